Source: an optimization exercise on an open RTL-to-GDS flow (aim: small area). Production flows keep margins and buffers that such runs may drop.
At most, simulation tests tie the RTL to the original design; equivalence was not proved.
Order is by start time. A run may have started before the one above it ended, and the first run may already hold edits.
Not every run is shown, and edits may drop behaviour that the tests do not exercise.
For run 1, only the layout was checked, not whether the RTL still works.
No activity file was given, so power comes from the tool's default toggle rates.

==> flow/run.sh <==
#!/bin/bash
# synth_recipe.tcl (not shown) runs the flow's synth.tcl, then flattens the netlist and writes it again
# the make line also repeats each setting of config.mk as NAME=value (left out here)
make -C /OpenROAD-flow-scripts/flow DESIGN_CONFIG=/design/flow/config.mk WORK_HOME=/design/flow/orfs CLKGATE_MAP_FILE= SYNTH_SCRIPT=/design/flow/synth_recipe.tcl finish
==> flow/config.mk <==
export PLATFORM = sky130hd
export DESIGN_NAME = parking_meter_core
export DESIGN_NICKNAME = parking_meter_core
export VERILOG_FILES = /design/flow/design.v
export SDC_FILE = /design/flow/constraint.sdc
export NUM_CORES = 4
export LEC_CHECK = 0
export CAP_MARGIN = 20
export CORE_MARGIN = 2
export CORE_UTILIZATION = 40
export SLEW_MARGIN = 20
==> flow/design.v <==
`timescale 1ns / 1ps
module second_counter(
    input clk,
    input tick,
    input rst,
    input parked,
    output reg [11:0] sec_count
    );
	always @(posedge clk) begin
		if (rst)
			sec_count <= 0;
		else if (tick && !parked)
			if (sec_count > 3599)
				sec_count <= 0;
			else
				sec_count <= sec_count + 1;
	end
endmodule
`timescale 1ns / 1ps
module cost_convert(
 input [7:0] sw, 
 input [11:0] sec_count,
 output [13:0] cst
);
 reg [13:0] cost;
 assign cst = cost;
 wire [2:0] location;
 assign location = sw[7:5];
 wire [4:0] hour;
 assign hour = sw[4:0];
 reg [11:0] min_count;
 always @* begin
  cost = 0;
  if(sec_count % 60 != 0)
     min_count = sec_count / 60 + 1;
  else
     min_count = sec_count / 60;
   if (location == 'b000) begin
   if (hour >= 'b00000 && hour < 'b01000) begin
      cost = min_count * 1;
   end else if (hour >= 'b01000 && hour < 'b01101) begin
      cost = min_count * 2;
   end else if (hour >= 'b01101 && hour < 'b10010) begin
      cost = min_count * 2;
   end else if (hour >= 'b10010 && hour < 'b11000) begin
      cost = min_count * 1;
   end
   end else if (location == 'b001) begin
   if (hour >= 'b00000 && hour < 'b01000) begin
      cost = min_count * 2;
   end else if (hour >= 'b01000 && hour < 'b01101) begin
      cost = min_count * 3;
   end else if (hour >= 'b01101 && hour < 'b10010) begin
      cost = min_count * 3;
   end else if (hour >= 'b10010 && hour < 'b11000) begin
      cost = min_count * 2;
   end
   end else if (location == 'b010) begin
   if (hour >= 'b00000 && hour < 'b01000) begin
      cost = min_count * 3;
   end else if (hour >= 'b01000 && hour < 'b01101) begin
      cost = min_count * 4;
   end else if (hour >= 'b01101 && hour < 'b10010) begin
      cost = min_count * 4;
   end else if (hour >= 'b10010 && hour < 'b11000) begin
      cost = min_count * 3;
   end
   end else if (location == 'b011) begin
   if (hour >= 'b00000 && hour < 'b01000) begin
      cost = min_count * 4;
   end else if (hour >= 'b01000 && hour < 'b01101) begin
      cost = min_count * 5;
   end else if (hour >= 'b01101 && hour < 'b10010) begin
      cost = min_count * 5;
   end else if (hour >= 'b10010 && hour < 'b11000) begin
      cost = min_count * 4;
   end
   end else if (location == 'b100) begin
   if (hour >= 'b00000 && hour < 'b01000) begin
      cost = min_count * 5;
   end else if (hour >= 'b01000 && hour < 'b01101) begin
      cost = min_count * 6;
   end else if (hour >= 'b01101 && hour < 'b10010) begin
      cost = min_count * 6;
   end else if (hour >= 'b10010 && hour < 'b11000) begin
      cost = min_count * 5;
   end
   end else if (location == 'b101) begin
   if (hour >= 'b00000 && hour < 'b01000) begin
      cost = min_count * 6;
   end else if (hour >= 'b01000 && hour < 'b01101) begin
      cost = min_count * 7;
   end else if (hour >= 'b01101 && hour < 'b10010) begin
      cost = min_count * 7;
   end else if (hour >= 'b10010 && hour < 'b11000) begin
      cost = min_count * 6;
   end
   end else if (location == 'b110) begin
   if (hour >= 'b00000 && hour < 'b01000) begin
      cost = min_count * 7;
   end else if (hour >= 'b01000 && hour < 'b01101) begin
      cost = min_count * 8;
   end else if (hour >= 'b01101 && hour < 'b10010) begin
      cost = min_count * 8;
   end else if (hour >= 'b10010 && hour < 'b11000) begin
      cost = min_count * 7;
   end
   end else if (location == 'b111) begin
   if (hour >= 'b00000 && hour < 'b01000) begin
      cost = min_count * 8;
   end else if (hour >= 'b01000 && hour < 'b01101) begin
      cost = min_count * 9;
   end else if (hour >= 'b01101 && hour < 'b10010) begin
      cost = min_count * 9;
   end else if (hour >= 'b10010 && hour < 'b11000) begin
      cost = min_count * 8;
   end
   end
 end
endmodule
`timescale 1ns / 1ps
module time_display(
    input [11:0] sec_count,
    output [3:0] min_tens,
    output [3:0] min_ones,
    output [3:0] sec_tens,
    output [3:0] sec_ones
    );
	assign min_tens = (sec_count / 600) % 10;
	assign min_ones = (sec_count / 60) % 10;
	assign sec_tens = ((sec_count % 60) / 10) % 10;
	assign sec_ones = sec_count % 10;
endmodule
`timescale 1ns / 1ps
module cost_display(
    input [13:0] cost,
    output [3:0] dol_tens,
    output [3:0] dol_ones,
    output [3:0] cent_tens,
    output [3:0] cent_ones
    );
	assign dol_tens = (cost / 1000) % 10;
	assign dol_ones = (cost / 100) % 10;
	assign cent_tens = (cost / 10) % 10;
	assign cent_ones = cost % 10;
endmodule
`timescale 1ns / 1ps
module display_control(
    input clk,
    input rst,
    input scan,
    input blink,
    input parked,
    input [3:0] digit3,
    input [3:0] digit2,
    input [3:0] digit1,
    input [3:0] digit0,
    output reg [7:0] seg,
    output reg [3:0] an
    );
	reg [1:0] digit;
	reg [3:0] value;
	always @(posedge clk) begin
	if (rst) begin
		digit <= 0;
		value <= 0;
		seg <= 'b11111111;
		an <= 'b1111;
	end
	else if (scan) begin
		case (digit)
			0: value <= digit0;
			1: value <= digit1;
			2: value <= digit2;
			3: value <= digit3;
		endcase
		case (value)
			0: seg <= 'b11000000;
			1: seg <= 'b11111001;
			2: seg <= 'b10100100;
			3: seg <= 'b10110000;
			4: seg <= 'b10011001;
			5: seg <= 'b10010010;
			6: seg <= 'b10000010;
			7: seg <= 'b11111000;
			8: seg <= 'b10000000;
			9: seg <= 'b10010000;
		endcase
		if (parked) begin
			if (blink)
				seg <= 'b11111111;
			else if (digit == 3)
				seg[7] <= 0;
		end
		case (digit)
			0: an <= 'b0111;
			1: an <= 'b1110;
			2: an <= 'b1101;
			3: an <= 'b1011;
		endcase
		digit <= digit + 1;
	end
	end
endmodule
`timescale 1ns / 1ps
module parking_meter_core(
    input clk,
    input rst,
    input tick,
    input scan,
    input blink,
    input parked,
    input [7:0] sw,
    output [7:0] seg,
    output [3:0] an
    );
	wire [11:0] sec_count;
	second_counter second_counter1(
		.clk(clk),
		.tick(tick),
		.rst(rst),
		.parked(parked),
		.sec_count(sec_count)
	);
	wire [13:0] cost;
	cost_convert cost_convert1(.sw(sw), .sec_count(sec_count), .cst(cost));
	wire [3:0] min_tens;
	wire [3:0] min_ones;
	wire [3:0] sec_tens;
	wire [3:0] sec_ones;
	time_display time_display1(
		.sec_count(sec_count),
		.min_tens(min_tens),
		.min_ones(min_ones),
		.sec_tens(sec_tens),
		.sec_ones(sec_ones)
	);
	wire [3:0] dol_tens;
	wire [3:0] dol_ones;
	wire [3:0] cent_tens;
	wire [3:0] cent_ones;
	cost_display cost_display1(
		.cost(cost),
		.dol_tens(dol_tens),
		.dol_ones(dol_ones),
		.cent_tens(cent_tens),
		.cent_ones(cent_ones)
	);
	reg [3:0] digit3;
	reg [3:0] digit2;
	reg [3:0] digit1;
	reg [3:0] digit0;
	always @* begin
		if (parked) begin
			digit3 = dol_tens;
			digit2 = dol_ones;
			digit1 = cent_tens;
			digit0 = cent_ones;
		end
		else begin
			digit3 = min_tens;
			digit2 = min_ones;
			digit1 = sec_tens;
			digit0 = sec_ones;
		end	
	end
	display_control display_control1(
		.clk(clk),
		.rst(rst),
		.scan(scan),
		.blink(blink),
		.parked(parked),
		.digit3(digit3),
		.digit2(digit2),
		.digit1(digit1),
		.digit0(digit0),
		.seg(seg),
		.an(an)
	);
endmodule
==> flow/constraint.sdc <==
create_clock -name core_clock -period 25.0 [get_ports {clk}]
set_input_delay 5.0000 -clock core_clock [delete_from_list [all_inputs] [get_ports {clk}]]
set_output_delay 5.0000 -clock core_clock [all_outputs]
set_load 0.01 [all_outputs]
==> run notes, run 1 <==
Clock Sinks 30; Hold Violations, Final 0; Critical Path AT 16680 ps; CTS Root Cell clkbuf_16; reg2reg setup slack 8500 ps; drt initial violations 1374; initial antenna violation count 0; top cells by count, synth nor2_1, nand2_1, o21ai_0, a21oi_1, clkbuf_1; Worst-Margin Slew 1010 ps; LEAKAGE 4.08 nW; Max Cap Viol 0; power density cells 28.9 mW/mm^2; Worst R2R Start second_counter1.sec_count[9]; Setup TNS 0 ps; delay of the slowest critical-path stage 850 ps; Final period util 0.660; Clk pwr share 0.192; async set-reset flop share out of synthesis 0; sequential area share after synthesis 0.0589; Final min period 16500 ps; via count 12100; Initial Utilization 0.406; top-count cell post-synth nor2_1; area leader, netlist ha_1; CP endpoint kind flop; unrepaired setup endpoints after global routing no; area fraction of the dominant cell type after synthesis 0.0675; P_sw 0.147 mW; R2R cell count 54; first-pass GRT wire length 58300 um; Min Hold Slack 465 ps; Final setup viols 0; min-delay worst type reg -> reg; H-Tree Depth 2; max-slew violation count 0; Max clock buf depth 2; Peak VDD IR 0.0766 mV; largest net degree at the start of global routing 60; combinational share of power 0.621; core box area 0.0251 sq mm; drt first pass iters 5; Antenna Cells 0; WL per Instance 19.9 um; Syn Inst Count 1537; Nets 1571; Area contributors post-synth ha_1, dfxtp_1, o21ai_0; gpl congestion 1.00; Slowest-stage cell, CP dfxtp_1; critical path launch point type flop; dominant synthesized flop cell dfxtp_1; post-route antenna net violation count 0; relative slew slack 0.310; setup bufs post-CTS 0; # hold bufs at CTS 0; PortBufs 24; routed wire length 36300 um; Crit. Startpoint second_counter1.sec_count[9]; Worst Path Max Fanout 22; Cell Count, Final, Fillers Out 1822; GRT Total Usage 0.266; FP Rows 58; Layout area overhead 5.30%; RR Endpoint display_control1.value[2]; die area 0.0268 sq mm; CP Class reg -> reg; CTS clk-pin slew, worst paths 50 ps; Ports 26; cts bufs inserted 5; internal power 0.164 mW; Vias/cell 6.66; CP endpoint display_control1.value[2]; Post-CTS Resized 0; Net Sw Frac 0.472; syn_nets 1617; Die Y 164 um; CTS tree done; hpwl dp 27600 um; Synth Register Bits 30; synth warn 4; vias in the first global route 11000; Worst-Skew Late Latency 280 ps; syn_area_per_cell 6.64 sq um; Worst Clk Skew 6.39 ps; Sequential Power Share 0.187; share of layout cells above drive strength 1 0.0690; GRT Residual Overflow 0; CP Data Required Time 25180 ps; Die Span X 164 um; # fillers 2752; synthesized area 0.0102 sq mm; status timing/DRC/antenna clean; # DRC 0; number of flops mapped to enable cells by yosys 0; Peak Freq 60.6 MHz; Distinct cells, synth 112; placed cells 1814
-- how the worst min path moves through the flow --
stage                       startpoint                 endpoint  slack [ps]  depth (start not counted)
2_1_floorplan  display_control1.seg[1]  display_control1.seg[1]         490                          2
3_3_place_gp   display_control1.seg[0]  display_control1.seg[0]         450                          1
3_5_place_dp   display_control1.seg[0]  display_control1.seg[0]         450                          1
4_1_cts        display_control1.seg[3]  display_control1.seg[3]         470                          1
5_1_grt        display_control1.seg[0]  display_control1.seg[0]         490                          1
6_report       display_control1.seg[3]  display_control1.seg[3]         470                          1
-- sequential cells by signal, summed over array words and instances, names as in the netlist --
register	flops
display_control1.digit	2
second_counter1.sec_count	12
display_control1.seg	8
display_control1.value	4
display_control1.an	4
-- cell type report --
cell class / count / area (sq um) / share of cell area
clock inverter: 1 / 5.00 / 0.000466
timing repair buffer: 40 / 355 / 0.0331
multi-input combinational: 1354 / 9000 / 0.838
sequential: 30 / 601 / 0.0559
tap: 330 / 413 / 0.0384
clock buffer: 7 / 143 / 0.0133
inverter: 60 / 225 / 0.0210
-- layer usage --
metal	track usage	share of wire	routed length (um)
met4	0.0857	0.030	1100
met5	0	0	0
met1	0.377	0.46	16600
met3	0.0230	0.078	2840
met2	0.425	0.44	15800
-- stage by stage --
stage	util	area [sq um]	power (mW)	worst slack, ps
2_1_floorplan	-	10200	0.203	12260
3_3_place_gp	0.422	10600	0.245	8980
3_5_place_dp	0.422	10600	0.246	8910
4_1_cts	0.428	10700	0.308	8850
5_1_grt	0.428	10700	0.334	7400
6_report	0.428	10700	0.310	8500
-- kinds of logic (layout without fill, tap and decap cells) --
kind of cell | count (synthesis) | in the layout | share of synthesized area
simple gates | 612 | 612 | 0.297
xor+xnor | 50 | 50 | 0.0429
compound gates | 596 | 596 | 0.422
flops | 30 | 30 | 0.0589
buf+inv | 153 | 108 | 0.0598
mux | 27 | 27 | 0.0275
fa+ha+maj | 69 | 69 | 0.0920
-- critical path, delay by kind of cell, from the launching register on --
kind / cells / cell delay, ps
and+or+nand+nor: 15 / 5250
DFF: 1 / 850
buffers and inverters: 5 / 1130
AOI/OAI and AO/OA: 26 / 6800
muxes: 1 / 320
adders and majority gates: 6 / 1880
xor gates and xnor gates: 1 / 120
-- cell usage in the layout, fill, tap and decap left out, types with 13 or more instances in the layout --
master and instances:
inv_1 55, and2_1 27, ha_1 55, nor2_1 154, a21oi_1 114, and3_1 23, mux2i_1 19, nand2b_1 24
a31oi_1 25, dfxtp_1 30, a211o_1 13, o31ai_1 18, o21ai_1 13, clkdlybuf4s50_1 23, a211oi_1 27, nor3_1 59
xor2_1 13, o211ai_1 22, or3_1 15, o21bai_1 16, buf_4 16, nand4_1 19, a21o_1 23, nand3_1 58
o21ai_0 116, o22ai_1 15, nand2_1 153, xnor2_1 37, a221oi_1 15
-- power by group through the flow --
stage               Combinational (mW)  Sequential, mW  Clock, mW
finish                           0.193          0.0581     0.0596
global route                     0.211          0.0589     0.0636
CTS                              0.189          0.0579     0.0616
detailed placement               0.187          0.0587          0
global placement                 0.186          0.0587          0
floorplan                        0.145          0.0571          0
==> run 2: changes to the inputs <==
==> flow/design.v (replaced) <==
`timescale 1ns / 1ps
module parking_meter_core(
    input clk,
    input rst,
    input tick,
    input scan,
    input blink,
    input parked,
    input [7:0] sw,
    output [7:0] seg,
    output [3:0] an
    );
	reg [2:0] mt;
	reg [3:0] mo;
	reg [2:0] st;
	reg [3:0] so;
	wire so9 = so[3] & so[0];
	wire st5 = st[2] & st[0];
	wire mo9 = mo[3] & mo[0];
	wire top = mt[2] & mt[1];
	wire [3:0] so_n = {(so[3] ^ (so[2] & so[1] & so[0])) & ~so9, so[2] ^ (so[1] & so[0]), (so[1] ^ so[0]) & ~so9, ~so[0]};
	wire [2:0] st_n = {(st[2] ^ (st[1] & st[0])) & ~st5, (st[1] ^ st[0]) & ~st5, ~st[0] & ~st5};
	wire [3:0] mo_n = {(mo[3] ^ (mo[2] & mo[1] & mo[0])) & ~mo9, mo[2] ^ (mo[1] & mo[0]), (mo[1] ^ mo[0]) & ~mo9, ~mo[0]};
	wire [2:0] mt_n = {mt[2] ^ (mt[1] & mt[0]), mt[1] ^ mt[0], ~mt[0]};
	always @(posedge clk) begin
		if (rst || (tick && !parked && top)) begin
			mt <= 0; mo <= 0; st <= 0; so <= 0;
		end
		else if (tick && !parked) begin
			so <= so_n;
			if (so9) begin
				st <= st_n;
				if (st5) begin
					mo <= mo_n;
					if (mo9)
						mt <= mt_n;
				end
			end
		end
	end
	wire part = |{st, so};
	wire [3:0] cmo = part ? (mo9 ? 4'd0 : mo_n) : mo;
	wire [2:0] cmt = (part & mo9) ? mt_n : mt;
	wire [3:0] rate;
	assign rate[0] = (~sw[5] & ~sw[4] & ~sw[3]) | (sw[5] & ~sw[4] & sw[3]) | (~sw[5] & ~sw[3] & sw[1]) | (sw[5] & sw[4] & ~sw[3] & ~sw[2] & ~sw[1]) | (~sw[5] & ~sw[3] & sw[2]);
	assign rate[1] = (~sw[6] & ~sw[4] & sw[3]) | (~sw[6] & sw[4] & ~sw[3] & ~sw[2] & ~sw[1]) | (~sw[6] & sw[5] & ~sw[3]) | (sw[6] & ~sw[5] & ~sw[4] & ~sw[3]) | (sw[6] & ~sw[5] & ~sw[3] & sw[1]) | (sw[6] & ~sw[5] & ~sw[3] & sw[2]);
	assign rate[2] = (~sw[7] & sw[6] & ~sw[4] & sw[3]) | (~sw[7] & sw[6] & sw[4] & ~sw[3] & ~sw[2] & ~sw[1]) | (sw[7] & ~sw[6] & ~sw[4]) | (sw[7] & ~sw[6] & ~sw[3]) | (sw[7] & ~sw[5] & ~sw[4] & ~sw[3]) | (sw[7] & ~sw[5] & ~sw[3] & sw[1]) | (~sw[7] & sw[6] & sw[5] & ~sw[3]) | (sw[7] & ~sw[5] & ~sw[3] & sw[2]);
	assign rate[3] = (sw[7] & sw[6] & ~sw[4] & sw[3]) | (sw[7] & sw[6] & sw[4] & ~sw[3] & ~sw[2] & ~sw[1]) | (sw[7] & sw[6] & sw[5] & ~sw[3]);
	wire [7:0] x;
	assign x[0] = (rate[0] & cmo[0]);
	assign x[1] = (rate[3] & ~rate[0] & ~cmo[2] & cmo[1] & ~cmo[0]) | (rate[3] & cmo[2] & ~cmo[1] & ~cmo[0]) | (rate[3] & cmo[2] & cmo[1] & cmo[0]) | (rate[3] & ~rate[0] & cmo[3] & cmo[0]) | (~rate[3] & ~rate[2] & ~rate[1] & rate[0] & cmo[1]) | (rate[3] & rate[0] & cmo[3] & ~cmo[0]) | (rate[1] & ~rate[0] & cmo[2] & cmo[1] & ~cmo[0]) | (~rate[2] & rate[1] & ~rate[0] & cmo[3] & ~cmo[0]) | (rate[1] & ~cmo[3] & ~cmo[2] & ~cmo[1] & cmo[0]) | (rate[2] & rate[1] & ~rate[0] & cmo[1] & ~cmo[0]) | (rate[2] & ~rate[1] & ~rate[0] & ~cmo[2] & cmo[1] & cmo[0]) | (rate[2] & ~rate[1] & ~rate[0] & cmo[2] & ~cmo[1] & ~cmo[0]) | (rate[2] & rate[1] & ~rate[0] & cmo[2] & cmo[1]) | (rate[2] & ~rate[1] & ~rate[0] & cmo[3]) | (~rate[2] & rate[1] & rate[0] & cmo[2] & ~cmo[1] & ~cmo[0]) | (rate[2] & rate[1] & cmo[2] & cmo[1] & ~cmo[0]) | (rate[2] & rate[1] & rate[0] & cmo[3]) | (rate[3] & rate[0] & cmo[1] & cmo[0]) | (rate[1] & rate[0] & cmo[3] & cmo[0]) | (~rate[2] & rate[1] & rate[0] & ~cmo[2] & cmo[1] & ~cmo[0]) | (~rate[2] & rate[1] & ~rate[0] & ~cmo[3] & ~cmo[2] & cmo[0]);
	assign x[2] = (rate[3] & ~rate[0] & ~cmo[2] & cmo[1]) | (rate[3] & ~rate[0] & cmo[1] & cmo[0]) | (rate[3] & ~rate[0] & cmo[3] & ~cmo[0]) | (rate[3] & ~cmo[2] & cmo[1] & cmo[0]) | (~rate[2] & rate[1] & ~rate[0] & cmo[1] & cmo[0]) | (~rate[2] & rate[1] & cmo[3] & ~cmo[0]) | (rate[0] & cmo[2] & ~cmo[1] & cmo[0]) | (~rate[2] & rate[1] & rate[0] & cmo[3]) | (rate[2] & ~rate[0] & cmo[2] & ~cmo[0]) | (rate[2] & ~rate[1] & rate[0] & cmo[0]) | (rate[1] & rate[0] & ~cmo[2] & cmo[1] & ~cmo[0]) | (rate[1] & rate[0] & cmo[3] & ~cmo[0]) | (rate[2] & ~rate[0] & ~cmo[2] & ~cmo[1] & cmo[0]) | (~rate[2] & ~rate[1] & rate[0] & cmo[2] & ~cmo[0]) | (~rate[3] & ~rate[2] & ~rate[1] & rate[0] & cmo[2]) | (~rate[2] & rate[1] & ~cmo[2] & cmo[1] & ~cmo[0]) | (rate[2] & rate[0] & ~cmo[3] & ~cmo[1] & cmo[0]);
	assign x[3] = (rate[3] & ~cmo[3] & ~cmo[2] & ~cmo[1] & cmo[0]) | (rate[2] & ~rate[1] & ~rate[0] & ~cmo[2] & cmo[1] & ~cmo[0]) | (rate[2] & rate[1] & ~rate[0] & ~cmo[2] & cmo[1] & cmo[0]) | (~rate[2] & rate[1] & ~rate[0] & cmo[2] & ~cmo[1] & ~cmo[0]) | (rate[3] & ~rate[0] & cmo[2] & cmo[1] & ~cmo[0]) | (rate[2] & ~rate[1] & ~rate[0] & cmo[2] & cmo[1] & cmo[0]) | (rate[2] & rate[1] & ~rate[0] & cmo[3] & ~cmo[0]) | (~rate[2] & rate[1] & ~rate[0] & cmo[3] & cmo[0]) | (rate[3] & rate[0] & ~cmo[2] & cmo[1] & ~cmo[0]) | (~rate[2] & rate[1] & rate[0] & ~cmo[2] & cmo[1] & cmo[0]) | (rate[2] & rate[1] & rate[0] & cmo[2] & ~cmo[1] & ~cmo[0]) | (~rate[3] & ~rate[2] & ~rate[1] & rate[0] & cmo[3]) | (~rate[2] & rate[1] & rate[0] & cmo[2] & cmo[1] & ~cmo[0]) | (rate[2] & rate[1] & rate[0] & cmo[2] & cmo[1] & cmo[0]);
	assign x[4] = (rate[3] & ~cmo[2] & cmo[1] & ~cmo[0]) | (rate[3] & cmo[2] & ~cmo[1] & ~cmo[0]) | (rate[3] & ~rate[0] & cmo[2] & cmo[1] & cmo[0]) | (rate[3] & ~rate[0] & cmo[3] & cmo[0]) | (rate[3] & rate[0] & cmo[3] & ~cmo[0]) | (~rate[2] & rate[1] & ~rate[0] & cmo[3]) | (rate[2] & ~rate[1] & ~rate[0] & cmo[2] & ~cmo[1] & ~cmo[0]) | (rate[2] & ~rate[1] & ~rate[0] & cmo[3]) | (rate[2] & ~rate[1] & rate[0] & cmo[1]) | (rate[1] & cmo[2] & ~cmo[1] & cmo[0]) | (rate[2] & rate[1] & rate[0] & cmo[3] & ~cmo[0]) | (rate[1] & ~rate[0] & cmo[2] & cmo[1] & ~cmo[0]) | (rate[2] & rate[1] & ~rate[0] & ~cmo[2] & cmo[1]) | (~rate[2] & rate[1] & rate[0] & cmo[2] & ~cmo[0]) | (rate[3] & rate[0] & cmo[1] & ~cmo[0]) | (rate[2] & ~rate[0] & cmo[3] & cmo[0]) | (rate[2] & ~rate[1] & ~cmo[2] & cmo[1] & cmo[0]) | (~rate[2] & rate[1] & ~rate[0] & cmo[2] & cmo[1]) | (rate[2] & rate[1] & ~cmo[2] & cmo[1] & ~cmo[0]);
	assign x[5] = (rate[3] & ~cmo[2] & cmo[1] & cmo[0]) | (rate[3] & cmo[2] & ~cmo[1] & ~cmo[0]) | (rate[3] & ~rate[0] & cmo[3]) | (rate[3] & rate[0] & cmo[1] & cmo[0]) | (rate[3] & cmo[3] & ~cmo[0]) | (~rate[2] & rate[1] & rate[0] & cmo[2] & cmo[1] & cmo[0]) | (rate[1] & rate[0] & cmo[3] & cmo[0]) | (rate[2] & ~rate[1] & ~rate[0] & cmo[3]) | (rate[2] & rate[1] & rate[0] & ~cmo[2] & cmo[1] & cmo[0]) | (~rate[2] & rate[1] & rate[0] & cmo[3]) | (rate[2] & ~rate[1] & rate[0] & cmo[2]) | (rate[2] & rate[1] & cmo[2] & ~cmo[1]) | (rate[2] & ~rate[1] & cmo[2] & cmo[1]) | (rate[2] & cmo[2] & ~cmo[1] & cmo[0]) | (rate[2] & rate[1] & ~rate[0] & cmo[2] & ~cmo[0]);
	assign x[6] = (rate[3] & cmo[2] & cmo[0]) | (rate[3] & cmo[2] & cmo[1]) | (rate[2] & rate[0] & cmo[3]) | (rate[2] & rate[1] & cmo[2] & cmo[1] & cmo[0]) | (rate[3] & ~rate[0] & cmo[3]) | (rate[2] & rate[1] & cmo[3]) | (rate[3] & cmo[3] & ~cmo[0]) | (rate[2] & rate[1] & rate[0] & cmo[2] & cmo[1]);
	assign x[7] = (rate[3] & rate[0] & cmo[3] & cmo[0]);
	wire [6:0] z;
	assign z[0] = (rate[0] & cmt[0]);
	assign z[1] = (rate[3] & ~rate[0] & ~cmt[2] & cmt[1] & ~cmt[0]) | (~rate[3] & ~rate[2] & ~rate[1] & rate[0] & cmt[1]) | (rate[2] & ~rate[1] & ~rate[0] & cmt[1] & cmt[0]) | (rate[2] & ~rate[1] & ~rate[0] & cmt[2] & ~cmt[1] & ~cmt[0]) | (rate[3] & cmt[2] & ~cmt[1] & ~cmt[0]) | (rate[2] & rate[1] & ~rate[0] & cmt[1] & ~cmt[0]) | (rate[1] & ~cmt[2] & ~cmt[1] & cmt[0]) | (rate[1] & ~rate[0] & cmt[2] & cmt[1]) | (~rate[2] & rate[1] & rate[0] & cmt[2] & ~cmt[1] & ~cmt[0]) | (rate[2] & rate[1] & cmt[2] & cmt[1]) | (rate[3] & rate[0] & cmt[1] & cmt[0]) | (~rate[2] & rate[1] & ~rate[0] & cmt[1] & cmt[0]) | (~rate[3] & ~rate[2] & rate[0] & ~cmt[2] & cmt[1] & ~cmt[0]);
	assign z[2] = (rate[3] & ~rate[0] & ~cmt[2] & cmt[1]) | (~rate[2] & ~rate[1] & rate[0] & cmt[2]) | (rate[2] & ~cmt[2] & ~cmt[1] & cmt[0]) | (rate[2] & ~rate[0] & cmt[2] & ~cmt[0]) | (rate[1] & rate[0] & ~cmt[2] & cmt[1] & ~cmt[0]) | (rate[3] & cmt[1] & cmt[0]) | (rate[2] & ~rate[1] & rate[0] & cmt[0]) | (rate[0] & cmt[2] & cmt[0]) | (~rate[2] & rate[1] & ~rate[0] & ~cmt[2] & cmt[1]);
	assign z[3] = (rate[3] & ~cmt[2] & ~cmt[1] & cmt[0]) | (rate[2] & ~rate[1] & ~rate[0] & ~cmt[2] & cmt[1] & ~cmt[0]) | (rate[3] & ~rate[0] & cmt[2] & cmt[1]) | (rate[3] & rate[0] & ~cmt[2] & cmt[1] & ~cmt[0]) | (rate[2] & rate[1] & ~rate[0] & cmt[1] & cmt[0]) | (~rate[2] & rate[1] & rate[0] & cmt[1] & cmt[0]) | (~rate[2] & rate[1] & ~rate[0] & cmt[2] & ~cmt[1] & ~cmt[0]) | (rate[2] & rate[1] & rate[0] & cmt[2] & ~cmt[1] & ~cmt[0]) | (~rate[2] & rate[1] & rate[0] & cmt[2] & cmt[1]);
	assign z[4] = (rate[3] & ~cmt[2] & cmt[1] & ~cmt[0]) | (rate[1] & cmt[2] & cmt[0]) | (rate[2] & ~rate[1] & ~rate[0] & cmt[2] & ~cmt[1] & ~cmt[0]) | (rate[3] & cmt[2] & ~cmt[1] & ~cmt[0]) | (rate[2] & ~rate[1] & rate[0] & cmt[1]) | (~rate[2] & rate[1] & rate[0] & cmt[2]) | (rate[2] & rate[1] & ~rate[0] & cmt[1]) | (rate[3] & rate[0] & cmt[1] & ~cmt[0]) | (~rate[2] & rate[1] & cmt[2] & cmt[1]) | (rate[2] & ~rate[0] & cmt[1] & cmt[0]) | (rate[2] & rate[1] & ~cmt[2] & cmt[1] & ~cmt[0]);
	assign z[5] = (rate[3] & cmt[1] & cmt[0]) | (rate[3] & cmt[2] & ~cmt[1] & ~cmt[0]) | (rate[2] & cmt[2] & cmt[0]) | (rate[2] & rate[1] & rate[0] & cmt[1] & cmt[0]) | (rate[2] & ~rate[0] & cmt[2] & cmt[1]) | (rate[2] & rate[0] & cmt[2] & ~cmt[1]) | (rate[2] & ~rate[1] & rate[0] & cmt[2]) | (rate[2] & rate[1] & ~rate[0] & cmt[2]);
	assign z[6] = (rate[3] & cmt[2] & cmt[0]) | (rate[2] & rate[1] & rate[0] & cmt[2] & cmt[1]) | (rate[3] & cmt[2] & cmt[1]);
	wire [4:0] w;
	assign w[0] = (~z[0] & x[4]) | (z[0] & ~x[4]);
	assign w[1] = (z[3] & ~z[0] & x[6] & ~x[5]) | (~z[3] & ~z[2] & ~z[1] & ~z[0] & x[5]) | (z[3] & x[7]) | (z[3] & z[0] & x[5] & x[4]) | (z[3] & x[6] & ~x[5] & ~x[4]) | (~z[3] & ~z[2] & ~z[1] & z[0] & ~x[5] & x[4]) | (~z[3] & ~z[2] & ~z[1] & x[5] & ~x[4]) | (~z[2] & z[1] & z[0] & ~x[6] & x[5] & x[4]) | (z[2] & ~z[1] & x[7]) | (z[2] & z[1] & ~z[0] & x[6] & x[5]) | (z[1] & ~x[7] & ~x[6] & ~x[5] & ~x[4]) | (z[2] & z[1] & z[0] & x[6] & ~x[5] & x[4]) | (z[2] & z[1] & x[6] & x[5] & ~x[4]) | (z[2] & ~z[1] & z[0] & x[6] & x[5] & x[4]) | (~z[2] & z[1] & ~z[0] & ~x[7] & ~x[5]) | (z[2] & ~z[1] & ~x[6] & x[5] & ~x[4]) | (~z[2] & z[1] & x[6] & ~x[5] & ~x[4]) | (z[1] & ~z[0] & ~x[6] & ~x[5] & x[4]) | (z[2] & ~z[1] & ~z[0] & ~x[6] & x[5]) | (z[2] & ~z[1] & z[0] & ~x[6] & ~x[5] & x[4]);
	assign w[2] = (z[3] & x[7]) | (~z[3] & ~z[2] & z[0] & ~x[6] & x[5] & x[4]) | (~z[2] & z[1] & ~x[6] & x[5]) | (~z[2] & z[1] & z[0] & ~x[6] & x[4]) | (z[2] & z[1] & z[0] & x[6] & x[5] & x[4]) | (z[3] & x[6] & x[5]) | (~z[3] & ~z[2] & ~z[1] & x[6] & ~x[4]) | (z[2] & ~z[1] & ~x[7] & ~x[6] & ~x[5]) | (z[2] & z[1] & ~x[6] & ~x[5] & ~x[4]) | (~z[3] & ~z[2] & ~z[0] & x[6] & ~x[5]) | (z[2] & ~z[1] & ~x[6] & x[5] & ~x[4]) | (~z[2] & ~z[1] & z[0] & x[6] & ~x[5] & x[4]) | (~z[2] & ~z[1] & ~z[0] & x[6] & x[5]) | (~z[2] & z[1] & x[6] & ~x[5] & ~x[4]) | (z[2] & ~z[0] & ~x[6] & ~x[5] & x[4]) | (z[2] & ~z[1] & ~z[0] & ~x[7] & ~x[6]);
	assign w[3] = (z[2] & ~z[1] & ~z[0] & x[6] & ~x[5]) | (z[2] & z[1] & ~z[0] & ~x[6] & x[5]) | (~z[2] & z[1] & ~z[0] & x[6] & x[5]) | (~z[3] & ~z[2] & ~z[1] & x[7]) | (z[3] & ~x[7] & ~x[6] & ~x[5] & ~x[4]) | (z[2] & z[1] & z[0] & ~x[6] & ~x[5] & x[4]) | (z[2] & z[1] & ~x[6] & x[5] & ~x[4]) | (z[2] & ~z[1] & z[0] & ~x[6] & x[5] & x[4]) | (z[2] & ~z[1] & x[6] & ~x[5] & ~x[4]) | (~z[2] & z[1] & z[0] & x[6] & ~x[5] & x[4]) | (~z[2] & z[1] & x[6] & x[5] & ~x[4]) | (~z[3] & ~z[2] & ~z[1] & z[0] & x[6] & x[5] & x[4]) | (z[3] & ~z[0] & ~x[6] & ~x[5] & x[4]);
	assign w[4] = (z[3] & x[5]) | (z[3] & x[6]) | (z[3] & x[7]) | (z[3] & z[0] & x[4]) | (z[1] & x[7]) | (z[2] & z[1] & x[6]) | (z[2] & x[6] & x[5]) | (z[2] & x[7]) | (z[2] & z[1] & z[0] & x[5] & x[4]) | (z[2] & z[0] & x[6] & x[4]) | (z[1] & z[0] & x[6] & x[5] & x[4]);
	wire [6:0] pat;
	assign pat[0] = (~code[3] & ~code[2] & ~code[1] & code[0]) | (code[3] & code[1]) | (code[2] & ~code[1] & ~code[0]);
	assign pat[1] = (code[3] & code[1]) | (code[2] & ~code[1] & code[0]) | (code[2] & code[1] & ~code[0]);
	assign pat[2] = (~code[2] & code[1] & ~code[0]) | (code[3] & code[1]);
	assign pat[3] = (~code[3] & ~code[2] & ~code[1] & code[0]) | (code[3] & code[1]) | (code[2] & ~code[1] & ~code[0]) | (code[2] & code[1] & code[0]);
	assign pat[4] = (code[0]) | (code[3] & code[1]) | (code[2] & ~code[1]);
	assign pat[5] = (~code[3] & ~code[2] & code[0]) | (~code[2] & code[1]) | (code[1] & code[0]);
	assign pat[6] = (~code[3] & ~code[2] & ~code[1]) | (code[3] & code[1]) | (code[2] & code[1] & code[0]);
	wire [3:0] f0 = x[3:0];
	wire [3:0] f1 = w[3:0];
	wire [2:0] f2 = w[4] ? {z[6] ^ (z[5] & z[4]), z[5] ^ z[4], ~z[4]} : z[6:4];
	reg [1:0] p;
	reg [3:0] v;
	reg [3:0] code;
	reg dp;
	reg [3:0] d;
	always @* begin
		case (p)
			2'd0: d = parked ? f0 : so;
			2'd1: d = parked ? f1 : {1'b0, st};
			2'd2: d = parked ? {1'b0, f2} : mo;
			default: d = parked ? 4'd0 : {1'b0, mt};
		endcase
	end
	wire rs = code[3] & code[2];
	wire blank = parked & blink;
	always @(posedge clk) begin
		if (rst) begin
			p <= 0;
			code <= 4'd15;
			dp <= 1'b1;
		end
		else if (scan) begin
			p <= {p[1] ^ p[0], ~p[0]};
			code <= blank ? 4'd10 : (rs ? 4'd0 : v);
			dp <= ~(parked & ~blink & p[1] & p[0]);
		end
	end
	always @(posedge clk)
		if (scan)
			v <= d;
	assign seg = {dp, pat};
	assign an = {~(~rs & ~p[1] & p[0]), ~(~rs & ~p[1] & ~p[0]),
	             ~(~rs & p[1] & p[0]), ~(~rs & p[1] & ~p[0])};
endmodule
--- a/flow/config.mk
+++ b/flow/config.mk
@@ -5,7 +5,8 @@
 export SDC_FILE = /design/flow/constraint.sdc
 export NUM_CORES = 4
 export LEC_CHECK = 0
+export ABC_AREA = 1
 export CAP_MARGIN = 20
 export CORE_MARGIN = 2
-export CORE_UTILIZATION = 40
+export CORE_UTILIZATION = 60
 export SLEW_MARGIN = 20
==> run 2 against run 1 <==
Sequential power shrank 24%. Combinational power is about 80% lower. Clock-buffer cell count down 4. Sequential cell count decreased by 5. Synthesized cell count is 57% lower. Highest routed layer unchanged. Area after synthesis fell by 64%. Largest cell class unchanged. Clock power shrank 58%. First-iteration DRC count decreased by 68%. Maximum frequency grew 100%.
==> run notes, run 2 <==
status timing/DRC/antenna clean; Worst R2R Start st[0]; commonest non-fill, non-tap cell in the layout nand2_1; Peak VDD IR 0.0282 mV; LEAKAGE 2.06 nW; largest net degree at the start of global routing 21; setup slack after layout 16740 ps; Layout area overhead 7.70%; Crit. Startpoint sw[1]; CP Data Required Time 25030 ps; Util after Layout 0.666; Area contributors post-synth nand2_1, nand3_1, dfxtp_1; H-Tree Depth 1; Final min period 8260 ps; Worst Path Max Fanout 14; Place WS 16570 ps; relative slew slack 0.567; area leader, netlist nand2_1; Die Span X 81.9 um; FP Rows 28; Post-CTS Resized 0; Final period util 0.330; CP Buf/Inv Count 2; top cells by count, synth nand2_1, nand3_1, inv_1, nor2_1, o21ai_0; WL per Instance 14.6 um; top-count cell post-synth nand2_1; Slowest-stage cell, CP clkdlybuf4s50_1; hpwl dp 8370 um; GRT Total Usage 0.334; CP top delay family simple AND/OR/NAND/NOR gates; number of flops mapped to enable cells by yosys 4; CP cell instances clkdlybuf4s50_1, nor2_1, nand2_1, nand3_4, nand2_1, nand2_1, nand2_1, inv_1, nand3_1, nand3_1, nor2_1, nand2_1, nor2_2, nor2_1, nand3_1, nand3_1, nor2_1, nand3_1, nand2_1, nand3_1, nand2_1, nand2_1; area fraction of the dominant cell type after synthesis 0.193; most used cell, CP nand2_1; Distinct cells, synth 39; CP endpoint kind flop; # DRC 0; delay of the slowest critical-path stage 460 ps; Min Hold Slack 469 ps; power density cells 27.7 mW/mm^2; min-delay worst type reg -> reg; # hold bufs at CTS 0; Initial Utilization 0.619; syn_area_per_cell 5.55 sq um; CTS tree done; die area 0.00671 sq mm; synth warn 1; CTS clk-pin slew, worst paths 80 ps; critical path launch point type input port; Max Cap Viol 0; post-route antenna net violation count 0; cts bufs inserted 3; routed wire length 10800 um; first-pass GRT wire length 17700 um; Die Y 81.9 um; Vias/cell 6.01; Worst-Skew Late Latency 280 ps; drt first pass iters 7; Synth Register Bits 25; drt initial violations 440; Worst-Margin Slew 647 ps; Critical Path AT 8280 ps; unrepaired setup endpoints after global routing no; Worst Clk Skew 12.0 ps; min-delay src v[1]; gpl congestion 0.980; GRT Residual Overflow 0; Ports 26; sequential area share after synthesis 0.148; Setup TNS 0 ps; synthesized area 0.00364 sq mm; Syn Inst Count 656; dominant synthesized flop cell dfxtp_1; Max clock buf depth 2; PortBufs 24; initial antenna violation count 0; Clock Sinks 25; Design Power 0.109 mW; most frequent cells in the layout nand2_1, nand3_1, inv_1, nor2_1, o21ai_0; Nets 694; Peak Freq 121 MHz; Hold Violations, Final 0; CP Class in -> reg; Final setup viols 0; share of layout cells above drive strength 1 0.0867; vias in the first global route 3772; async set-reset flop share out of synthesis 0; max-slew violation count 0; setup bufs post-CTS 0; core box area 0.00589 sq mm; syn_nets 680; CTS Root Cell clkbuf_8; Antenna Cells 0; via count 4473
==> run 2: changes by cell type in the layout (fill, tap and decap cells not counted), sizes merged, moves of 28 or more <==
cell and change:
and2 -28, o21ai -91, nor2 -74, nand2 +55
a21oi -84, nor3 -53, a211oi -28, xnor2 -37
ha -45, nand3 +40
==> run 2: final cells by class <==
cell class	instances	area, sq um
Multi-Input combinational cell	531	2670
Fill cell	587	1960
Sequential cell	25	541
Inverter	83	312
Timing Repair Buffer	26	255
Tap cell	75	93.8
Clock buffer	3	41.3
Clock inverter	1	6.26
==> run 2: logic make-up (layout without fill, tap and decap cells) <==
group	after synthesis	in the layout	synth area share
AO/OA/AOI/OAI	103	103	0.163
XOR/XNOR	4	4	0.00962
buffers and inverters	100	113	0.118
AND/OR/NAND/NOR	414	414	0.527
adder cells (fa/ha/maj)	10	10	0.0344
flip-flops	25	25	0.148
==> run 2: layer usage <==
metal  wire length [um]  vias up  GRT usage  share of wire
li1                   -     2206          -              -
met1               4720     1988      0.461           0.44
met2               4810      251      0.534           0.44
met3               1100       28     0.0714           0.10
met4                212        0     0.0683          0.020
met5                  0        -          0              0
==> run 2: worst reg2reg max path, delay by kind of cell, from the launching register on <==
family / cells / cell delay (ps)
adder cells (fa/ha/maj): 1 / 180
buffers and inverters: 3 / 450
flip-flops: 1 / 340
AND/OR/NAND/NOR: 21 / 2380
==> run 2: worst paths after layout <==
check | slack [ps] | cells after the start | to
max | 16740 | 22 | v[2]
min | 470 | 2 | code[1]
max reg2reg | 21420 | 25 | v[2]
min reg2reg | 470 | 2 | code[1]
==> run 2: through the flow <==
stage | cells | cell area (sq um)
detailed placement | 740 | 3870
finish | 744 | 3920
global placement | 740 | 3870
CTS | 744 | 3920
floorplan | 656 | 3640
global route | 744 | 3920
==> run 2: report_power, final <==
part	internal (mW)	total [mW]	switching (mW)
clock network	0.0114	0.0248	0.0134
logic	0.0137	0.0395	0.0257
registers	0.0426	0.0444	0.00172
total	0.0678	0.109	0.0408
==> run 3: changes to the inputs <==
==> flow/design.v (replaced) <==
module parking_meter_core(clk, rst, tick, scan, blink, parked, sw, seg, an);
  input clk;
  wire clk;
  input rst;
  wire rst;
  input tick;
  wire tick;
  input scan;
  wire scan;
  input blink;
  wire blink;
  input parked;
  wire parked;
  input [7:0] sw;
  wire [7:0] sw;
  output [7:0] seg;
  wire [7:0] seg;
  output [3:0] an;
  wire [3:0] an;
  reg [3:0] code;
  wire [3:0] d;
  reg dp;
  reg [3:0] mo;
  wire [3:0] mo_n;
  reg [2:0] mt;
  wire [2:0] mt_n;
  wire n0;
  wire n1;
  wire n10;
  wire n100;
  wire n101;
  wire n102;
  wire n103;
  wire n104;
  wire n105;
  wire n106;
  wire n107;
  wire n108;
  wire n109;
  wire n11;
  wire n110;
  wire n111;
  wire n112;
  wire n113;
  wire n114;
  wire n115;
  wire n116;
  wire n117;
  wire n118;
  wire n119;
  wire n12;
  wire n120;
  wire n121;
  wire n122;
  wire n123;
  wire n124;
  wire n125;
  wire n126;
  wire n127;
  wire n128;
  wire n129;
  wire n13;
  wire n130;
  wire n131;
  wire n132;
  wire n133;
  wire n134;
  wire n135;
  wire n136;
  wire n137;
  wire n138;
  wire n139;
  wire n14;
  wire n140;
  wire n141;
  wire n142;
  wire n143;
  wire n144;
  wire n145;
  wire n146;
  wire n147;
  wire n148;
  wire n149;
  wire n15;
  wire n150;
  wire n151;
  wire n152;
  wire n153;
  wire n154;
  wire n155;
  wire n156;
  wire n157;
  wire n158;
  wire n159;
  wire n16;
  wire n160;
  wire n161;
  wire n162;
  wire n163;
  wire n164;
  wire n165;
  wire n166;
  wire n167;
  wire n168;
  wire n169;
  wire n17;
  wire n170;
  wire n171;
  wire n172;
  wire n173;
  wire n174;
  wire n175;
  wire n176;
  wire n177;
  wire n178;
  wire n179;
  wire n18;
  wire n180;
  wire n181;
  wire n182;
  wire n183;
  wire n184;
  wire n185;
  wire n186;
  wire n187;
  wire n188;
  wire n189;
  wire n19;
  wire n190;
  wire n191;
  wire n192;
  wire n193;
  wire n194;
  wire n195;
  wire n196;
  wire n197;
  wire n198;
  wire n199;
  wire n2;
  wire n20;
  wire n200;
  wire n201;
  wire n202;
  wire n203;
  wire n204;
  wire n205;
  wire n206;
  wire n207;
  wire n208;
  wire n209;
  wire n21;
  wire n210;
  wire n211;
  wire n212;
  wire n213;
  wire n214;
  wire n215;
  wire n216;
  wire n217;
  wire n218;
  wire n219;
  wire n22;
  wire n220;
  wire n221;
  wire n222;
  wire n223;
  wire n224;
  wire n225;
  wire n226;
  wire n227;
  wire n228;
  wire n229;
  wire n23;
  wire n230;
  wire n231;
  wire n232;
  wire n233;
  wire n234;
  wire n235;
  wire n236;
  wire n237;
  wire n238;
  wire n239;
  wire n24;
  wire n240;
  wire n241;
  wire n242;
  wire n243;
  wire n244;
  wire n245;
  wire n246;
  wire n247;
  wire n248;
  wire n249;
  wire n25;
  wire n250;
  wire n251;
  wire n252;
  wire n253;
  wire n254;
  wire n255;
  wire n256;
  wire n257;
  wire n258;
  wire n259;
  wire n26;
  wire n260;
  wire n261;
  wire n262;
  wire n263;
  wire n264;
  wire n265;
  wire n266;
  wire n267;
  wire n268;
  wire n269;
  wire n27;
  wire n270;
  wire n271;
  wire n272;
  wire n273;
  wire n274;
  wire n275;
  wire n276;
  wire n277;
  wire n278;
  wire n279;
  wire n28;
  wire n280;
  wire n281;
  wire n282;
  wire n283;
  wire n284;
  wire n285;
  wire n286;
  wire n287;
  wire n288;
  wire n289;
  wire n29;
  wire n290;
  wire n291;
  wire n292;
  wire n293;
  wire n294;
  wire n295;
  wire n296;
  wire n297;
  wire n298;
  wire n299;
  wire n3;
  wire n30;
  wire n300;
  wire n301;
  wire n302;
  wire n303;
  wire n304;
  wire n305;
  wire n306;
  wire n307;
  wire n308;
  wire n309;
  wire n31;
  wire n310;
  wire n311;
  wire n312;
  wire n313;
  wire n314;
  wire n315;
  wire n316;
  wire n317;
  wire n318;
  wire n319;
  wire n32;
  wire n320;
  wire n321;
  wire n322;
  wire n323;
  wire n324;
  wire n325;
  wire n326;
  wire n327;
  wire n328;
  wire n329;
  wire n33;
  wire n330;
  wire n331;
  wire n332;
  wire n333;
  wire n334;
  wire n335;
  wire n336;
  wire n337;
  wire n338;
  wire n339;
  wire n34;
  wire n340;
  wire n341;
  wire n342;
  wire n343;
  wire n344;
  wire n345;
  wire n346;
  wire n347;
  wire n348;
  wire n349;
  wire n35;
  wire n350;
  wire n351;
  wire n352;
  wire n353;
  wire n354;
  wire n355;
  wire n356;
  wire n357;
  wire n358;
  wire n359;
  wire n36;
  wire n360;
  wire n37;
  wire n38;
  wire n39;
  wire n4;
  wire n40;
  wire n41;
  wire n42;
  wire n43;
  wire n44;
  wire n45;
  wire n46;
  wire n47;
  wire n48;
  wire n49;
  wire n5;
  wire n50;
  wire n51;
  wire n52;
  wire n53;
  wire n54;
  wire n55;
  wire n56;
  wire n57;
  wire n58;
  wire n59;
  wire n6;
  wire n60;
  wire n61;
  wire n62;
  wire n63;
  wire n64;
  wire n65;
  wire n66;
  wire n67;
  wire n68;
  wire n69;
  wire n7;
  wire n70;
  wire n71;
  wire n72;
  wire n73;
  wire n74;
  wire n75;
  wire n76;
  wire n77;
  wire n78;
  wire n79;
  wire n8;
  wire n80;
  wire n81;
  wire n82;
  wire n83;
  wire n84;
  wire n85;
  wire n86;
  wire n87;
  wire n88;
  wire n89;
  wire n9;
  wire n90;
  wire n91;
  wire n92;
  wire n93;
  wire n94;
  wire n95;
  wire n96;
  wire n97;
  wire n98;
  wire n99;
  reg [1:0] p;
  reg [3:0] so;
  wire [3:0] so_n;
  reg [2:0] st;
  wire [2:0] st_n;
  reg [3:0] v;
  assign n272 = mt[1] & mt[0];
  assign n271 = ~mt[1] & ~mt[0];
  assign mt_n[1] = ~n271 & ~n272;
  assign n270 = sw[3] & sw[4];
  assign n269 = ~sw[1] & sw[4];
  assign n268 = n269 & ~sw[2];
  assign n267 = ~n268 & ~sw[3];
  assign n266 = n267 & ~sw[5];
  assign n265 = ~n266 & sw[6];
  assign n264 = n266 & ~sw[6];
  assign n263 = ~n264 & ~n265;
  assign n262 = n263 & ~n270;
  assign n261 = ~st[2] & ~so[0];
  assign n260 = n261 & ~so[2];
  assign n259 = ~so[3] & ~so[1];
  assign n258 = ~st[1] & ~st[0];
  assign n257 = n258 & n259;
  assign n256 = n257 & n260;
  assign n255 = mo[0] & mo[3];
  assign n254 = n255 & ~n256;
  assign n253 = n254 & mt[0];
  assign n252 = ~n253 & ~mt[1];
  assign n251 = n253 & mt[1];
  assign n250 = ~n251 & ~n252;
  assign n249 = n250 & n262;
  assign n248 = ~n265 & sw[7];
  assign n247 = ~n267 & sw[5];
  assign n246 = ~n247 & ~sw[6];
  assign n245 = ~n246 & ~n248;
  assign n244 = n245 & n249;
  assign n243 = n265 & ~sw[7];
  assign n242 = ~n243 & ~n248;
  assign n241 = ~n242 & ~n270;
  assign n240 = n247 & ~n270;
  assign n239 = ~n240 & ~n266;
  assign n238 = ~n254 & ~mt[0];
  assign n237 = ~n238 & ~n253;
  assign n236 = n237 & ~n239;
  assign n235 = ~n236 & ~n250;
  assign n234 = ~n235 & n263;
  assign n233 = ~n234 & n241;
  assign n232 = ~n233 & ~n244;
  assign n231 = ~n251 & ~mt[2];
  assign n230 = mt[1] & mt[2];
  assign n229 = n230 & n253;
  assign n228 = ~n229 & ~n231;
  assign n227 = n228 & ~n232;
  assign n226 = ~n270 & sw[7];
  assign n225 = n226 & n265;
  assign n224 = n262 & sw[7];
  assign n223 = n224 & n237;
  assign n222 = ~n223 & ~n225;
  assign n221 = ~n222 & n250;
  assign n220 = ~n221 & ~n227;
  assign n219 = ~n256 & mo[0];
  assign n218 = n256 & ~mo[0];
  assign n217 = ~n218 & ~n219;
  assign n216 = mo[1] & mo[0];
  assign n215 = n216 & mo[2];
  assign n214 = ~n215 & ~mo[3];
  assign mo_n[3] = ~n214 & ~n255;
  assign n213 = mo_n[3] & ~n217;
  assign n212 = n217 & mo[3];
  assign n211 = ~n212 & ~n213;
  assign n210 = ~n211 & n241;
  assign n209 = mo[1] & ~mo[0];
  assign n208 = mo[0] & ~mo[3];
  assign n207 = n208 & ~mo[1];
  assign mo_n[1] = n207 | n209;
  assign n206 = mo_n[1] & ~n217;
  assign n205 = n206 & mo[2];
  assign n204 = n205 & n224;
  assign n203 = ~n204 & ~n210;
  assign n202 = ~n203 & ~n239;
  assign n201 = ~mo_n[1] & ~n217;
  assign n200 = ~n219 & mo[2];
  assign n199 = n217 & mo[1];
  assign n198 = ~n216 & ~mo[2];
  assign mo_n[2] = ~n198 & ~n215;
  assign n197 = mo_n[2] & ~n209;
  assign n196 = n197 & ~n199;
  assign n195 = n196 & ~mo[3];
  assign n194 = ~n195 & ~n200;
  assign n193 = ~n194 & n225;
  assign n192 = n193 & ~n201;
  assign n191 = n199 & mo[2];
  assign n190 = ~n191 & n211;
  assign n189 = ~n190 & n224;
  assign n188 = n217 & ~n239;
  assign n187 = ~n188 & n225;
  assign n186 = n187 & ~n211;
  assign n185 = ~n186 & ~n189;
  assign n184 = n185 & ~n192;
  assign n183 = n184 & ~n202;
  assign n182 = n237 & n241;
  assign n181 = n228 & ~n239;
  assign n180 = n181 & ~n249;
  assign n179 = ~n236 & n249;
  assign n178 = n179 & ~n181;
  assign n177 = ~n178 & ~n180;
  assign n176 = n177 & ~n182;
  assign n175 = n182 & ~n230;
  assign n174 = n175 & ~n177;
  assign n173 = ~n174 & ~n176;
  assign n172 = n173 & ~n183;
  assign n171 = n183 & n210;
  assign n170 = ~n171 & ~n193;
  assign n169 = ~n170 & ~n192;
  assign n168 = ~n217 & n239;
  assign n167 = ~n168 & ~n188;
  assign n166 = n167 & ~n190;
  assign n165 = n168 & ~n194;
  assign n164 = ~n165 & n206;
  assign n163 = ~n164 & ~n166;
  assign n162 = n194 & ~n217;
  assign n161 = ~n162 & ~n213;
  assign n160 = ~n161 & n224;
  assign n159 = ~n160 & ~n225;
  assign n158 = ~n159 & ~n163;
  assign n157 = n167 & ~n194;
  assign n156 = ~n211 & n239;
  assign n155 = ~n156 & ~n157;
  assign n154 = ~n155 & ~sw[7];
  assign n153 = n196 & n217;
  assign n152 = n165 & mo_n[1];
  assign n151 = ~n152 & ~n153;
  assign n150 = n151 & ~n154;
  assign n149 = ~n150 & n262;
  assign n148 = ~n199 & ~n206;
  assign n147 = n148 & ~n262;
  assign n146 = n147 & n165;
  assign n145 = ~n239 & ~n262;
  assign n144 = n145 & ~n148;
  assign n143 = n199 & ~mo[2];
  assign n142 = ~n143 & ~n212;
  assign n141 = ~n142 & n239;
  assign n140 = ~n141 & ~n144;
  assign n139 = n140 & ~n146;
  assign n138 = ~n139 & n241;
  assign n137 = ~n138 & ~n149;
  assign n136 = n137 & ~n158;
  assign n135 = n136 & ~n169;
  assign n134 = ~n135 & n236;
  assign n133 = ~n148 & n262;
  assign n132 = n133 & ~n165;
  assign n131 = ~n194 & n241;
  assign n130 = n131 & ~n146;
  assign n129 = n130 & ~n132;
  assign n128 = ~n212 & sw[7];
  assign n127 = ~n128 & n262;
  assign n126 = n127 & ~n190;
  assign n125 = n247 & sw[6];
  assign n124 = ~n125 & ~n194;
  assign n123 = n199 & n226;
  assign n122 = n123 & ~n124;
  assign n121 = ~n122 & ~n126;
  assign n120 = ~n121 & ~n246;
  assign n119 = ~n120 & ~n186;
  assign n118 = n119 & ~n129;
  assign n117 = n118 & ~n169;
  assign n116 = n117 & ~n134;
  assign n115 = ~n117 & n134;
  assign n114 = ~n115 & ~n116;
  assign n113 = n237 & n262;
  assign n112 = ~n239 & n250;
  assign n111 = ~n112 & n113;
  assign n110 = n112 & ~n113;
  assign n109 = ~n110 & ~n111;
  assign n108 = n109 & n114;
  assign n107 = ~n108 & ~n116;
  assign n106 = ~n173 & n183;
  assign n105 = ~n106 & ~n172;
  assign n104 = n105 & n107;
  assign n103 = ~n104 & ~n172;
  assign n102 = n228 & n236;
  assign n101 = ~n102 & ~n250;
  assign n100 = ~n101 & n241;
  assign n99 = n228 & n262;
  assign n98 = n99 & ~n112;
  assign n97 = ~n98 & ~n113;
  assign n96 = n97 & n100;
  assign n95 = n98 & ~n100;
  assign n94 = ~n225 & ~n244;
  assign n93 = ~n94 & n237;
  assign n92 = ~n93 & ~n95;
  assign n91 = n92 & ~n96;
  assign n90 = n91 & n103;
  assign n89 = ~n91 & ~n103;
  assign n88 = ~n89 & ~n90;
  assign n87 = n125 & n226;
  assign n86 = n87 & n212;
  assign n85 = ~n86 & n88;
  assign n84 = ~n85 & ~n90;
  assign n83 = n84 & ~n220;
  assign n82 = ~n84 & n220;
  assign n81 = ~n82 & ~n83;
  assign n80 = ~n105 & ~n107;
  assign n79 = ~n80 & ~n104;
  assign n78 = ~n79 & n81;
  assign n77 = n226 & n228;
  assign n76 = n77 & ~n233;
  assign n75 = n76 & ~n83;
  assign n74 = ~n76 & n83;
  assign n73 = ~n74 & ~n75;
  assign n72 = n86 & ~n88;
  assign n71 = ~n72 & ~n85;
  assign n70 = ~n71 & n73;
  assign n69 = n70 & ~n78;
  assign n68 = n71 & ~n73;
  assign n67 = n79 & ~n81;
  assign n66 = ~n67 & n68;
  assign n65 = ~n66 & ~n69;
  assign n64 = ~n109 & ~n114;
  assign n63 = ~n64 & ~n108;
  assign n62 = ~n70 & n78;
  assign n61 = ~n62 & ~n68;
  assign n60 = n61 & ~n69;
  assign n59 = ~n60 & ~n63;
  assign n58 = n59 & n65;
  assign n57 = ~n67 & ~n68;
  assign n56 = ~n57 & ~n78;
  assign n55 = ~n68 & n78;
  assign n54 = ~n55 & ~n56;
  assign n53 = n63 & ~n65;
  assign n52 = ~n53 & ~n54;
  assign n51 = n52 & ~n58;
  assign n50 = ~n51 & parked;
  assign n49 = ~st[2] & ~parked;
  assign n48 = p[0] & ~p[1];
  assign n47 = n48 & ~n49;
  assign n46 = n47 & ~n50;
  assign n45 = n68 & ~n81;
  assign n44 = ~p[0] & p[1];
  assign n43 = n44 & parked;
  assign n42 = n43 & ~n73;
  assign n41 = n42 & ~n45;
  assign n40 = ~p[0] & ~p[1];
  assign n39 = n40 & parked;
  assign n38 = n39 & n188;
  assign n37 = ~mo_n[1] & ~mo_n[3];
  assign n36 = n37 & ~n161;
  assign n35 = ~n239 & n241;
  assign n34 = ~n145 & ~n241;
  assign n33 = ~n34 & ~n35;
  assign n32 = ~n225 & ~n262;
  assign n31 = n32 & ~n33;
  assign n30 = ~n31 & ~n153;
  assign n29 = n30 & ~n36;
  assign n28 = n161 & ~n199;
  assign n27 = n28 & n33;
  assign n26 = ~n28 & ~n33;
  assign n25 = ~n26 & ~n27;
  assign n24 = ~n201 & ~mo[3];
  assign n23 = n24 & ~n143;
  assign n22 = ~n23 & n245;
  assign n21 = n23 & ~n245;
  assign n20 = ~n21 & ~n22;
  assign n19 = ~n20 & n25;
  assign n18 = ~n19 & n29;
  assign n17 = ~n18 & n38;
  assign n16 = ~n25 & ~n188;
  assign n15 = n29 & n39;
  assign n14 = n15 & n16;
  assign n13 = p[0] & p[1];
  assign n12 = n13 & mt[2];
  assign n11 = n44 & mo[2];
  assign n10 = n40 & so[2];
  assign n9 = ~n10 & ~n11;
  assign n8 = n9 & ~n12;
  assign n7 = ~n8 & ~parked;
  assign n6 = ~n7 & ~n14;
  assign n5 = n6 & ~n17;
  assign n4 = n5 & ~n41;
  assign d[2] = ~n4 | n46;
  assign n3 = n53 & ~n56;
  assign n2 = ~n3 & ~n60;
  assign n1 = ~n2 & n63;
  assign n0 = n48 & parked;
  assign n360 = n0 & ~n59;
  assign n359 = n360 & ~n1;
  assign n358 = n61 & n81;
  assign n357 = ~n358 & ~n45;
  assign n356 = ~n357 & n43;
  assign n355 = n13 & mt[1];
  assign n354 = n48 & st[1];
  assign n353 = ~n354 & ~n355;
  assign n352 = n44 & mo[1];
  assign n351 = n40 & so[1];
  assign n350 = ~n351 & ~n352;
  assign n349 = n350 & n353;
  assign n348 = ~n349 & ~parked;
  assign n347 = n25 & n188;
  assign n346 = ~n20 & n26;
  assign n345 = n20 & ~n26;
  assign n344 = ~n345 & ~n346;
  assign n343 = ~n344 & ~n347;
  assign n342 = ~n25 & n188;
  assign n341 = ~n342 & n15;
  assign n340 = n341 & ~n343;
  assign n339 = ~n340 & ~n348;
  assign n338 = n339 & ~n356;
  assign d[1] = ~n338 | n359;
  assign n337 = n2 & n43;
  assign n336 = n135 & ~n236;
  assign n335 = n0 & ~n134;
  assign n334 = n335 & ~n336;
  assign n333 = n48 & st[0];
  assign n332 = n40 & so[0];
  assign n331 = ~n332 & ~n333;
  assign n330 = n13 & mt[0];
  assign n329 = n44 & mo[0];
  assign n328 = ~n329 & ~n330;
  assign n327 = n328 & n331;
  assign n326 = ~n327 & ~parked;
  assign n325 = ~n326 & ~n38;
  assign n324 = n325 & ~n334;
  assign d[0] = ~n324 | n337;
  assign n323 = ~n3 & ~n58;
  assign n322 = ~n323 & n0;
  assign n321 = n44 & mo[3];
  assign n320 = n40 & so[3];
  assign n319 = ~n320 & ~n321;
  assign n318 = ~n319 & ~parked;
  assign n317 = n15 & ~n16;
  assign n315 = n317 & n343;
  assign n311 = ~n315 & ~n318;
  assign d[3] = ~n311 | n322;
  assign n310 = blink & parked;
  assign n314 = ~n310 & v[2];
  assign n313 = n310 | v[1];
  assign n312 = ~n310 & v[0];
  assign n306 = tick & ~parked;
  assign n309 = so[3] & so[0];
  assign n303 = n309 & n306;
  assign n308 = st[2] & st[0];
  assign n304 = n308 & n303;
  assign n305 = n304 & n255;
  assign n307 = code[2] & code[3];
  assign an[3] = n307 | ~n48;
  assign an[2] = n307 | ~n40;
  assign n302 = ~code[2] & ~code[3];
  assign n301 = n302 & code[0];
  assign n300 = ~code[0] & code[2];
  assign n299 = ~n300 & ~n301;
  assign n298 = ~n299 & ~code[1];
  assign n294 = code[1] & code[3];
  assign seg[0] = n294 | n298;
  assign an[1] = n307 | ~n13;
  assign an[0] = n307 | ~n44;
  assign n293 = ~blink & parked;
  assign n297 = ~n293 | ~n13;
  assign n296 = n310 | v[3];
  assign n295 = n44 | n48;
  assign n292 = n302 & ~code[1];
  assign n291 = ~n300 & code[1];
  assign n290 = n291 & code[2];
  assign n289 = ~n290 & ~n294;
  assign seg[6] = ~n289 | n292;
  assign n288 = n291 & ~code[0];
  assign seg[2] = n288 | n294;
  assign seg[5] = n291 | n301;
  assign seg[3] = ~n289 | n298;
  assign n287 = ~seg[3] & code[2];
  assign seg[1] = n287 | n294;
  assign seg[4] = seg[0] | code[0];
  assign n285 = ~n272 & ~mt[2];
  assign n284 = n272 & mt[2];
  assign mt_n[2] = ~n284 & ~n285;
  assign n283 = n306 & n230;
  assign n286 = n283 | rst;
  assign n282 = st[1] & st[0];
  assign n281 = n282 & ~st[2];
  assign n280 = st[2] & ~st[0];
  assign st_n[2] = n280 | n281;
  assign n279 = ~n308 & ~n258;
  assign st_n[1] = n279 & ~n281;
  assign n278 = so[1] & so[0];
  assign n277 = n278 & so[2];
  assign n276 = ~n277 & ~so[3];
  assign so_n[3] = ~n276 & ~n309;
  assign n275 = ~n278 & ~so[2];
  assign so_n[2] = ~n275 & ~n277;
  assign n274 = so[1] & ~so[0];
  assign n273 = n259 & so[0];
  assign so_n[1] = n273 | n274;
  assign mt_n[0] = ~mt[0];
  assign mo_n[0] = ~mo[0];
  assign so_n[0] = ~so[0];
  assign n316 = ~p[0];
  assign st_n[0] = ~st[0];
  always @(posedge clk)
    if (n286) so[0] <= 1'h0;
    else if (n306) so[0] <= so_n[0];
  always @(posedge clk)
    if (n286) so[1] <= 1'h0;
    else if (n306) so[1] <= so_n[1];
  always @(posedge clk)
    if (n286) so[2] <= 1'h0;
    else if (n306) so[2] <= so_n[2];
  always @(posedge clk)
    if (n286) so[3] <= 1'h0;
    else if (n306) so[3] <= so_n[3];
  always @(posedge clk)
    if (n286) st[0] <= 1'h0;
    else if (n303) st[0] <= st_n[0];
  always @(posedge clk)
    if (n286) st[1] <= 1'h0;
    else if (n303) st[1] <= st_n[1];
  always @(posedge clk)
    if (n286) st[2] <= 1'h0;
    else if (n303) st[2] <= st_n[2];
  always @(posedge clk)
    if (n286) mo[0] <= 1'h0;
    else if (n304) mo[0] <= mo_n[0];
  always @(posedge clk)
    if (n286) mo[1] <= 1'h0;
    else if (n304) mo[1] <= mo_n[1];
  always @(posedge clk)
    if (n286) mo[2] <= 1'h0;
    else if (n304) mo[2] <= mo_n[2];
  always @(posedge clk)
    if (n286) mo[3] <= 1'h0;
    else if (n304) mo[3] <= mo_n[3];
  always @(posedge clk)
    if (n286) mt[0] <= 1'h0;
    else if (n305) mt[0] <= mt_n[0];
  always @(posedge clk)
    if (n286) mt[1] <= 1'h0;
    else if (n305) mt[1] <= mt_n[1];
  always @(posedge clk)
    if (n286) mt[2] <= 1'h0;
    else if (n305) mt[2] <= mt_n[2];
  always @(posedge clk)
    if (rst) dp <= 1'h1;
    else if (scan) dp <= n297;
  always @(posedge clk)
    if (rst) code[0] <= 1'h1;
    else if (scan) code[0] <= n312;
  always @(posedge clk)
    if (rst) code[1] <= 1'h1;
    else if (scan) code[1] <= n313;
  always @(posedge clk)
    if (rst) code[2] <= 1'h1;
    else if (scan) code[2] <= n314;
  always @(posedge clk)
    if (rst) code[3] <= 1'h1;
    else if (scan) code[3] <= n296;
  always @(posedge clk)
    if (rst) p[0] <= 1'h0;
    else if (scan) p[0] <= n316;
  always @(posedge clk)
    if (rst) p[1] <= 1'h0;
    else if (scan) p[1] <= n295;
  always @(posedge clk)
    if (rst) v[0] <= 1'h0;
    else if (scan) v[0] <= d[0];
  always @(posedge clk)
    if (rst) v[1] <= 1'h0;
    else if (scan) v[1] <= d[1];
  always @(posedge clk)
    if (rst) v[2] <= 1'h0;
    else if (scan) v[2] <= d[2];
  always @(posedge clk)
    if (rst) v[3] <= 1'h0;
    else if (scan) v[3] <= d[3];
  assign seg[7] = dp;
endmodule
==> run 3 against run 2 <==
Still clean. Clock power fell by 2%. First-iteration DRC count fell by 76%. Core utilization rose by 3.9 points. Register-to-register slack got worse by 1200 ps. Maximum frequency fell by 12%. Sequential share of layout area rose by 4.0 points. Via count fell by 42%. Setup slack got worse by 1200 ps. Final area fell by 28%. Area after synthesis fell by 31%. Sequential cell count did not move. Routed wire length fell by 46%. Highest routed layer unchanged.
==> run notes, run 3 <==
Peak VDD IR 0.0413 mV; share of layout cells above drive strength 1 0.0926; Clock Sinks 25; synthesized area 0.00249 sq mm; power density cells 32.8 mW/mm^2; relative slew slack 0.584; CP Data Required Time 25210 ps; CTS Root Cell clkbuf_8; GRT Residual Overflow 0; Worst Clk Skew 6.26 ps; hpwl dp 4730 um; most used cell, CP nand2_1; status timing/DRC/antenna clean; Initial Utilization 0.624; FP Rows 23; CP endpoint kind flop; dominant synthesized flop cell dfxtp_1; critical path launch point type input port; Final period util 0.377; via count 2588; Layout area overhead 13.1%; drt initial violations 105; first-pass GRT wire length 9920 um; H-Tree Depth 1; unrepaired setup endpoints after global routing no; # hold bufs at CTS 0; initial antenna violation count 0; delay of the slowest critical-path stage 450 ps; WHS Path Cells 2; Worst-Skew Late Latency 270 ps; Design Power 0.0926 mW; commonest non-fill, non-tap cell in the layout nand2_1; top cells by count, synth nand2_1, inv_1, nor2_1, nand3_1, o21ai_0; Die Y 68.5 um; CP Class in -> reg; cts bufs inserted 3; CTS tree done; Vias/cell 5.37; Area contributors post-synth dfxtp_1, nand2_1, inv_1; gpl congestion 0.984; PortBufs 24; Worst-Margin Slew 620 ps; CTS clk-pin slew, worst paths 80 ps; Post-CTS Resized 0; Synth Register Bits 25; GRT Total Usage 0.274; Antenna Cells 0; setup bufs post-CTS 0; reg2reg setup slack 20240 ps; sequential area share after synthesis 0.201; Critical Path AT 9630 ps; routed wire length 5810 um; number of flops mapped to enable cells by yosys 0; die area 0.00469 sq mm; most frequent cells in the layout nand2_1, inv_1, nor2_1, nand3_1, o21ai_0; Ports 26; Peak Freq 106 MHz; largest net degree at the start of global routing 15; vias in the first global route 2277; Nets 464; CP Buf/Inv Count 8; Setup TNS 0 ps; area leader, netlist dfxtp_1; async set-reset flop share out of synthesis 0; R2R cell count 30; synth warn 1; area fraction of the dominant cell type after synthesis 0.201; Die Span X 68.5 um; top-count cell post-synth nand2_1; Slowest-stage cell, CP clkdlybuf4s50_1; Max Cap Viol 0; post-route antenna net violation count 0; LEAKAGE 1.36 nW; # DRC 0; Crit. path cell count 32; Distinct cells, synth 40; drt first pass iters 4; Max clock buf depth 2; max-slew violation count 0; syn_area_per_cell 6.11 sq um; Hold Violations, Final 0; Worst Path Max Fanout 8; core box area 0.00400 sq mm; Final min period 9420 ps; CP top delay family simple AND/OR/NAND/NOR gates; WL per Instance 12.1 um; Final setup viols 0; syn_nets 439; Syn Inst Count 408; biggest regs code: 4 flops, mo: 4 flops, v: 4 flops; min-delay worst type reg -> reg
## run 3: power by group
| group | total, mW | switching (mW) | internal [mW] |
|---|---|---|---|
| Sequential | 0.0423 | 0.00118 | 0.0411 |
| Combinational | 0.0261 | 0.0154 | 0.0108 |
| Clock | 0.0242 | 0.0130 | 0.0112 |
## run 3: cells by family after synthesis
group,Yosys count,synth area share
and+or+nand+nor,214,0.408
buffers and inverters,75,0.116
AOI/OAI and AO/OA,73,0.168
DFF,25,0.201
adders and majority gates,17,0.0943
xor gates and xnor gates,4,0.0140
## run 3: through the flow
| stage | hold slack (ps) | instance area, sq um | utilization | std cells | worst slack (ps) |
|---|---|---|---|---|---|
| after floorplan | 439 | 2490 | - | 408 | 16280 |
| after global placement | 449 | 2780 | 0.694 | 478 | 15430 |
| after detailed placement | 461 | 2780 | 0.694 | 478 | 15350 |
| after CTS | 481 | 2820 | 0.705 | 482 | 15620 |
| after global routing | 489 | 2820 | 0.705 | 482 | 15160 |
| final | 489 | 2820 | 0.705 | 482 | 15580 |
## run 3: area by class of cell
type	count	area, sq um
tap	50	62.6
fill	361	1180
clock inverter	1	5.00
timing repair buffer	24	240
multi-input combinational	308	1710
sequential	25	500
clock buffer	3	41.3
inverter	71	267
## run 3: path summary, 6_finish.rpt
path,startpoint,end
hold reg to reg,v[1],code[1]
hold / removal,v[1],code[1]
setup / recovery,sw[2],v[2]
setup reg to reg,so[2],v[2]
## run 3: routing by layer
metal / part of all wire / vias to the layer above / track usage / wire [um]
met1: 0.48 / 1144 / 0.381 / 2790
met2: 0.47 / 64 / 0.445 / 2710
met4: 0.0084 / 0 / 0.0600 / 49
li1: - / 1374 / - / -
met5: 0 / - / 0 / 0
met3: 0.046 / 6 / 0.0395 / 267
## run 3: worst register-to-register path, delay by kind of cell, from the launching register on
family | cells | cell delay, ps
AOI/OAI and AO/OA | 3 | 380
adders and majority gates | 5 | 1610
DFF | 1 | 350
buffers and inverters | 4 | 240
and+or+nand+nor | 18 | 2140
==> run 4: changes to the inputs <==
==> flow/flow/run.sh (new file) <==
#!/bin/bash
# Standard layout, but the port buffers are the smallest buffer (buf_1).
cp standard.sh standard_sh_copy.log
export BUFFER_PORTS_ARGS="-buffer_cell sky130_fd_sc_hd__buf_1"
bash standard.sh > standard.log 2>&1
==> flow/standard.sh (new file) <==
#!/bin/bash
# synth_recipe.tcl (not shown) runs the flow's synth.tcl, then flattens the netlist and writes it again
# the make line also repeats each setting of config.mk as NAME=value (left out here)
make -C /OpenROAD-flow-scripts/flow DESIGN_CONFIG=/design/flow/config.mk WORK_HOME=/design/flow/orfs CLKGATE_MAP_FILE= SYNTH_SCRIPT=/design/flow/synth_recipe.tcl "${@:-finish}"
removed: flow/run.sh
==> run 4 against run 3 <==
Critical path depth down 2. Critical path type unchanged. Highest routed layer unchanged. Register-to-register slack better by 70 ps. Clock skew up 0.80 ps. Maximum frequency up 4.9%. Combinational power down 13%. Clock power about the same. Routed wire length down 2.5%.
==> run notes, run 4 <==
cts bufs inserted 3; CP endpoint kind flop; post-route antenna net violation count 0; biggest regs code: 4 flops, mo: 4 flops, v: 4 flops; CTS clk-pin slew, worst paths 80 ps; Initial Utilization 0.624; critical path launch point type input port; async set-reset flop share out of synthesis 0; Worst Clk Skew 7.06 ps; Worst-Margin Slew 585 ps; Peak Freq 111 MHz; Worst-Skew Late Latency 270 ps; gpl congestion 0.975; PortBufs 24; routed wire length 5660 um; Area contributors post-synth dfxtp_1, nand2_1, inv_1; Sequential Power Share 0.475; dominant synthesized flop cell dfxtp_1; core box area 0.00400 sq mm; Net Sw Frac 0.326; Max Cap Viol 0; Cell Count, Final, Fillers Out 482; GRT Total Usage 0.255; Post-CTS Resized 0; power density cells 33.3 mW/mm^2; Nets 464; Antenna Cells 0; Setup TNS 0 ps; CTS tree done; Distinct cells, synth 40; delay of the slowest critical-path stage 400 ps; top-count cell post-synth nand2_1; H-Tree Depth 1; max-slew violation count 0; synth warn 1; vias in the first global route 2145; Slowest-stage cell, CP fa_1; top cells by count, synth nand2_1, inv_1, nor2_1, nand3_1, o21ai_0; placed cells 478; Max clock buf depth 2; largest net degree at the start of global routing 15; Design Power 0.0890 mW; Critical Path AT 9180 ps; combinational share of power 0.256; Util after Layout 0.668; number of flops mapped to enable cells by yosys 0; # fillers 428; min-delay worst type reg -> reg; area fraction of the dominant cell type after synthesis 0.201; Synth Register Bits 25; sequential area share after synthesis 0.201; initial antenna violation count 0; drt first pass iters 5; area leader, netlist dfxtp_1; Final period util 0.359; FP Rows 23; drt initial violations 139; Vias/cell 5.40; status timing/DRC/antenna clean; # DRC 0; Die Y 68.5 um; CTS Root Cell clkbuf_8; LEAKAGE 1.29 nW; Die Span X 68.5 um; Syn Inst Count 408; WL per Instance 11.8 um; Clock Sinks 25; CP Class in -> reg; CP Data Required Time 25210 ps; first-pass GRT wire length 9190 um; synthesized area 0.00249 sq mm; internal power 0.0600 mW; Clk pwr share 0.268; Layout area overhead 7.02%; hpwl dp 4590 um; unrepaired setup endpoints after global routing no; Min Hold Slack 482 ps; most frequent cells in the layout nand2_1, inv_1, nor2_1, nand3_1, o21ai_0; Hold Violations, Final 0; die area 0.00469 sq mm; Ports 26; syn_nets 439; Final setup viols 0; Peak VDD IR 0.0336 mV; commonest non-fill, non-tap cell in the layout nand2_1; setup bufs post-CTS 0; relative slew slack 0.607; # hold bufs at CTS 0; Final min period 8980 ps; most used cell, CP nand2_1; share of layout cells above drive strength 1 0.0903; P_sw 0.0290 mW; GRT Residual Overflow 0; via count 2603; Worst Path Max Fanout 8; syn_area_per_cell 6.11 sq um
run 4: cell counts after synthesis:
Identical to the previous run, type by type.
run 4: cells by family (layout without fill, tap and decap cells):
| group | after synthesis | in the layout | share of synthesized area |
|---|---|---|---|
| flip-flops | 25 | 25 | 0.201 |
| AO/OA/AOI/OAI | 73 | 73 | 0.168 |
| adder cells (fa/ha/maj) | 17 | 17 | 0.0943 |
| buffers and inverters | 75 | 99 | 0.116 |
| XOR/XNOR | 4 | 4 | 0.0140 |
| AND/OR/NAND/NOR | 214 | 214 | 0.408 |
run 4: critical path: cells and delay by family:
kind / cells / cell delay, ps
buffers and inverters: 7 / 500
and+or+nand+nor: 16 / 1880
AOI/OAI and AO/OA: 2 / 230
adders and majority gates: 5 / 1580
run 4: final timing paths:
path                   to  cells past startpoint  start  slack (ps)
setup / recovery     v[2]                     30  sw[5]       16020
hold / removal    code[3]                      2   v[3]         480
setup reg to reg     v[2]                     30  st[0]       20310
hold reg to reg   code[3]                      2   v[3]         480
run 4: layer usage:
| layer | vias to the layer above | GRT usage | routed length [um] | share of wire |
|---|---|---|---|---|
| met2 | 70 | 0.410 | 2550 | 0.45 |
| met1 | 1142 | 0.363 | 2780 | 0.49 |
| met5 | - | 0 | 0 | 0 |
| met3 | 2 | 0.0477 | 323 | 0.057 |
| met4 | 0 | 0.0300 | 8 | 0.0014 |
| li1 | 1389 | - | - | - |
run 4: power by group through the flow:
stage          logic (mW)  clock network (mW)  registers (mW)
3_3_place_gp       0.0222                   0          0.0432
5_1_grt            0.0260              0.0256          0.0425
4_1_cts            0.0228              0.0244          0.0423
3_5_place_dp       0.0227                   0          0.0432
6_report           0.0228              0.0239          0.0423
2_1_floorplan      0.0173                   0          0.0429
run 4: per-stage QoR:
step / setup WS [ps] / cell area [sq um]
floorplan: 16280 / 2490
global placement: 15810 / 2630
detailed placement: 15770 / 2630
CTS: 16040 / 2670
global route: 15620 / 2670
finish: 16020 / 2670
run 4: area by class of cell:
type | instances | area (sq um) | share of cell area
Timing Repair Buffer | 24 | 90.1 | 0.0337
Tap cell | 50 | 62.6 | 0.0234
Sequential cell | 25 | 500 | 0.187
Clock buffer | 4 | 45.0 | 0.0169
Inverter | 71 | 267 | 0.0998
Multi-Input combinational cell | 308 | 1710 | 0.639
==> run 5: changes to the inputs <==
==> flow/flow/run.sh (replaced) <==
#!/bin/bash
# The standard layout with two changes to how it is made:
# 1. After the standard synthesis, flow/remap.tcl re-maps the combinational
#    logic of its netlist with an area-oriented ABC script (flow/abc.script).
#    Every register keeps its instance, name and cell type; only the gates
#    between registers and ports change.
# 2. The port buffers are the smallest buffer, sky130_fd_sc_hd__buf_1.
# Each tool's output goes to a log file of its own in this folder.
set -euo pipefail
RES="$PWD/orfs/results/sky130hd/parking_meter_core/base"
LIB="$FLOW_HOME/platforms/sky130hd/lib/sky130_fd_sc_hd__tt_025C_1v80.lib"

bash standard.sh synth > synth.log 2>&1
cp "$RES/1_2_yosys.v" standard_1_2_yosys.v

REMAP_LIB="$LIB" REMAP_IN=standard_1_2_yosys.v REMAP_OUT=remapped.v \
  REMAP_SCRIPT="$PWD/flow/abc.script" yosys -c flow/remap.tcl > remap.log 2>&1
cp remapped.v "$RES/1_2_yosys.v"
touch "$RES/1_2_yosys.v"
rm -f "$RES/1_synth.odb"

export BUFFER_PORTS_ARGS="-buffer_cell sky130_fd_sc_hd__buf_1"
bash standard.sh finish > standard.log 2>&1
==> flow/flow/abc.script (new file) <==
strash
dch
amap
topo
==> flow/flow/remap.tcl (new file) <==
# Re-maps the combinational logic of the standard synthesis netlist with an
# area-oriented ABC script. Registers (and every sequential cell) stay the same
# instances with the same names; only the logic between them is re-mapped.
yosys -import
set lib $::env(REMAP_LIB)
set net $::env(REMAP_IN)
read_liberty -overwrite -ignore_miss_func -setattr liberty_cell $lib
foreach pat {df* edf* sdf* sedf* dl* sdl*} {
  setattr -mod -set keep_hierarchy 1 sky130_fd_sc_hd__$pat
}
read_verilog -overwrite $net
hierarchy -top parking_meter_core
flatten
opt_clean -purge
opt -purge
abc -liberty $lib -dont_use *lpflow* -dont_use *probe* -script $::env(REMAP_SCRIPT)
opt_clean -purge
hilomap -singleton -hicell sky130_fd_sc_hd__conb_1 HI -locell sky130_fd_sc_hd__conb_1 LO
insbuf -buf sky130_fd_sc_hd__buf_4 A X
splitnets
opt_clean -purge
stat -liberty $lib
select parking_meter_core
write_verilog -noattr -nohex -nodec -selected $::env(REMAP_OUT)
--- a/flow/config.mk
+++ b/flow/config.mk
@@ -9,4 +9,5 @@
 export CAP_MARGIN = 20
 export CORE_MARGIN = 2
 export CORE_UTILIZATION = 60
+export CTS_BUF_LIST = sky130_fd_sc_hd__clkbuf_8
 export SLEW_MARGIN = 20
==> run 5 against run 4 <==
Still clean. Area after synthesis fell by 16%. Via count fell by 5.0%. Final area fell by 15%. Non-clock buffer count did not move. Clock power rose by 6%. Clock skew fell by 5.4 ps. Largest cell class unchanged. First-iteration DRC count rose by 32%. Combinational power fell by 12%. Total power fell by 1.8%.
==> run notes, run 5 <==
Peak Freq 100 MHz; commonest non-fill, non-tap cell in the layout nor2_1; reg2reg setup slack 19240 ps; power density cells 38.3 mW/mm^2; Cell Count, Final, Fillers Out 424; CP Data Required Time 25200 ps; Die Span X 63.1 um; syn_nets 365; FF/Latch Area 500 sq um; Final period util 0.399; Nets 393; via count 2473; Design Power 0.0874 mW; setup bufs post-CTS 0; min-delay src v[2]; Hold Violations, Final 0; R2R cell count 32; area of the multi-input gates 0.00141 sq mm; H-Tree Depth 1; # hold bufs at CTS 0; vias in the first global route 2267; status timing/DRC/antenna clean; post-route antenna net violation count 0; largest net degree at the start of global routing 16; Vias/cell 5.83; GRT Total Usage 0.286; CTS tree done; Critical Path AT 10170 ps; CP endpoint kind flop; CP top delay family compound AO/OA/AOI/OAI gates; LEAKAGE 0.706 nW; Slowest-stage cell, CP o21ai_0; Worst R2R Start so[3]; biggest regs code: 4 flops, mo: 4 flops, v: 4 flops; Worst Path Max Fanout 8; FP Rows 21; WHS Path Cells 2; RR Endpoint v[2]; critical path launch point type input port; synth warn 1; Max Cap Viol 0; unrepaired setup endpoints after global routing no; drt first pass iters 5; Initial Utilization 0.627; Ports 26; die area 0.00398 sq mm; # fillers 327; initial antenna violation count 0; syn_area_per_cell 5.96 sq um; Clock Sinks 25; placed cells 420; Final min period 9970 ps; Setup TNS 0 ps; most frequent cells in the layout nor2_1, clkinv_1, o21ai_0, nand2_1, dfxtp_1; Worst Clk Skew 1.66 ps; WL per Instance 12.6 um; Final setup viols 0; CP Buf/Inv Count 4; synthesized area 0.00209 sq mm; worst hold path endpoint v[2]; share of layout cells above drive strength 1 0.0106; delay of the slowest critical-path stage 470 ps; Post-CTS Resized 0; drt initial violations 184; Worst-Margin Slew 717 ps; Max clock buf depth 2; hpwl dp 4200 um; most used cell, CP o21ai_0; routed wire length 5350 um; CTS Root Cell clkbuf_8; Die Y 63.1 um; Syn Inst Count 351; gpl congestion 0.922; Worst-Skew Late Latency 280 ps; CP Class in -> reg; Antenna Cells 0; # DRC 0; PortBufs 24; CTS clk-pin slew, worst paths 90 ps; Peak VDD IR 0.0292 mV; Crit. path cell count 28; max-slew violation count 0; min-delay worst type reg -> reg; core box area 0.00334 sq mm; first-pass GRT wire length 9430 um; cts bufs inserted 3; GRT Residual Overflow 0; Layout area overhead 9.03%; relative slew slack 0.522
run 5: final cells by class:
cell class	instances	share of cell area
well taps	46	0.0252
multi-input cells	279	0.619
inverters	46	0.0757
flip-flops and latches	25	0.219
repair buffers	24	0.0395
clock buffers	3	0.0181
clock inverters	1	0.00329
run 5: worst max-delay path by stage:
stage	from	endpoint	slack, ps
3_3_place_gp	sw[1]	v[2]	14960
6_report	sw[1]	v[2]	15030
2_1_floorplan	sw[1]	v[2]	15870
4_1_cts	sw[1]	v[2]	15090
5_1_grt	sw[1]	v[2]	14280
3_5_place_dp	sw[1]	v[2]	14870
run 5: worst register-to-register path, delay by kind of cell, from the launching register on:
| family | cells | cell delay, ps |
|---|---|---|
| flops | 1 | 350 |
| buf+inv | 1 | 140 |
| simple gates | 19 | 2740 |
| compound gates | 12 | 2430 |
run 5: layer usage:
metal,part of all wire,GRT usage,up-vias
met4,0.015,0.0944,0
met3,0.051,0.0482,11
met2,0.47,0.493,69
met1,0.46,0.359,1089
li1,-,-,1304
met5,0,0,-
run 5: through the flow:
step,util,hold WS (ps),setup WS [ps],area [sq um]
global route,0.684,493,14280,2280
finish,0.684,472,15030,2280
detailed placement,0.669,449,14870,2230
CTS,0.684,472,15090,2280
global placement,0.669,443,14960,2230
floorplan,-,426,15870,2090
run 5: report_power, final:
| group | internal (mW) | switching (mW) | total, mW |
|---|---|---|---|
| Clock | 0.0113 | 0.0139 | 0.0253 |
| Sequential | 0.0411 | 0.000960 | 0.0421 |
| Combinational | 0.00585 | 0.0142 | 0.0201 |
| Total | 0.0583 | 0.0291 | 0.0874 |
==> run 6: changes to the inputs <==
==> flow/design.v (replaced) <==
module parking_meter_core(clk, rst, tick, scan, blink, parked, sw, seg, an);
  input clk;
  wire clk;
  input rst;
  wire rst;
  input tick;
  wire tick;
  input scan;
  wire scan;
  input blink;
  wire blink;
  input parked;
  wire parked;
  input [7:0] sw;
  wire [7:0] sw;
  output [7:0] seg;
  wire [7:0] seg;
  output [3:0] an;
  wire [3:0] an;
  reg [3:0] code;
  wire [3:0] d;
  reg dp;
  reg [3:0] mo;
  wire [3:0] mo_n;
  reg [2:0] mt;
  wire [2:0] mt_n;
  wire n0;
  wire n1;
  wire n10;
  wire n100;
  wire n101;
  wire n102;
  wire n103;
  wire n104;
  wire n105;
  wire n106;
  wire n107;
  wire n108;
  wire n109;
  wire n11;
  wire n110;
  wire n111;
  wire n112;
  wire n113;
  wire n114;
  wire n115;
  wire n116;
  wire n117;
  wire n118;
  wire n119;
  wire n12;
  wire n120;
  wire n121;
  wire n122;
  wire n123;
  wire n124;
  wire n125;
  wire n126;
  wire n127;
  wire n128;
  wire n129;
  wire n13;
  wire n130;
  wire n131;
  wire n132;
  wire n133;
  wire n134;
  wire n135;
  wire n136;
  wire n137;
  wire n138;
  wire n139;
  wire n14;
  wire n140;
  wire n141;
  wire n142;
  wire n143;
  wire n144;
  wire n145;
  wire n146;
  wire n147;
  wire n148;
  wire n149;
  wire n15;
  wire n150;
  wire n151;
  wire n152;
  wire n153;
  wire n154;
  wire n155;
  wire n156;
  wire n157;
  wire n158;
  wire n159;
  wire n16;
  wire n160;
  wire n161;
  wire n162;
  wire n163;
  wire n164;
  wire n165;
  wire n166;
  wire n167;
  wire n168;
  wire n169;
  wire n17;
  wire n170;
  wire n171;
  wire n172;
  wire n173;
  wire n174;
  wire n175;
  wire n176;
  wire n177;
  wire n178;
  wire n179;
  wire n18;
  wire n180;
  wire n181;
  wire n182;
  wire n183;
  wire n184;
  wire n185;
  wire n186;
  wire n187;
  wire n188;
  wire n189;
  wire n19;
  wire n190;
  wire n191;
  wire n192;
  wire n193;
  wire n194;
  wire n195;
  wire n196;
  wire n197;
  wire n198;
  wire n199;
  wire n2;
  wire n20;
  wire n200;
  wire n201;
  wire n202;
  wire n203;
  wire n204;
  wire n205;
  wire n206;
  wire n207;
  wire n208;
  wire n209;
  wire n21;
  wire n210;
  wire n211;
  wire n212;
  wire n213;
  wire n214;
  wire n215;
  wire n216;
  wire n217;
  wire n218;
  wire n219;
  wire n22;
  wire n220;
  wire n221;
  wire n222;
  wire n223;
  wire n224;
  wire n225;
  wire n226;
  wire n227;
  wire n228;
  wire n229;
  wire n23;
  wire n230;
  wire n231;
  wire n232;
  wire n233;
  wire n234;
  wire n235;
  wire n236;
  wire n237;
  wire n238;
  wire n239;
  wire n24;
  wire n240;
  wire n241;
  wire n242;
  wire n243;
  wire n244;
  wire n245;
  wire n246;
  wire n247;
  wire n248;
  wire n249;
  wire n25;
  wire n250;
  wire n251;
  wire n252;
  wire n253;
  wire n254;
  wire n255;
  wire n256;
  wire n257;
  wire n258;
  wire n259;
  wire n26;
  wire n260;
  wire n261;
  wire n262;
  wire n263;
  wire n264;
  wire n265;
  wire n266;
  wire n267;
  wire n268;
  wire n269;
  wire n27;
  wire n270;
  wire n271;
  wire n272;
  wire n273;
  wire n274;
  wire n275;
  wire n276;
  wire n277;
  wire n278;
  wire n279;
  wire n28;
  wire n280;
  wire n281;
  wire n282;
  wire n283;
  wire n284;
  wire n285;
  wire n286;
  wire n287;
  wire n288;
  wire n289;
  wire n29;
  wire n290;
  wire n291;
  wire n292;
  wire n293;
  wire n294;
  wire n295;
  wire n296;
  wire n297;
  wire n298;
  wire n299;
  wire n3;
  wire n30;
  wire n300;
  wire n301;
  wire n302;
  wire n303;
  wire n304;
  wire n305;
  wire n306;
  wire n307;
  wire n308;
  wire n309;
  wire n31;
  wire n310;
  wire n311;
  wire n312;
  wire n313;
  wire n314;
  wire n315;
  wire n316;
  wire n317;
  wire n318;
  wire n319;
  wire n32;
  wire n320;
  wire n321;
  wire n322;
  wire n323;
  wire n324;
  wire n325;
  wire n326;
  wire n327;
  wire n328;
  wire n329;
  wire n33;
  wire n330;
  wire n331;
  wire n332;
  wire n333;
  wire n334;
  wire n335;
  wire n336;
  wire n337;
  wire n338;
  wire n339;
  wire n34;
  wire n340;
  wire n341;
  wire n342;
  wire n343;
  wire n344;
  wire n345;
  wire n346;
  wire n347;
  wire n348;
  wire n349;
  wire n35;
  wire n350;
  wire n351;
  wire n352;
  wire n353;
  wire n354;
  wire n355;
  wire n356;
  wire n357;
  wire n358;
  wire n359;
  wire n36;
  wire n360;
  wire n361;
  wire n362;
  wire n363;
  wire n364;
  wire n365;
  wire n366;
  wire n367;
  wire n368;
  wire n369;
  wire n37;
  wire n370;
  wire n371;
  wire n372;
  wire n373;
  wire n374;
  wire n375;
  wire n376;
  wire n377;
  wire n378;
  wire n379;
  wire n38;
  wire n380;
  wire n381;
  wire n382;
  wire n39;
  wire n4;
  wire n40;
  wire n41;
  wire n42;
  wire n43;
  wire n44;
  wire n45;
  wire n46;
  wire n47;
  wire n48;
  wire n49;
  wire n5;
  wire n50;
  wire n51;
  wire n52;
  wire n53;
  wire n54;
  wire n55;
  wire n56;
  wire n57;
  wire n58;
  wire n59;
  wire n6;
  wire n60;
  wire n61;
  wire n62;
  wire n63;
  wire n64;
  wire n65;
  wire n66;
  wire n67;
  wire n68;
  wire n69;
  wire n7;
  wire n70;
  wire n71;
  wire n72;
  wire n73;
  wire n74;
  wire n75;
  wire n76;
  wire n77;
  wire n78;
  wire n79;
  wire n8;
  wire n80;
  wire n81;
  wire n82;
  wire n83;
  wire n84;
  wire n85;
  wire n86;
  wire n87;
  wire n88;
  wire n89;
  wire n9;
  wire n90;
  wire n91;
  wire n92;
  wire n93;
  wire n94;
  wire n95;
  wire n96;
  wire n97;
  wire n98;
  wire n99;
  reg [1:0] p;
  reg [3:0] so;
  wire [3:0] so_n;
  reg [2:0] st;
  wire [2:0] st_n;
  reg [3:0] v;
  assign n292 = mt[1] & mt[0];
  assign n291 = ~mt[1] & ~mt[0];
  assign mt_n[1] = ~n291 & ~n292;
  assign n290 = ~st[2] & ~so[0];
  assign n289 = n290 & ~so[2];
  assign n288 = ~so[3] & ~so[1];
  assign n287 = ~st[1] & ~st[0];
  assign n286 = n287 & n288;
  assign n285 = n286 & n289;
  assign n284 = mo[0] & mo[3];
  assign n283 = n284 & ~n285;
  assign n282 = ~n285 & mo[0];
  assign n281 = n285 & ~mo[0];
  assign n280 = ~n281 & ~n282;
  assign n279 = mo[1] & mo[0];
  assign n278 = n279 & mo[2];
  assign n277 = ~n278 & ~mo[3];
  assign mo_n[3] = ~n277 & ~n284;
  assign n276 = mo_n[3] & ~n280;
  assign n275 = ~n276 & ~mo[3];
  assign n274 = ~n275 & ~n283;
  assign n273 = n280 & mo[1];
  assign n272 = mo[0] & ~mo[3];
  assign n271 = n272 & ~mo[1];
  assign n270 = mo[1] & ~mo[0];
  assign mo_n[1] = n270 | n271;
  assign n269 = mo_n[1] & ~n280;
  assign n268 = ~n269 & ~n273;
  assign n267 = ~n268 & mo[2];
  assign n266 = sw[3] & sw[4];
  assign n265 = ~sw[1] & sw[4];
  assign n264 = n265 & ~sw[2];
  assign n263 = ~n264 & ~sw[3];
  assign n262 = n263 & ~sw[5];
  assign n261 = ~n263 & sw[5];
  assign n260 = ~n261 & ~n262;
  assign n259 = ~n260 & ~n266;
  assign n258 = ~n259 & sw[7];
  assign n257 = n273 & ~mo[2];
  assign n256 = ~n257 & ~n269;
  assign n255 = ~n256 & n258;
  assign n254 = ~mo[1] & mo[2];
  assign n253 = n254 & n280;
  assign n252 = ~n253 & ~n255;
  assign n251 = n252 & n267;
  assign n250 = ~n251 & ~n274;
  assign n249 = ~n262 & sw[6];
  assign n248 = n262 & ~sw[6];
  assign n247 = ~n248 & ~n249;
  assign n246 = n247 & ~n266;
  assign n245 = n246 & sw[7];
  assign n244 = n245 & ~n250;
  assign n243 = n285 & mo[2];
  assign n242 = ~n279 & ~mo[2];
  assign mo_n[2] = ~n242 & ~n278;
  assign n241 = mo_n[2] & ~n284;
  assign n240 = n241 & ~n257;
  assign n239 = ~n240 & ~n243;
  assign n238 = ~n239 & n268;
  assign n237 = n238 & ~n280;
  assign n236 = n249 & sw[7];
  assign n235 = n236 & ~n266;
  assign n234 = n235 & ~n239;
  assign n233 = n234 & ~n237;
  assign n232 = ~n249 & ~sw[7];
  assign n231 = ~n232 & ~n236;
  assign n230 = n231 & ~n266;
  assign n229 = n230 & ~n247;
  assign n228 = n229 & ~n260;
  assign n227 = n259 & n280;
  assign n226 = ~n227 & n235;
  assign n225 = ~n226 & ~n228;
  assign n224 = ~n225 & n274;
  assign n223 = ~n224 & ~n233;
  assign n222 = n223 & ~n244;
  assign n221 = n283 & mt[0];
  assign n220 = ~n283 & ~mt[0];
  assign n219 = ~n220 & ~n221;
  assign n218 = n219 & n230;
  assign n217 = n221 & mt[1];
  assign n216 = ~n221 & ~mt[1];
  assign n215 = ~n216 & ~n217;
  assign n214 = n215 & n246;
  assign n213 = ~n214 & ~n218;
  assign n212 = n218 & mt[1];
  assign n211 = ~n212 & ~n213;
  assign n210 = ~n217 & ~mt[2];
  assign n209 = mt[1] & mt[2];
  assign n208 = n209 & n221;
  assign n207 = ~n208 & ~n210;
  assign n206 = ~n259 & ~sw[6];
  assign n205 = n206 & ~n207;
  assign n204 = n207 & n259;
  assign n203 = ~n204 & n213;
  assign n202 = ~n203 & ~n205;
  assign n201 = n202 & ~n211;
  assign n200 = ~n248 & n259;
  assign n199 = n200 & n215;
  assign n198 = n199 & ~sw[7];
  assign n197 = ~n198 & ~n235;
  assign n196 = ~n197 & n219;
  assign n195 = ~n204 & n211;
  assign n194 = n195 & ~n196;
  assign n193 = ~n194 & ~n201;
  assign n192 = ~n193 & ~n222;
  assign n191 = n193 & n222;
  assign n190 = ~n191 & ~n192;
  assign n189 = ~n280 & sw[7];
  assign n188 = ~n189 & n274;
  assign n187 = n188 & ~n260;
  assign n186 = n239 & ~n268;
  assign n185 = n186 & n227;
  assign n184 = ~n185 & ~n238;
  assign n183 = ~n184 & sw[7];
  assign n182 = ~n183 & ~n187;
  assign n181 = ~n182 & n246;
  assign n180 = ~n259 & n268;
  assign n179 = ~n180 & ~n239;
  assign n178 = ~n259 & n274;
  assign n177 = ~n178 & ~n179;
  assign n176 = ~n177 & ~n247;
  assign n175 = ~n252 & mo[2];
  assign n174 = ~n175 & ~n176;
  assign n173 = ~n174 & n230;
  assign n172 = n186 & n235;
  assign n171 = n200 & ~n231;
  assign n170 = n171 & ~n239;
  assign n169 = ~n170 & ~n172;
  assign n168 = ~n169 & n273;
  assign n167 = ~n237 & ~n274;
  assign n166 = ~n167 & n226;
  assign n165 = ~n166 & ~n168;
  assign n164 = n165 & ~n173;
  assign n163 = n164 & ~n181;
  assign n162 = ~n221 & ~n247;
  assign n161 = ~n162 & ~n220;
  assign n160 = n161 & mt[1];
  assign n159 = n160 & n259;
  assign n158 = ~n260 & mt[1];
  assign n157 = ~n158 & ~n266;
  assign n156 = n157 & ~n161;
  assign n155 = n221 & n260;
  assign n154 = ~n155 & ~n266;
  assign n153 = n154 & ~n156;
  assign n152 = n153 & ~n159;
  assign n151 = ~n152 & n163;
  assign n150 = n219 & n259;
  assign n149 = n186 & n229;
  assign n148 = ~n149 & ~n166;
  assign n147 = ~n148 & n280;
  assign n146 = n234 & n252;
  assign n145 = ~n167 & n229;
  assign n144 = ~n145 & ~n146;
  assign n143 = ~n144 & n260;
  assign n142 = ~n273 & ~n276;
  assign n141 = n142 & ~n186;
  assign n140 = n200 & sw[7];
  assign n139 = n140 & ~n141;
  assign n138 = ~n139 & n169;
  assign n137 = ~n138 & ~n280;
  assign n136 = n228 & ~n268;
  assign n135 = n267 & ~sw[7];
  assign n134 = ~n135 & ~n188;
  assign n133 = ~n134 & n260;
  assign n132 = ~n133 & n252;
  assign n131 = ~n132 & n246;
  assign n130 = ~n131 & ~n136;
  assign n129 = n130 & ~n137;
  assign n128 = n129 & ~n143;
  assign n127 = n128 & ~n147;
  assign n126 = ~n127 & n150;
  assign n125 = n152 & ~n163;
  assign n124 = ~n125 & ~n151;
  assign n123 = n124 & ~n126;
  assign n122 = ~n123 & ~n151;
  assign n121 = ~n122 & n190;
  assign n120 = n122 & ~n190;
  assign n119 = ~n120 & ~n121;
  assign n118 = n187 & n235;
  assign n117 = ~n150 & ~n215;
  assign n116 = ~n117 & n230;
  assign n115 = ~n116 & ~n198;
  assign n114 = ~n115 & ~n246;
  assign n113 = n115 & n246;
  assign n112 = ~n113 & ~n114;
  assign n111 = ~n112 & n207;
  assign n110 = n260 & mt[2];
  assign n109 = ~n110 & ~n216;
  assign n108 = n109 & n230;
  assign n107 = n108 & ~n160;
  assign n106 = ~n107 & ~n196;
  assign n105 = n106 & ~n111;
  assign n104 = ~n105 & n118;
  assign n103 = ~n121 & ~n191;
  assign n102 = n105 & ~n118;
  assign n101 = ~n102 & ~n104;
  assign n100 = n101 & n103;
  assign n99 = ~n100 & ~n104;
  assign n98 = ~n117 & n245;
  assign n97 = ~n98 & ~n235;
  assign n96 = ~n199 & ~n230;
  assign n95 = ~n96 & n207;
  assign n94 = n95 & n97;
  assign n93 = ~n97 & n215;
  assign n92 = n93 & ~n211;
  assign n91 = ~n92 & ~n94;
  assign n90 = ~n91 & ~n99;
  assign n89 = n91 & n99;
  assign n88 = ~n89 & ~n90;
  assign n87 = n88 & n119;
  assign n86 = p[0] & ~p[1];
  assign n85 = n86 & parked;
  assign n84 = ~n101 & ~n103;
  assign n83 = ~n84 & ~n100;
  assign n82 = n83 & n85;
  assign n81 = ~n124 & n126;
  assign n80 = ~n81 & ~n123;
  assign n79 = n80 & n85;
  assign n78 = ~n97 & n207;
  assign n77 = ~n78 & n90;
  assign n76 = n78 & ~n90;
  assign n75 = ~n76 & ~n77;
  assign n74 = n75 & ~n87;
  assign n73 = ~n74 & ~n83;
  assign n72 = ~n75 & n119;
  assign n71 = ~n72 & n73;
  assign n70 = n74 & n83;
  assign n69 = ~n88 & ~n119;
  assign n68 = n69 & n70;
  assign n67 = ~n83 & ~n88;
  assign n66 = n67 & ~n75;
  assign n65 = ~n66 & ~n68;
  assign n64 = n65 & ~n71;
  assign n63 = ~n64 & n79;
  assign n62 = ~n63 & ~n82;
  assign n61 = ~n62 & n87;
  assign n60 = ~n80 & n85;
  assign n59 = n60 & ~n88;
  assign n58 = ~n59 & n75;
  assign n57 = ~n58 & ~n67;
  assign n56 = ~n57 & n60;
  assign n55 = n56 & n71;
  assign n54 = ~n75 & ~n80;
  assign n53 = ~n54 & n119;
  assign n52 = n67 & n85;
  assign n51 = n52 & ~n53;
  assign n50 = n51 & ~n55;
  assign n49 = ~n60 & ~n82;
  assign n48 = ~n49 & ~n119;
  assign n47 = ~p[0] & p[1];
  assign n46 = n47 & parked;
  assign n45 = ~n46 & ~n48;
  assign n44 = ~n45 & n57;
  assign n43 = ~p[0] & ~p[1];
  assign n42 = n43 & parked;
  assign n41 = n42 & n227;
  assign n40 = ~n281 & ~mo[2];
  assign n39 = ~n40 & ~n276;
  assign n38 = n39 & n268;
  assign n37 = n38 & ~n237;
  assign n36 = n42 & ~n266;
  assign n35 = n36 & ~n283;
  assign n34 = n35 & ~n228;
  assign n33 = n34 & ~n37;
  assign n32 = n246 & ~n258;
  assign n31 = ~n246 & n258;
  assign n30 = ~n31 & ~n32;
  assign n29 = n30 & n141;
  assign n28 = ~n30 & ~n141;
  assign n27 = n167 & ~n257;
  assign n26 = ~n171 & ~n249;
  assign n25 = n26 & ~n27;
  assign n24 = ~n26 & n27;
  assign n23 = ~n24 & ~n25;
  assign n22 = n23 & ~n28;
  assign n21 = n22 & ~n29;
  assign n20 = ~n21 & n33;
  assign n19 = ~n20 & n41;
  assign n18 = ~n28 & ~n29;
  assign n17 = ~n18 & n227;
  assign n16 = ~n17 & n33;
  assign n15 = n16 & ~n18;
  assign n14 = n43 & ~so[2];
  assign n13 = ~n14 & ~parked;
  assign n12 = p[0] & p[1];
  assign n11 = n12 & ~mt[2];
  assign n10 = n47 & ~mo[2];
  assign n9 = n86 & ~st[2];
  assign n8 = ~n9 & ~n10;
  assign n7 = n8 & ~n11;
  assign n6 = n7 & n13;
  assign n5 = ~n6 & ~n15;
  assign n4 = n5 & ~n19;
  assign n3 = n4 & ~n44;
  assign n2 = n3 & ~n50;
  assign d[2] = ~n2 | n61;
  assign n1 = n78 & n88;
  assign n0 = ~n1 & ~n70;
  assign n382 = ~n0 & ~n80;
  assign n381 = ~n382 & n64;
  assign n380 = ~n381 & n46;
  assign n379 = n380 & n67;
  assign n378 = n46 & n88;
  assign n377 = n60 & ~n70;
  assign n376 = ~n377 & ~n378;
  assign n375 = ~n376 & ~n73;
  assign n374 = ~n23 & n28;
  assign n373 = ~n374 & ~n22;
  assign n372 = n373 & ~n227;
  assign n371 = ~n372 & n16;
  assign n370 = n47 & ~mo[1];
  assign n369 = ~n370 & ~parked;
  assign n368 = n12 & ~mt[1];
  assign n367 = n43 & ~so[1];
  assign n366 = n86 & ~st[1];
  assign n365 = ~n366 & ~n367;
  assign n364 = n365 & ~n368;
  assign n363 = n364 & n369;
  assign n362 = ~n363 & ~n371;
  assign n361 = n362 & ~n375;
  assign n360 = n361 & ~n63;
  assign d[1] = ~n360 | n379;
  assign n359 = n127 & ~n150;
  assign n358 = n85 & ~n126;
  assign n357 = n358 & ~n359;
  assign n356 = n12 & mt[0];
  assign n355 = n43 & so[0];
  assign n354 = ~n355 & ~n356;
  assign n353 = n47 & mo[0];
  assign n352 = n86 & st[0];
  assign n351 = ~n352 & ~n353;
  assign n350 = n351 & n354;
  assign n349 = ~n350 & ~parked;
  assign n348 = ~n349 & ~n41;
  assign n347 = n348 & ~n357;
  assign d[0] = ~n347 | n380;
  assign n346 = ~n0 & n79;
  assign n345 = n346 & n64;
  assign n344 = n18 & ~n227;
  assign n343 = ~n344 & ~n17;
  assign n342 = ~n343 & n33;
  assign n341 = n342 & n373;
  assign n340 = ~so[3] & ~p[1];
  assign n339 = ~mo[3] & p[1];
  assign n338 = ~p[0] & ~parked;
  assign n336 = n338 & ~n339;
  assign n332 = n336 & ~n340;
  assign n331 = ~n332 & ~n341;
  assign n330 = n331 & ~n55;
  assign d[3] = ~n330 | n345;
  assign n329 = blink & parked;
  assign n335 = ~n329 & v[2];
  assign n334 = n329 | v[1];
  assign n333 = ~n329 & v[0];
  assign n327 = tick & ~parked;
  assign n328 = so[3] & so[0];
  assign n323 = n328 & n327;
  assign n325 = st[2] & st[0];
  assign n324 = n325 & n323;
  assign n326 = n324 & n284;
  assign n322 = code[3] & code[1];
  assign n321 = code[2] & ~code[0];
  assign n320 = ~code[2] & ~code[3];
  assign n319 = n320 & code[0];
  assign n318 = ~n319 & ~n321;
  assign n317 = ~n318 & ~code[1];
  assign seg[0] = n317 | n322;
  assign seg[4] = seg[0] | code[0];
  assign n316 = ~n320 & code[1];
  assign n315 = n316 & seg[4];
  assign seg[3] = n315 | n317;
  assign n311 = ~seg[3] & code[2];
  assign seg[1] = n311 | n322;
  assign n310 = code[2] & code[3];
  assign an[3] = n310 | ~n86;
  assign an[2] = n310 | ~n43;
  assign an[1] = n310 | ~n12;
  assign an[0] = n310 | ~n47;
  assign seg[7] = ~n43 | ~dp;
  assign n314 = ~blink & parked;
  assign n313 = n329 | v[3];
  assign n312 = n47 | n86;
  assign n309 = n320 & ~code[1];
  assign seg[6] = n309 | n315;
  assign n308 = ~n321 & code[1];
  assign seg[5] = n308 | n319;
  assign n307 = n308 & ~code[0];
  assign seg[2] = n307 | n322;
  assign n305 = ~n292 & ~mt[2];
  assign n304 = n292 & mt[2];
  assign mt_n[2] = ~n304 & ~n305;
  assign n303 = n327 & n209;
  assign n306 = n303 | rst;
  assign n302 = st[1] & st[0];
  assign n301 = n302 & ~st[2];
  assign n300 = st[2] & ~st[0];
  assign st_n[2] = n300 | n301;
  assign n299 = ~n325 & ~n287;
  assign st_n[1] = n299 & ~n301;
  assign n298 = so[1] & so[0];
  assign n297 = n298 & so[2];
  assign n296 = ~n297 & ~so[3];
  assign so_n[3] = ~n296 & ~n328;
  assign n295 = ~n298 & ~so[2];
  assign so_n[2] = ~n295 & ~n297;
  assign n294 = so[1] & ~so[0];
  assign n293 = n288 & so[0];
  assign so_n[1] = n293 | n294;
  assign mt_n[0] = ~mt[0];
  assign mo_n[0] = ~mo[0];
  assign so_n[0] = ~so[0];
  assign n337 = ~p[0];
  assign st_n[0] = ~st[0];
  always @(posedge clk)
    if (n306) so[0] <= 1'h0;
    else if (n327) so[0] <= so_n[0];
  always @(posedge clk)
    if (n306) so[1] <= 1'h0;
    else if (n327) so[1] <= so_n[1];
  always @(posedge clk)
    if (n306) so[2] <= 1'h0;
    else if (n327) so[2] <= so_n[2];
  always @(posedge clk)
    if (n306) so[3] <= 1'h0;
    else if (n327) so[3] <= so_n[3];
  always @(posedge clk)
    if (n306) st[0] <= 1'h0;
    else if (n323) st[0] <= st_n[0];
  always @(posedge clk)
    if (n306) st[1] <= 1'h0;
    else if (n323) st[1] <= st_n[1];
  always @(posedge clk)
    if (n306) st[2] <= 1'h0;
    else if (n323) st[2] <= st_n[2];
  always @(posedge clk)
    if (n306) mo[0] <= 1'h0;
    else if (n324) mo[0] <= mo_n[0];
  always @(posedge clk)
    if (n306) mo[1] <= 1'h0;
    else if (n324) mo[1] <= mo_n[1];
  always @(posedge clk)
    if (n306) mo[2] <= 1'h0;
    else if (n324) mo[2] <= mo_n[2];
  always @(posedge clk)
    if (n306) mo[3] <= 1'h0;
    else if (n324) mo[3] <= mo_n[3];
  always @(posedge clk)
    if (n306) mt[0] <= 1'h0;
    else if (n326) mt[0] <= mt_n[0];
  always @(posedge clk)
    if (n306) mt[1] <= 1'h0;
    else if (n326) mt[1] <= mt_n[1];
  always @(posedge clk)
    if (n306) mt[2] <= 1'h0;
    else if (n326) mt[2] <= mt_n[2];
  always @(posedge clk)
    if (rst) dp <= 1'h0;
    else if (scan) dp <= n314;
  always @(posedge clk)
    if (rst) code[0] <= 1'h1;
    else if (scan) code[0] <= n333;
  always @(posedge clk)
    if (rst) code[1] <= 1'h1;
    else if (scan) code[1] <= n334;
  always @(posedge clk)
    if (rst) code[2] <= 1'h1;
    else if (scan) code[2] <= n335;
  always @(posedge clk)
    if (rst) code[3] <= 1'h1;
    else if (scan) code[3] <= n313;
  always @(posedge clk)
    if (rst) p[0] <= 1'h0;
    else if (scan) p[0] <= n337;
  always @(posedge clk)
    if (rst) p[1] <= 1'h0;
    else if (scan) p[1] <= n312;
  always @(posedge clk)
    if (rst) v[0] <= 1'h0;
    else if (scan) v[0] <= d[0];
  always @(posedge clk)
    if (rst) v[1] <= 1'h0;
    else if (scan) v[1] <= d[1];
  always @(posedge clk)
    if (rst) v[2] <= 1'h0;
    else if (scan) v[2] <= d[2];
  always @(posedge clk)
    if (rst) v[3] <= 1'h0;
    else if (scan) v[3] <= d[3];
endmodule
--- a/flow/flow/run.sh
+++ b/flow/flow/run.sh
@@ -1,7 +1,7 @@
 #!/bin/bash
 # The standard layout with two changes to how it is made:
 # 1. After the standard synthesis, flow/remap.tcl re-maps the combinational
-#    logic of its netlist with an area-oriented ABC script (flow/abc.script).
+#    logic of its netlist with an area-oriented ABC script (flow/abc.script: &deepsyn, then amap).
 #    Every register keeps its instance, name and cell type; only the gates
 #    between registers and ports change.
 # 2. The port buffers are the smallest buffer, sky130_fd_sc_hd__buf_1.
==> flow/flow/abc.script (replaced) <==
strash
&get -n
&deepsyn -T 120
&put
dch
amap
topo
--- a/flow/config.mk
+++ b/flow/config.mk
@@ -10,4 +10,5 @@
 export CORE_MARGIN = 2
 export CORE_UTILIZATION = 60
 export CTS_BUF_LIST = sky130_fd_sc_hd__clkbuf_8
+export CTS_CLUSTER_SIZE = 30
 export SLEW_MARGIN = 20
==> run 6 against run 5 <==
Still clean on timing, DRC and antenna. Clock-buffer cell count did not move. Non-clock buffer count is the same. Sequential cell count unchanged. Clock power shrank 9.5%. Synthesized cell count up 2.0%. Combinational power is 2% lower. Final area up 0.99%. Global-route usage fell by 0.46 points. Highest routed layer unchanged.
==> run notes, run 6 <==
via count 2573; Nets 401; Worst Path Max Fanout 7; P_sw 0.0263 mW; Worst-Margin Slew 752 ps; share of layout cells above drive strength 1 0.0104; Clk pwr share 0.269; gpl congestion 0.957; # hold bufs at CTS 0; setup bufs post-CTS 0; cts bufs inserted 3; hpwl dp 4300 um; Worst-Skew Late Latency 260 ps; unrepaired setup endpoints after global routing no; max-slew violation count 0; Max Cap Viol 0; syn_area_per_cell 5.90 sq um; Setup TNS 0 ps; GRT Total Usage 0.281; Peak Freq 97.3 MHz; Ports 26; Layout area overhead 9.19%; commonest non-fill, non-tap cell in the layout nor2_1; Initial Utilization 0.628; power density cells 36.9 mW/mm^2; drt initial violations 258; Slowest-stage cell, CP nor2_1; Peak VDD IR 0.0478 mV; Syn Inst Count 358; critical path launch point type input port; GRT met3 Usage 0.0304; core box area 0.00336 sq mm; delay of the slowest critical-path stage 390 ps; CTS Root Cell clkbuf_8; Final min period 10270 ps; Worst Clk Skew 2.04 ps; CP endpoint kind flop; FP Rows 21; post-route antenna net violation count 0; vias in the first global route 2308; Post-CTS Resized 0; relative slew slack 0.493; internal power 0.0587 mW; met1 usage 0.387; H-Tree Depth 1; combinational share of power 0.232; min-delay worst type reg -> reg; CTS clk-pin slew, worst paths 80 ps; CP Class in -> reg; Antenna Cells 0; status timing/DRC/antenna clean; most used cell, CP nor2_1; first-pass GRT wire length 9540 um; Net Sw Frac 0.310; biggest regs code: 4 flops, mo: 4 flops, v: 4 flops; Max clock buf depth 2; GRT busiest layer met2; synthesized area 0.00211 sq mm; synth warn 1; largest net degree at the start of global routing 15; drt first pass iters 4; Vias/cell 5.96; Hold Violations, Final 0; PortBufs 24; syn_nets 372; GRT Residual Overflow 0; Sequential Power Share 0.499; Final setup viols 0; CTS tree done; Critical Path AT 10450 ps; # DRC 0; initial antenna violation count 0; die area 0.00401 sq mm; most frequent cells in the layout nor2_1, clkinv_1, o21ai_0, nand2_1, dfxtp_1; Die Y 63.3 um; WL per Instance 12.2 um; CP Data Required Time 25180 ps; LEAKAGE 0.755 nW; GRT met2 Usage 0.485; Die Span X 63.3 um; routed wire length 5290 um; Util after Layout 0.685; Final period util 0.411; Clock Sinks 25
==> run 6: layout make-up <==
class / count / area (sq um)
multi-input cells: 280 / 1410
well taps: 46 / 57.6
inverters: 53 / 199
repair buffers: 24 / 90.1
clock inverters: 1 / 5.00
flip-flops and latches: 25 / 500
fillers: 328 / 1060
clock buffers: 3 / 41.3
==> run 6: worst paths after layout <==
| path | end | slack, ps | cells after the start | start |
|---|---|---|---|---|
| setup / recovery | v[2] | 14730 | 37 | sw[4] |
| hold / removal | v[2] | 460 | 2 | v[2] |
| setup reg to reg | v[2] | 18460 | 38 | st[0] |
| hold reg to reg | v[2] | 460 | 2 | v[2] |
==> run 6: power groups by stage <==
| stage | clock, mW | sequential [mW] | combinational (mW) |
|---|---|---|---|
| 2_1_floorplan | 0 | 0.0430 | 0.0140 |
| 3_3_place_gp | 0 | 0.0433 | 0.0192 |
| 3_5_place_dp | 0 | 0.0434 | 0.0193 |
| 4_1_cts | 0.0234 | 0.0424 | 0.0194 |
| 5_1_grt | 0.0250 | 0.0426 | 0.0225 |
| 6_report | 0.0229 | 0.0424 | 0.0197 |
==> run 6: layer usage <==
metal	vias to the layer above	part of all wire
met5	-	0
met4	0	0.0059
met3	11	0.058
met2	102	0.46
met1	1143	0.48
li1	1317	-
==> run 6: through the flow <==
step / area, sq um / power, mW / cells / setup WS, ps / hold slack, ps
final: 2300 / 0.0850 / 432 / 14730 / 461
after global routing: 2300 / 0.0901 / 432 / 13800 / 484
after CTS: 2300 / 0.0852 / 432 / 14850 / 458
after detailed placement: 2260 / 0.0627 / 428 / 14590 / 446
after global placement: 2260 / 0.0624 / 428 / 14600 / 444
after floorplan: 2110 / 0.0571 / 358 / 15460 / 423
==> run 6: worst max-delay path: cells and delay by family <==
family,cells,cell delay [ps]
and+or+nand+nor,16,2220
AOI/OAI and AO/OA,15,2660
buffers and inverters,6,550
==> run 7: changes to the inputs <==
--- a/flow/config.mk
+++ b/flow/config.mk
@@ -10,5 +10,4 @@
 export CORE_MARGIN = 2
 export CORE_UTILIZATION = 60
 export CTS_BUF_LIST = sky130_fd_sc_hd__clkbuf_8
-export CTS_CLUSTER_SIZE = 30
 export SLEW_MARGIN = 20
==> run 7 against run 6 <==
Area after synthesis unchanged. Combinational power about the same. Sequential share of layout area unchanged. Highest routed layer unchanged. Hold slack stayed put. Total power did not move. Maximum frequency unchanged. Register-to-register slack is essentially flat. Die area did not move. Synthesized cell count stayed put. Clock skew unchanged. Still clean on timing, DRC and antenna. Final area did not move. Routed wire length stayed put.
==> run notes, run 7 <==
gpl congestion 0.957; Peak Freq 97.3 MHz; CTS Root Cell clkbuf_8; Die Y 63.3 um; # DRC 0; PortBufs 24; Sequential Power Share 0.499; setup bufs post-CTS 0; Clock Sinks 25; # fillers 328; syn_area_per_cell 5.90 sq um; die area 0.00401 sq mm; power density cells 36.9 mW/mm^2; Vias/cell 5.96; synthesized area 0.00211 sq mm; Max clock buf depth 2; vias in the first global route 2308; biggest regs code: 4 flops, mo: 4 flops, v: 4 flops; CP top delay family compound AO/OA/AOI/OAI gates; CP endpoint kind flop; Slowest-stage cell, CP nor2_1; Final period util 0.411; WL per Instance 12.2 um; GRT Total Usage 0.281; GRT met2 Usage 0.485; cts bufs inserted 3; delay of the slowest critical-path stage 390 ps; CTS clk-pin slew, worst paths 80 ps; hpwl dp 4300 um; Worst Clk Skew 2.04 ps; internal power 0.0587 mW; # hold bufs at CTS 0; commonest non-fill, non-tap cell in the layout nor2_1; Net Sw Frac 0.310; first-pass GRT wire length 9540 um; unrepaired setup endpoints after global routing no; Die Span X 63.3 um; drt initial violations 258; CP Data Required Time 25180 ps; via count 2573; P_sw 0.0263 mW; area of the multi-input gates 0.00141 sq mm; share of layout cells above drive strength 1 0.0104; GRT Residual Overflow 0; H-Tree Depth 1; Max Cap Viol 0; Worst Path Max Fanout 7; Initial Utilization 0.628; met1 usage 0.387; Ports 26; post-route antenna net violation count 0; Final min period 10270 ps; critical path launch point type input port; max-slew violation count 0; Post-CTS Resized 0; GRT met3 Usage 0.0304; Critical Path AT 10450 ps; Clk pwr share 0.269; synth warn 1; Layout area overhead 9.19%; status timing/DRC/antenna clean; Util after Layout 0.685; drt first pass iters 4; Hold Violations, Final 0; most frequent cells in the layout nor2_1, clkinv_1, o21ai_0, nand2_1, dfxtp_1; Worst-Margin Slew 752 ps; FP Rows 21; Final setup viols 0; Antenna Cells 0; Setup TNS 0 ps; Nets 401; FF/Latch Area 500 sq um; core box area 0.00336 sq mm; LEAKAGE 0.755 nW; Worst-Skew Late Latency 260 ps; min-delay worst type reg -> reg; syn_nets 372; GRT busiest layer met2; Syn Inst Count 358; relative slew slack 0.493; combinational share of power 0.232; CP Class in -> reg; Peak VDD IR 0.0478 mV; largest net degree at the start of global routing 15; CTS tree done; initial antenna violation count 0; most used cell, CP nor2_1; routed wire length 5290 um; CP Buf/Inv Count 6
## run 7: cell counts in the layout (fill, tap and decap cells not counted)
No cell type changed its count.
## run 7: layer usage
| layer | wire length [um] | vias to the layer above | part of all wire |
|---|---|---|---|
| met5 | 0 | - | 0 |
| met4 | 31 | 0 | 0.0059 |
| met3 | 308 | 11 | 0.058 |
| met2 | 2420 | 102 | 0.46 |
| met1 | 2520 | 1143 | 0.48 |
| li1 | - | 1317 | - |
## run 7: final cells by class
| class | count | area share |
|---|---|---|
| clock inverters | 1 | 0.00217 |
| multi-input cells | 280 | 0.612 |
| repair buffers | 24 | 0.0391 |
| inverters | 53 | 0.0863 |
| clock buffers | 3 | 0.0179 |
| well taps | 46 | 0.0250 |
| flip-flops and latches | 25 | 0.217 |
## run 7: worst reg2reg max path, delay by kind of cell (launching register included)
family / cells / cell delay [ps]
buffers and inverters: 5 / 630
AOI/OAI and AO/OA: 16 / 3190
and+or+nand+nor: 17 / 2230
DFF: 1 / 410
## run 7: power by group through the flow
| stage | clock [mW] | combinational [mW] | sequential [mW] |
|---|---|---|---|
| final | 0.0229 | 0.0197 | 0.0424 |
| after global routing | 0.0250 | 0.0225 | 0.0426 |
| after CTS | 0.0234 | 0.0194 | 0.0424 |
| after detailed placement | 0 | 0.0193 | 0.0434 |
| after global placement | 0 | 0.0192 | 0.0433 |
| after floorplan | 0 | 0.0140 | 0.0430 |
## run 7: through the flow
step / hold WS, ps / instances / power (mW) / worst slack, ps / area (sq um)
2_1_floorplan: 423 / 358 / 0.0571 / 15460 / 2110
3_3_place_gp: 444 / 428 / 0.0624 / 14600 / 2260
3_5_place_dp: 446 / 428 / 0.0627 / 14590 / 2260
4_1_cts: 458 / 432 / 0.0852 / 14850 / 2300
5_1_grt: 484 / 432 / 0.0901 / 13800 / 2300
6_report: 461 / 432 / 0.0850 / 14730 / 2300
## run 7: final timing paths
kind,slack (ps),cells past startpoint,from,to
hold / removal,460,2,v[2],v[2]
hold reg to reg,460,2,v[2],v[2]
setup / recovery,14730,37,sw[4],v[2]
setup reg to reg,18460,38,st[0],v[2]
==> run 8: changes to the inputs <==
==> flow/flow/abc.script (replaced) <==
strash
&get -n
&deepsyn -T 300
&put
dch
amap
topo
==> run 8 against run 7 <==
Via count down 4.6%. Clock power grew 3%. Clock-buffer cell count stayed put. Highest routed layer unchanged.
==> run notes, run 8 <==
CTS tree done; Worst R2R Start st[0]; FP Rows 21; Net Sw Frac 0.330; power density cells 39.8 mW/mm^2; Ports 26; GRT Residual Overflow 0; drt first pass iters 4; syn_nets 349; commonest non-fill, non-tap cell in the layout nor2_1; routed wire length 5340 um; Worst Clk Skew 2.55 ps; max-slew violation count 0; R2R cell count 40; syn_area_per_cell 6.12 sq um; relative slew slack 0.513; Max Cap Viol 0; # fillers 328; # hold bufs at CTS 0; setup bufs post-CTS 0; Clock Sinks 25; Vias/cell 5.99; CTS clk-pin slew, worst paths 80 ps; Crit. Startpoint sw[4]; Worst-Margin Slew 731 ps; synthesized area 0.00205 sq mm; min-delay worst type reg -> reg; Min Hold Slack 459 ps; core box area 0.00331 sq mm; status timing/DRC/antenna clean; first-pass GRT wire length 9480 um; biggest regs code: 4 flops, mo: 4 flops, v: 4 flops; CTS Root Cell clkbuf_8; Final setup viols 0; Post-CTS Resized 0; drt initial violations 220; wl on met1 2510 um; Slowest-stage cell, CP a21oi_1; LEAKAGE 0.740 nW; Hold Violations, Final 0; CP endpoint kind flop; largest net degree at the start of global routing 14; DR top layer met4; Antenna Cells 0; Setup TNS 0 ps; PortBufs 24; die area 0.00390 sq mm; Max clock buf depth 2; CP Data Required Time 25160 ps; Clk pwr share 0.263; internal power 0.0600 mW; Nets 379; gpl congestion 0.969; share of layout cells above drive strength 1 0.0110; Sequential Power Share 0.475; Peak VDD IR 0.0382 mV; final design area excluding fillers 0.00225 sq mm; RR Endpoint v[0]; Final min period 11440 ps; CP endpoint v[0]; most frequent cells in the layout nor2_1, clkinv_1, o21ai_0, a21oi_1, nand2_1; Met3 Wirelength 282 um; hpwl dp 4270 um; placed instance area 0.00220 sq mm; post-route antenna net violation count 0; Worst-Skew Late Latency 270 ps; Peak Freq 87.4 MHz; combinational share of power 0.261; synth warn 1; cts bufs inserted 3; Layout area overhead 9.77%; Initial Utilization 0.619; # DRC 0; Syn Inst Count 335; Critical Path AT 11600 ps; H-Tree Depth 1; CP Class in -> reg; Detail Route met2 WL 2520 um; GRT Total Usage 0.288; via count 2455; initial antenna violation count 0; P_sw 0.0295 mW; critical path launch point type input port; Worst Path Max Fanout 9; unrepaired setup endpoints after global routing no; most used cell, CP nor2_1; reg2reg setup slack 17970 ps; Final period util 0.458; WL per Instance 13.0 um; vias in the first global route 2237; Die Span X 62.4 um; Die Y 62.4 um; delay of the slowest critical-path stage 590 ps
## run 8: worst max-delay path, delay by kind of cell
family,cells,cell delay [ps]
compound gates,19,4340
simple gates,12,1350
buf+inv,7,890
## run 8: layout make-up
type | instances | area (sq um) | share of cell area
Inverter | 51 | 191 | 0.0851
Timing Repair Buffer | 25 | 97.6 | 0.0434
Tap cell | 46 | 57.6 | 0.0256
Clock inverter | 1 | 3.75 | 0.00167
Sequential cell | 25 | 500 | 0.222
Clock buffer | 3 | 41.3 | 0.0184
Multi-Input combinational cell | 259 | 1360 | 0.603
## run 8: how the worst min path moves through the flow
stage          from   end  slack, ps  cells after the start
2_1_floorplan  v[0]  v[0]        420                      2
3_3_place_gp   v[0]  v[0]        440                      2
3_5_place_dp   v[0]  v[0]        440                      2
4_1_cts        v[0]  v[0]        460                      2
5_1_grt        v[0]  v[0]        500                      2
6_report       v[0]  v[0]        460                      2
## run 8: power groups by stage
| stage | Sequential (mW) | Combinational, mW | Clock, mW |
|---|---|---|---|
| 2_1_floorplan | 0.0431 | 0.0167 | 0 |
| 3_3_place_gp | 0.0434 | 0.0227 | 0 |
| 3_5_place_dp | 0.0435 | 0.0230 | 0 |
| 4_1_cts | 0.0425 | 0.0231 | 0.0237 |
| 5_1_grt | 0.0429 | 0.0266 | 0.0253 |
| 6_report | 0.0426 | 0.0234 | 0.0236 |
## run 8: routing by layer
layer,global-route usage,vias up
li1,-,1268
met1,0.400,1116
met2,0.474,67
met3,0.0432,4
met4,0.0667,0
met5,0,-
## run 8: stage by stage
step	util	worst slack [ps]	power, mW	cells
finish	0.680	13560	0.0896	410
floorplan	-	14590	0.0599	335
global route	0.680	12510	0.0947	410
global placement	0.666	13400	0.0661	406
detailed placement	0.666	13370	0.0665	406
CTS	0.680	13600	0.0894	410

## port drivers added, routing unchanged
The results above use ideal ports. As a check the final layouts listed here were re-extracted and re-timed, cells and wires unchanged.
Step 1 assumes that a clkbuf_16 drives the clock port and a buf_2 every other input.
Step 2, shift: input delay + t, output delay - t, t = (earliest + latest rising clock arrival at the registers) / 2. This alone moves slack from input paths to output paths.
a / b / c = ideal ports / drivers / drivers and shift; a / b = the first two.
| run | t (ns) | setup slack, ns | worst slew at a driven data input, ns |
|---|---|---|---|
| run 1 | 0.313 | 8.504 / 8.504 / 8.504 | 0.03 |
| run 2 | 0.298 | 16.743 / 16.750 / 16.452 | 0.04 |
| run 3 | 0.292 | 15.582 / 15.584 / 15.292 | 0.03 |
| run 4 | 0.289 | 16.023 / 16.027 / 15.738 | 0.03 |
| run 5 | 0.304 | 15.028 / 15.037 / 14.732 | 0.04 |
| run 6 | 0.282 | 14.728 / 14.728 / 14.446 | 0.03 |
| run 7 | 0.282 | 14.728 / 14.728 / 14.446 | 0.03 |
| run 8 | 0.291 | 13.558 / 13.555 / 13.264 | 0.03 |
After both steps every run listed still meets setup and hold. The setup slack of run 5, which loses most, moves by +0.009 ns with the drivers and by -0.296 ns with both steps.
